Background: an optimization exercise with open tools, aiming at small area, a short achievable clock period and few clock cycles. Do not read the settings as production practice. The RTL was checked by simulation tests, not by an equivalence proof against the original design. Order is by start time. A run may have started before the one above it ended, and the first run may already hold edits. Some runs may be left out. An edit can pass the tests and still lose a function that they never use.

File: design/flow/run.sh
#!/bin/bash
# synth_recipe.tcl (not shown) runs the flow's synth.tcl, then flattens the netlist and writes it again
# the make line also repeats each setting of config.mk as NAME=value (left out here)
make -C /OpenROAD-flow-scripts/flow DESIGN_CONFIG=/design/flow/config.mk WORK_HOME=/design/flow/orfs CLKGATE_MAP_FILE= SYNTH_SCRIPT=/design/flow/synth_recipe.tcl finish
File: design/flow/config.mk
export PLATFORM = sky130hd
export DESIGN_NAME = RISC_V_Processor
export DESIGN_NICKNAME = RISC_V_Processor
export VERILOG_FILES = /design/flow/design.v
export SDC_FILE = /design/flow/constraint.sdc
export NUM_CORES = 8
export LEC_CHECK = 0
export CAP_MARGIN = 20
export CORE_MARGIN = 2
export CORE_UTILIZATION = 40
export SETUP_SLACK_MARGIN = 0.4
export SLEW_MARGIN = 20
File: design/flow/constraint.sdc
create_clock -name core_clock -period 12.5 [get_ports {clk}]
set_input_delay 2.5000 -clock core_clock [delete_from_list [all_inputs] [get_ports {clk}]]
set_output_delay 2.5000 -clock core_clock [all_outputs]
set_load 0.01 [all_outputs]
File: design/flow/design.v
module Program_Counter(
    input  clk, reset, 
    input  [63:0] PC_In,
    output reg [63:0] PC_Out
);
    always @(posedge clk or posedge reset)
        if (reset == 1'b1)
            PC_Out <= 64'b0;
        else
            PC_Out <= PC_In;
endmodule
module Adder(
    input  [63:0] a,
    input  [63:0] b,
    output [63:0] c
);
    assign c = a + b;
endmodule
module MUX(
    input [63:0] A,
    input [63:0] B,
    output [63:0] O,
    input S
);
assign O = (S==1'b1) ? A: B;
endmodule
module MUX_3_1(
    input [63:0] A,
    input [63:0] B,
    input [63:0] C,
    output [63:0] O,
    input [1:0] S
);
assign O = (S==2'b00) ? A: (S==2'b01) ? B: C;
endmodule
module immediate_generator(
    input [31:0] instruction,
    output wire [63:0] immed_value
);
MUX_3_1 m1(
        .A({{52{instruction[31]}},instruction[31:20]}),
        .B({{52{instruction[31]}},instruction[31:25], instruction[11:7]}),
        .C({{52{instruction[31]}},instruction[31], instruction[7], instruction[30:25], instruction[11:8]}),
        .O(immed_value), .S(instruction[6:5])
    );
endmodule
module instruction_parser (
    input [31: 0] instruction,
    output [ 6: 0] opcode,
    output [11: 7] rd,
    output [14:12] funct3,
    output [19:15] rs1,
    output [24:20] rs2,
    output [31:25] funct7
);
    assign opcode = instruction [ 6: 0];
    assign rd     = instruction [11: 7];
    assign funct3 = instruction [14:12];
    assign rs1    = instruction [19:15];
    assign rs2    = instruction [24:20];
    assign funct7 = instruction [31:25];
endmodule
module registerFile (
    input  [63:0] WriteData,
    input  [4:0]  rs1,
    input  [4:0]  rs2,
    input  [4:0]  rd,
    input  RegWrite,
    input  clk,
    input  reset,
    output reg [63:0] ReadData1,
    output reg [63:0] ReadData2
);
    wire [63:0] registers [31:0];
    assign registers[0] = 64'd0;
    always @(*) begin
        ReadData1 = (reset == 1'b1) ? 64'd0 : registers[rs1];
        ReadData2 = (reset == 1'b1) ? 64'd0 : registers[rs2];
    end
    genvar i;
    generate
        for (i = 1; i < 32; i = i + 1) begin : gen_reg
            reg [63:0] r;
            always @(posedge clk or posedge reset) begin
                if (reset == 1'b1)
                    r <= i;
                else if (RegWrite == 1'b1 && rd == i)
                    r <= WriteData;
            end
            assign registers[i] = r;
        end
    endgenerate
endmodule
module Control_Unit(
    input  [6:0] Opcode,
    output reg Branch, MemRead, MemtoReg, MemWrite, ALUSrc, RegWrite,
    output reg [1:0] ALUOp
);
    always@(*) begin    
      case(Opcode)
        7'b0110011:
        begin                        
          ALUSrc   = 1'b0 ; 
          MemtoReg = 1'b0 ; 
          RegWrite = 1'b1 ; 
          MemRead  = 1'b0 ; 
          MemWrite = 1'b0 ; 
          Branch   = 1'b0 ; 
          ALUOp    = 2'b10;
        end
        7'b0000011:
        begin                        
          ALUSrc   = 1'b1 ; 
          MemtoReg = 1'b1 ; 
          RegWrite = 1'b1 ; 
          MemRead  = 1'b1 ; 
          MemWrite = 1'b0 ; 
          Branch   = 1'b0 ; 
          ALUOp    = 2'b00;
        end
        7'b0100011:
        begin                         
          ALUSrc   = 1'b1 ; 
          MemtoReg = 1'b0 ; 
          RegWrite = 1'b0 ; 
          MemRead  = 1'b0 ; 
          MemWrite = 1'b1 ; 
          Branch   = 1'b0 ; 
          ALUOp    = 2'b00;
        end
        7'b1100011:
        begin                         
          ALUSrc   = 1'b0 ; 
          MemtoReg = 1'b0 ; 
          RegWrite = 1'b0 ; 
          MemRead  = 1'b0 ; 
          MemWrite = 1'b0 ; 
          Branch   = 1'b1 ; 
          ALUOp    = 2'b01;
        end
        7'b0010011: begin          
          ALUSrc = 1'b1; 
          MemtoReg = 1'b0; 
          RegWrite = 1'b1; 
          MemRead = 1'b0; 
          MemWrite = 1'b0; 
          Branch = 1'b0; 
          ALUOp = 2'b00;
        end
        default: begin            
          ALUSrc = 1'b0; 
          MemtoReg = 1'b0; 
          RegWrite = 1'b0; 
          MemRead = 1'b0; 
          MemWrite = 1'b0; 
          Branch = 1'b0; 
          ALUOp = 2'b00;
        end
      endcase
    end
endmodule
module ALU_Control(
    input  [1:0] ALUOp,
    input  [3:0] Funct,
    output reg [3:0] Operation
);
    always @(ALUOp, Funct) begin
        Operation = 4'b0010;
        if(ALUOp == 2'b00)
          Operation = 4'b0010;
        else if(ALUOp == 2'b01)
          Operation = 4'b0110;
        else if(ALUOp == 2'b10) begin
          if      (Funct == 4'b0000)
              Operation = 4'b0010;
          else if (Funct == 4'b1000)
              Operation = 4'b0110;
          else if (Funct == 4'b0111)
              Operation = 4'b0000;
          else if (Funct == 4'b0110)
              Operation = 4'b0001;
        end
    end
endmodule
module ALU_64_bit(
    input  [63:0] A,
    input  [63:0] B,
    input  [ 3:0] Operation, 
    output reg [63:0] O, 
    output reg Zero
);
    always@(*)
        begin
            case (Operation)
                4'd0:     O = A & B; 
                4'd1:     O = A | B; 
                4'd2:     O = A + B; 
                4'd6:     O = A - B; 
                default:  O =~(A|B);
            endcase
            Zero = (O == 64'b0) ? 1'b1 : 1'b0;
        end
endmodule
module RISC_V_Processor(
    input clk, reset,
    output [63:0] Inst_address,
    input  [31:0] Inst_data,
    output [63:0] Mem_Addr,
    output [63:0] Mem_WriteData,
    output        Mem_Write,
    output        Mem_Read,
    input  [63:0] Mem_ReadData
);
    wire [63: 0] PC_Out, ReadData1, ReadData2, WriteData, ALUresult, imm_data, ReadDataMem;
    wire [63: 0] Adder1Out, Adder2Out, MuxBranchOut, MuxALUOut, MuxMemOut;
    wire [31: 0] instruction;
    wire [ 6: 0] Opcode, funct7;
    wire [ 4: 0] rs1, rs2, rd;
    wire [ 3: 0] Funct, Operation;
    wire [ 2: 0] funct3;
    wire [ 1: 0] ALUOp;
    wire Branch, MemRead, MemtoReg, MemWrite, ALUSrc, RegWrite, Zero;
    Program_Counter PC(
            .clk(clk),
            .reset(reset),
            .PC_In(MuxBranchOut),
            .PC_Out(PC_Out)
        );
    immediate_generator Igen(
            .instruction(instruction),
            .immed_value(imm_data)
        );
    Adder add1(
            .a(64'd4),
            .b(PC_Out),
            .c(Adder1Out)
        );
    Adder add2(
            .a(PC_Out),
            .b(imm_data << 1),
            .c(Adder2Out)
        );
    MUX muxBranch(
            .A(Adder2Out),
            .B(Adder1Out),
            .O(MuxBranchOut),
            .S(Branch&Zero)
        );
    assign Inst_address = PC_Out;
    assign instruction  = Inst_data;
    Control_Unit c1(
            .Opcode(Opcode),
            .Branch(Branch), 
            .MemRead(MemRead), 
            .MemtoReg(MemtoReg), 
            .MemWrite(MemWrite), 
            .ALUSrc(ALUSrc), 
            .RegWrite(RegWrite), 
            .ALUOp(ALUOp)
        );
    instruction_parser iParser(
            .instruction(instruction),
            .opcode(Opcode),
            .rd(rd),
            .rs1(rs1),
            .rs2(rs2),
            .funct3(funct3),
            .funct7(funct7)
        );
    registerFile rFile(
            .WriteData(MuxMemOut), 
            .rs1(rs1), 
            .rs2(rs2), 
            .rd(rd), 
            .clk(clk), 
            .reset(reset), 
            .RegWrite(RegWrite), 
            .ReadData1(ReadData1), .ReadData2(ReadData2)
        );
    ALU_Control ac1(
            .ALUOp(ALUOp),
            .Funct({instruction[30], funct3}),
            .Operation(Operation)
        );
    MUX muxALUSrc(
            .B(ReadData2),
            .A(imm_data),
            .O(MuxALUOut),
            .S(ALUSrc)
        );
    ALU_64_bit ALU64(
            .A(ReadData1),
            .B(MuxALUOut), 
            .O(ALUresult), 
            .Zero(Zero), 
            .Operation(Operation)
        );
    assign Mem_Addr      = ALUresult;
    assign Mem_WriteData = ReadData2;
    assign Mem_Write     = MemWrite;
    assign Mem_Read      = MemRead;
    assign ReadDataMem   = Mem_ReadData;
    MUX muxMemory(
            .A(ReadDataMem),
            .B(ALUresult),
            .O(MuxMemOut),
            .S(MemtoReg)
        );
endmodule
==> out/results.tsv, run 1 <==
stage	metric	value	unit
floorplan	Core Footprint	0.2712	mm^2
logic_synthesis	synthesized flop and latch total	2047	
logic_synthesis	Post-synth ARST share	1.000	
timing	RSZ-0062 raised after global routing	true	
critical_path	maximum fanout along the worst path	5	
timing	setup ws final	332.5	ps
critical_path	CP top delay family	simple AND/OR/NAND/NOR gates	
logic_synthesis	syn_area_per_cell	8.693	um^2
cells_and_area	layout cells sized above 1	0.1725	
cells_and_area	post-layout util	0.4983	
floorplan	row count	191	
critical_path	WS Path Type	primary input to output port	
cts	clock transition at the registers of the reported paths	60	ps
detailed_routing	Starting DRT DRC Count	23040	
logic_synthesis	Synth Warn #	5	
global_routing	initial antenna violation count	60	
detailed_routing	TritonRoute pass-1 iters	13	
critical_path	Crit. End Element	output port	
placed_design	input/output buffers	290	
cts	Sink Count	2047	
placed_design	Placed Instances	16630	
detailed_routing	Post-route DRC	0	
logic_synthesis	Post-synth EDFFs	0	
placed_design	detailed placer's ending HPWL	460600	um
timing	minimum clock period	12170	ps
timing	skew final	107.9	ps
logic_synthesis	post-synth top area share	0.4501	
logic_synthesis	biggest area consumer among synthesized cells	dfrtp_1	
logic_synthesis	Unique masters post-synth	87	
timing	Max Slew Vio Count	0	
critical_path	required time worst endpoint	10000	ps
critical_path	Arrival @ worst endpoint	9670	ps
run_status	outcome	no timing/DRC/antenna violations	
critical_path	worst path buffer plus inverter count	7	
timing	post-route clock period utilization	0.9734	
critical_path	CP max stage cell	or4_4	
run	max_cap viols	0	
cts	Clock Root Buffer	clkbuf_16	
timing	Final setup viols	0	
timing	worst hold margin	501.7	ps
detailed_routing	DR WL/cell	40.74	um
placed_design	RePlAce Congestion	1.062	
global_routing	Tot GR Track Use	0.4881	
critical_path	CP most frequent cell	buf_6	
floorplan	die footprint	0.2776	mm^2
placed_design	pre-CTS setup slack	-1007	ps
global_routing	grt ovf	0	
cells_and_area	final non-filler cell total	17150	
cts	TritonCTS clock tree	yes	
cells_and_area	fin nets	13590	
logic_synthesis	commonest register cell after synthesis	dfrtp_1	
timing	Hold Fails Final Rpt	0	
cells_and_area	Area Growth Syn to Fin	23.59	%
floorplan	Starting Density	0.4031	
hold_path	Min-Delay Path Class	register to register	
cts	htree depth	4	
floorplan	io pins	292	
logic_synthesis	Synth Net Count	12820	
logic_synthesis	synthesized instance count	12580	
timing	Slew HR	0.1442	
cts	CTS buffer count	229	
timing	Max Fclk	82.19	MHz
global_routing	vias in the first global route	111400	
detailed_routing	Total Routed Length	698900	um
cts	Skew-Pair Late Insertion Delay	1000	ps
detailed_routing	via count	119900	
critical_path	Crit path largest cell delay	530	ps
cts	maximum buffer depth of the clock tree	4	
logic_synthesis	Area contributors post-synth	dfrtp_1 (45%), o21ai_0 (9.6%), a22oi_1 (9.1%), nand2_1 (8.8%), clkbuf_1 (3.6%)	
logic_synthesis	area of the mapped netlist	0.1093	mm^2
timing	worst-margin pin slew	1284	ps
cts	cts hold-fix bufs	0	
critical_path	crit start category	primary input	
global_routing	largest net degree at the start of global routing	167	
global_routing	first-pass GRT wire length	945300	um
detailed_routing	post-route ant nets	0	
detailed_routing	DR vias/cell	6.989	
floorplan	Die Y	526.9	um
logic_synthesis	sequential share of the synthesized area	0.4694	
floorplan	die width	526.9	um
==> tightest hold or removal path, stage by stage, from the launching register on <==
cell	delay (ps)
dfstp_2	380
nand2_1	50
o21ai_0	70
==> cells in the mapped netlist (all sizes together) (20+ instances only) <==
cell,instances
and3,522
inv,78
buf,119
maj3,44
a221oi,101
nand2b,38
nor4,71
dfstp,80
a21oi,256
and4,26
a2111oi,148
nand3,301
nor3,121
xor2,109
clkbuf,1063
nor2,247
o31ai,21
mux2i,129
o21ai,2099
a22o,96
a222oi,40
nand2,2555
or2,20
o21a,21
a21o,82
xnor2,114
nand3b,20
nand4,204
a22oi,1329
dfrtp,1967
ha,137
and2,70
or4,40
nor2b,29
mux2,47
a31oi,44
==> logic make-up (layout without fill, tap and decap cells) <==
| kind of cell | after synthesis | count (layout) | synth area share |
|---|---|---|---|
| AO/OA/AOI/OAI | 4359 | 4359 | 0.2507 |
| XOR/XNOR | 224 | 224 | 0.01814 |
| adder cells (fa/ha/maj) | 183 | 183 | 0.02007 |
| buffers and inverters | 1261 | 2225 | 0.04378 |
| flip-flops | 2047 | 2047 | 0.4694 |
| multiplexers | 176 | 176 | 0.01675 |
| other | 1 | 41 | 0.00003429 |
| AND/OR/NAND/NOR | 4328 | 4329 | 0.1812 |
==> cells in the final DEF, fill, tap and decap left out, types with 136 or more instances in the layout <==
cell type | synthesis | layout
nand4_1 | 204 | 204
buf_12 | 0 | 136
a22oi_1 | 1329 | 1325
a21oi_1 | 256 | 226
nand2_1 | 2555 | 2518
dfrtp_1 | 1967 | 1967
o21ai_0 | 2093 | 2061
and3_1 | 522 | 515
buf_4 | 8 | 1247
clkbuf_16 | 0 | 232
nand3_1 | 300 | 297
nor2_1 | 247 | 198
clkdlybuf4s50_1 | 0 | 268
==> per-stage QoR <==
stage          cell area (um^2)  setup TNS (ps)
2_1_floorplan            109500               -
3_3_place_gp             125400          -17730
3_5_place_dp             125400          -15200
4_1_cts                  134200               0
5_1_grt                  135100               0
6_report                 135100               0
==> timing repair <==
action,4_1_cts,5_1_grt
buffers inserted,37,17
cloned,5,0
resized for setup,194,163
pin swaps,61,60
setup endpoints to repair,37,32
==> layout make-up <==
| cell class | instances | area [um^2] |
|---|---|---|
| flip-flops and latches | 2047 | 51320 |
| fillers | 25660 | 136100 |
| well taps | 3570 | 4467 |
| repair buffers | 1720 | 15590 |
| clock inverters | 102 | 1062 |
| diodes | 40 | 100.1 |
| multi-input cells | 9272 | 55570 |
| clock buffers | 324 | 6731 |
| inverters | 79 | 301.5 |
==> metal layers <==
| metal | vias up | GRT usage | part of all wire |
|---|---|---|---|
| met1 | 58380 | 0.6280 | 0.37 |
| met2 | 11050 | 0.6648 | 0.39 |
| met3 | 3116 | 0.2118 | 0.16 |
| met4 | 22 | 0.3091 | 0.081 |
| li1 | 47320 | - | - |
| met5 | - | 0 | 0.00021 |
==> worst paths after layout <==
kind,cells past startpoint,startpoint,slack (ps),endpoint
worst max-delay path,34,Inst_data[22],330,Mem_Addr[63]
worst min-delay path,2,rFile.gen_reg[12].r[3],500,rFile.gen_reg[12].r[3]
worst max register to register,39,rFile.gen_reg[4].r[19],3570,PC.PC_Out[21]
worst min register to register,2,rFile.gen_reg[12].r[3],500,rFile.gen_reg[12].r[3]
max in group asynchronous,8,reset,5750,rFile.gen_reg[24].r[29]
min in group asynchronous,3,reset,2440,rFile.gen_reg[29].r[7]
==> state kept, by name (all words and copies together), names as in the netlist <==
register and flops:
PC.PC_Out 63, rFile.gen.r 1984
Testbench counts, summed over its fixed seeds: cycles 63,650.
Power of run 1 is not shown: the default activity estimate is doubtful for this run.
==> run 2, diff against run 1 <==
==> design/flow/design.v (replaced) <==
module registerFile (
    input  [63:0] WriteData,
    input  [4:0]  rs1,
    input  [4:0]  rs2,
    input  [4:0]  rd,
    input  RegWrite,
    input  clk,
    input  reset,
    output [63:0] ReadData1,
    output [63:0] ReadData2
);
    wire [63:0] registers [31:0];
    assign registers[0] = 64'd0;
    assign ReadData1 = registers[rs1];
    assign ReadData2 = registers[rs2];
    genvar i;
    generate
        for (i = 1; i < 32; i = i + 1) begin : gen_reg
            reg [63:0] r;
            always @(posedge clk or posedge reset) begin
                if (reset == 1'b1)
                    r <= i;
                else if (RegWrite == 1'b1 && rd == i)
                    r <= WriteData;
            end
            assign registers[i] = r;
        end
    endgenerate
endmodule
module RISC_V_Processor(
    input clk, reset,
    output [63:0] Inst_address,
    input  [31:0] Inst_data,
    output [63:0] Mem_Addr,
    output [63:0] Mem_WriteData,
    output        Mem_Write,
    output        Mem_Read,
    input  [63:0] Mem_ReadData
);
    localparam OP_ADD = 2'd0, OP_SUB = 2'd1, OP_AND = 2'd2, OP_OR = 2'd3;
    reg [63:0] pc;
    reg        id_valid;
    reg [31:0] id_ir;
    reg [63:0] id_pc;
    reg        ex_regwrite, ex_memread, ex_memwrite, ex_branch;
    reg [1:0]  ex_op;
    reg [4:0]  ex_rd;
    reg [63:0] ex_a, ex_b, ex_s, ex_target;
    reg        ex_fwda, ex_fwdb, ex_fwds;
    reg        mem_regwrite, mem_memread, mem_memwrite;
    reg [4:0]  mem_rd;
    reg [63:0] mem_alu, mem_sd;
    reg        wb_regwrite;
    reg [4:0]  wb_rd;
    reg [63:0] wb_data;
    wire [6:0] opc = id_ir[6:0];
    wire [4:0] rs1 = id_ir[19:15];
    wire [4:0] rs2 = id_ir[24:20];
    wire [4:0] rd  = id_ir[11:7];
    wire is_r    = (opc == 7'b0110011);
    wire is_ld   = (opc == 7'b0000011);
    wire is_sd   = (opc == 7'b0100011);
    wire is_br   = (opc == 7'b1100011);
    wire is_addi = (opc == 7'b0010011);
    wire br_same = (rs1 == rs2);
    wire uses1   = is_r | is_ld | is_sd | is_addi | (is_br & ~br_same);
    wire uses2   = is_r | is_sd | (is_br & ~br_same);
    wire b_reg   = is_r | is_br;
    wire d_regwrite = (is_r | is_ld | is_addi) & (rd != 5'd0);
    wire [3:0] fn = {id_ir[30], id_ir[14:12]};
    wire [1:0] d_op = ~is_r            ? OP_ADD :
                      (fn == 4'b1000)  ? OP_SUB :
                      (fn == 4'b0111)  ? OP_AND :
                      (fn == 4'b0110)  ? OP_OR  : OP_ADD;
    wire [63:0] imm_i = {{52{id_ir[31]}}, id_ir[31:20]};
    wire [63:0] imm_s = {{52{id_ir[31]}}, id_ir[31:25], id_ir[11:7]};
    wire [63:0] imm_b = {{51{id_ir[31]}}, id_ir[31], id_ir[7], id_ir[30:25], id_ir[11:8], 1'b0};
    wire [63:0] id_target = id_pc + imm_b;
    wire stall     = id_valid & ex_memread &
                     ((uses1 & (ex_rd == rs1)) | (uses2 & (ex_rd == rs2)));
    wire id_uncond = id_valid & is_br & br_same;
    wire [63:0] rf1, rf2;
    registerFile rFile(
            .WriteData(wb_data),
            .rs1(rs1),
            .rs2(rs2),
            .rd(wb_rd),
            .clk(clk),
            .reset(reset),
            .RegWrite(wb_regwrite),
            .ReadData1(rf1), .ReadData2(rf2)
        );
    wire mem_hit1 = mem_regwrite & (mem_rd == rs1);
    wire mem_hit2 = mem_regwrite & (mem_rd == rs2);
    wire wb_hit1  = wb_regwrite & (wb_rd == rs1);
    wire wb_hit2  = wb_regwrite & (wb_rd == rs2);
    wire [63:0] rv1_nl = mem_hit1 ? mem_alu : wb_hit1 ? wb_data : rf1;
    wire [63:0] rv2_nl = mem_hit2 ? mem_alu : wb_hit2 ? wb_data : rf2;
    wire ld1 = mem_hit1 & mem_memread;
    wire ld2 = mem_hit2 & mem_memread;
    wire [63:0] rv1   = ld1 ? Mem_ReadData : rv1_nl;
    wire [63:0] rv2   = ld2 ? Mem_ReadData : rv2_nl;
    wire [63:0] b_nl  = b_reg ? rv2_nl : (is_sd ? imm_s : imm_i);
    wire [63:0] b_val = (b_reg & ld2) ? Mem_ReadData : b_nl;
    wire fwd1 = ex_regwrite & ~ex_memread & (ex_rd == rs1);
    wire fwd2 = ex_regwrite & ~ex_memread & (ex_rd == rs2);
    wire [63:0] A = ex_fwda ? mem_alu : ex_a;
    wire [63:0] B = ex_fwdb ? mem_alu : ex_b;
    wire [63:0] S = ex_fwds ? mem_alu : ex_s;
    wire        sub  = (ex_op == OP_SUB);
    wire [63:0] sum  = A + (B ^ {64{sub}}) + {63'd0, sub};
    wire [63:0] result = (ex_op == OP_AND) ? (A & B) :
                         (ex_op == OP_OR)  ? (A | B) : sum;
    wire taken = ex_branch & (A == B);
    assign Inst_address  = pc;
    assign Mem_Addr      = mem_alu;
    assign Mem_WriteData = mem_sd;
    assign Mem_Write     = mem_memwrite;
    assign Mem_Read      = mem_memread;
    always @(posedge clk or posedge reset) begin
        if (reset == 1'b1) begin
            pc           <= 64'd0;
            id_valid     <= 1'b0;
            ex_regwrite  <= 1'b0;
            ex_memread   <= 1'b0;
            ex_memwrite  <= 1'b0;
            ex_branch    <= 1'b0;
            mem_regwrite <= 1'b0;
            mem_memread  <= 1'b0;
            mem_memwrite <= 1'b0;
            wb_regwrite  <= 1'b0;
        end else begin
            if (taken)
                pc <= ex_target;
            else if (!stall)
                pc <= id_uncond ? id_target : pc + 64'd4;
            if (taken | id_uncond)
                id_valid <= 1'b0;
            else if (!stall)
                id_valid <= 1'b1;
            if (taken | stall | ~id_valid) begin
                ex_regwrite <= 1'b0;
                ex_memread  <= 1'b0;
                ex_memwrite <= 1'b0;
                ex_branch   <= 1'b0;
            end else begin
                ex_regwrite <= d_regwrite;
                ex_memread  <= is_ld;
                ex_memwrite <= is_sd;
                ex_branch   <= is_br & ~br_same;
            end
            mem_regwrite <= ex_regwrite;
            mem_memread  <= ex_memread;
            mem_memwrite <= ex_memwrite;
            wb_regwrite  <= mem_regwrite;
        end
    end
    always @(posedge clk) begin
        if (!stall) begin
            id_ir <= Inst_data;
            id_pc <= pc;
        end
        ex_op     <= d_op;
        ex_rd     <= rd;
        ex_a      <= rv1;
        ex_b      <= b_val;
        ex_s      <= rv2;
        ex_target <= id_target;
        ex_fwda   <= fwd1;
        ex_fwdb   <= fwd2 & b_reg;
        ex_fwds   <= fwd2;
        mem_rd    <= ex_rd;
        mem_alu   <= result;
        mem_sd    <= S;
        wb_rd     <= mem_rd;
        wb_data   <= mem_memread ? Mem_ReadData : mem_alu;
    end
endmodule
==> run 2 against run 1 <==
Effect of this change: first-iteration DRC count grew 2.5%; routed wire length fell by 8.0%; final area increased by 10%; critical path depth is 22 lower; largest cell class is now sequential cells; highest routed layer unchanged.
==> out/results.tsv, run 2 <==
stage	metric	value	unit
logic_synthesis	Synth Net Count	11650	
detailed_routing	Post-route DRC	0	
run_status	outcome	no timing/DRC/antenna violations	
critical_path	Crit. End Element	register	
global_routing	first-pass GRT wire length	880600	um
floorplan	Starting Density	0.4008	
timing	Post-Route Setup TNS	0	ps
critical_path	Crit path largest cell delay	880	ps
timing	Slew HR	0.1234	
cells_and_area	Fillers	29660	
cells_and_area	commonest non-fill, non-tap cell in the layout	mux2_2	
critical_path	Critical Path Stages	12	
detailed_routing	post-route ant nets	0	
critical_path	worst path buffer plus inverter count	2	
logic_synthesis	sequential share of the synthesized area	0.4875	
floorplan	Core Footprint	0.3266	mm^2
logic_synthesis	Area contributors post-synth	dfrtp_1 (38%), mux2_2 (19%), dfxtp_1 (7.2%), a22oi_1 (3.9%), a221oi_1 (3.9%)	
critical_path	WS Path Type	register to register	
logic_synthesis	post-synthesis simple-gate area fraction	0.05823	
logic_synthesis	Post-synth EDFFs	96	
floorplan	die footprint	0.3319	mm^2
global_routing	vias in the first global route	110300	
logic_synthesis	syn_area_per_cell	11.59	um^2
timing	Final setup viols	0	
timing	skew final	73.57	ps
cts	CTS buffer count	287	
hold_path	Min-Delay Path Class	register to register	
logic_synthesis	synthesized instance count	11300	
cts	Sink Count	2621	
logic_synthesis	Post-Synth Adder-Cell Area	0.02458	
global_routing	largest net degree at the start of global routing	183	
floorplan	Die Y	576.1	um
detailed_routing	DR vias/cell	7.303	
critical_path	CP top delay family	simple AND/OR/NAND/NOR gates	
logic_synthesis	most frequent cell after synthesis	mux2_2	
timing	Max Fclk	166.1	MHz
detailed_routing	Total Routed Length	643000	um
placed_design	Cell Area, Placed	0.1390	mm^2
timing	minimum clock period	6021	ps
logic_synthesis	Unique masters post-synth	98	
floorplan	row count	210	
cells_and_area	fin nets	11520	
detailed_routing	TritonRoute pass-1 iters	14	
cts	maximum buffer depth of the clock tree	4	
timing	post-route clock period utilization	0.4817	
cells_and_area	commonest non-fill, non-tap cells in the layout	mux2_2 (2168), dfrtp_1 (1976), a22oi_1 (680)	
cells_and_area	Top reg by flops	rFile.gen.r	
critical_path	required time worst endpoint	13280	ps
cts	htree depth	5	
detailed_routing	Starting DRT DRC Count	23620	
logic_synthesis	top cells by count, synth	mux2_2 (2168), dfrtp_1 (1977), clkbuf_1 (879), a22oi_1 (680), a221oi_1 (576)	
logic_synthesis	mux cell area share after synthesis	0.2020	
logic_synthesis	synthesized flop and latch total	2621	
critical_path	Arrival @ worst endpoint	6800	ps
hold_path	Hold Path Cell Cnt	0	
placed_design	input/output buffers	291	
logic_synthesis	area of the mapped netlist	0.1309	mm^2
cells_and_area	max reg flops	1984	
placed_design	detailed placer's ending HPWL	361400	um
logic_synthesis	Post-Synth XOR/XNOR Area	0.01728	
critical_path	CP max stage cell	dfxtp_4	
logic_synthesis	Post-synth ARST share	0.7848	
logic_synthesis	commonest register cell after synthesis	dfrtp_1	
cells_and_area	Area Growth Syn to Fin	13.69	%
cts	Clock Root Buffer	clkbuf_16	
cts	# resized after CTS	0	
cells_and_area	layout cells sized above 1	0.2775	
logic_synthesis	biggest area consumer among synthesized cells	dfrtp_1	
run	max_cap viols	0	
global_routing	Tot GR Track Use	0.3733	
logic_synthesis	compound-cell area share of the yosys netlist	0.1747	
critical_path	maximum fanout along the worst path	36	
global_routing	met1 GRT Util	0.4705	
cts	setup bufs post-CTS	0	
critical_path	sequence of cells on the critical path	buf_4, mux2i_1, ha_1, nor2_1, nand4_1, nor4_2, buf_4, and4_1, nor2_1, a21o_1, a221o_1, a21o_1	
timing	Hold Fails Final Rpt	0	
global_routing	met3 usage	0.1570	
cells_and_area	footprint of the multi-input gates	0.06328	mm^2
critical_path	crit start category	register	
detailed_routing	DR WL/cell	40.74	um
timing	RSZ-0062 raised after global routing	false	
placed_design	RePlAce Congestion	0.9583	
cells_and_area	register area	0.06387	mm^2
logic_synthesis	post-synth top area share	0.3779	
critical_path	worst r2r path cells	12	
cts	clock transition at the registers of the reported paths	60	ps
global_routing	met2 global-route usage	0.5081	
floorplan	die width	576.1	um
timing	Max Slew Vio Count	0	
logic_synthesis	Synth Warn #	2	
floorplan	io pins	292	
cts	cts hold-fix bufs	0	
cells_and_area	design area	0.1488	mm^2
timing	worst-margin pin slew	1305	ps
global_routing	initial antenna violation count	49	
cts	TritonCTS clock tree	yes	
global_routing	grt ovf	0	
global_routing	layer with the highest usage	met2	
cts	Skew-Pair Late Insertion Delay	940	ps
detailed_routing	via count	115300	
logic_synthesis	largest family of logic cells by synthesized area	multiplexers	
## run 2: final cells by class
type	instances	area share
clock buffers	436	0.05779
flip-flops and latches	2621	0.4291
clock inverters	72	0.006507
repair buffers	587	0.03818
well taps	4346	0.03653
diodes	46	0.0007734
inverters	232	0.005910
multi-input cells	7445	0.4252
## run 2: cells by family after synthesis
kind of cell,after synthesis
compound gates,3019
xor+xnor,241
fa+ha+maj,257
buf+inv,1230
flops,2621
mux,2359
simple gates,1569
## run 2: worst register-to-register path: cells and delay by family (launching register included)
family | cells | cell delay, ps
and+or+nand+nor | 5 | 2500
buffers and inverters | 2 | 1050
DFF | 1 | 880
AOI/OAI and AO/OA | 3 | 670
muxes | 1 | 500
adders and majority gates | 1 | 300
## run 2: through the flow
step	utilization	hold slack, ps	worst slack, ps	cells
3_3_place_gp	0.4254	345.7	5606	15220
5_1_grt	0.4554	379.6	6467	15740
3_5_place_dp	0.4257	345.1	6766	15230
2_1_floorplan	-	331.2	-18500	11300
4_1_cts	0.4550	367.5	6750	15730
6_report	0.4557	362.6	6479	15790
## run 2: path summary, 6_finish.rpt
path | end | start | slack [ps]
setup / recovery | pc[58] | ex_fwdb | 6480
hold / removal | mem_memwrite | ex_memwrite | 360
setup reg to reg | pc[58] | ex_fwdb | 6480
hold reg to reg | mem_memwrite | ex_memwrite | 360
max in group asynchronous | rFile.gen_reg[30].r[61] | reset | 7620
min in group asynchronous | rFile.gen_reg[28].r[9] | reset | 2040
## run 2: per-layer routing
layer | up-vias | share of wire
li1 | 43070 | -
met1 | 57660 | 0.36
met2 | 10950 | 0.39
met3 | 3569 | 0.15
met4 | 32 | 0.093
met5 | - | 0.00043
Testbench counts for the RTL of run 2, summed over its fixed seeds: cycles 71,611.
Power of run 2 is not shown: the default activity estimate is doubtful for this run.
==> run 3, diff against run 2 <==
--- a/design/flow/design.v
+++ b/design/flow/design.v
@@ -1 +1,33 @@
+module Adder #(parameter W = 64) (
+    input  [W-1:0] a,
+    input  [W-1:0] b,
+    input          ci,
+    output [W-1:0] c,
+    output         co
+);
+    localparam L = (W <= 2) ? 1 : (W <= 4) ? 2 : (W <= 8) ? 3 : (W <= 16) ? 4 :
+                   (W <= 32) ? 5 : (W <= 64) ? 6 : 7;
+    wire [W-1:0] p0 = a ^ b;
+    wire [W-1:0] g0 = a & b;
+    wire [W-1:0] g [0:L];
+    wire [W-1:0] p [0:L];
+    assign g[0] = {g0[W-1:1], g0[0] | (p0[0] & ci)};
+    assign p[0] = p0;
+    genvar k, i;
+    generate
+        for (k = 0; k < L; k = k + 1) begin : lvl
+            for (i = 0; i < W; i = i + 1) begin : col
+                if (i >= (1 << k)) begin : merge
+                    assign g[k+1][i] = g[k][i] | (p[k][i] & g[k][i - (1 << k)]);
+                    assign p[k+1][i] = p[k][i] & p[k][i - (1 << k)];
+                end else begin : pass
+                    assign g[k+1][i] = g[k][i];
+                    assign p[k+1][i] = p[k][i];
+                end
+            end
+        end
+    endgenerate
+    assign c  = p0 ^ {g[L][W-2:0], ci};
+    assign co = g[L][W-1];
+endmodule
 module registerFile (
@@ -11,6 +43,22 @@
 );
-    wire [63:0] registers [31:0];
-    assign registers[0] = 64'd0;
-    assign ReadData1 = registers[rs1];
-    assign ReadData2 = registers[rs2];
+    wire [63:0] regs [1:31];
+    wire [31:1] w;
+    wire [31:0] dec1 = 32'd1 << rs1;
+    wire [31:0] dec2 = 32'd1 << rs2;
+    wire [31:1] sel1 = dec1[31:1] & w;
+    wire [31:1] sel2 = dec2[31:1] & w;
+    wire        dflt1 = ~|sel1;
+    wire        dflt2 = ~|sel2;
+    reg  [63:0] rd1, rd2;
+    integer k;
+    always @(*) begin
+        rd1 = {59'd0, rs1 & {5{dflt1}}};
+        rd2 = {59'd0, rs2 & {5{dflt2}}};
+        for (k = 1; k < 32; k = k + 1) begin
+            rd1 = rd1 | (regs[k] & {64{sel1[k]}});
+            rd2 = rd2 | (regs[k] & {64{sel2[k]}});
+        end
+    end
+    assign ReadData1 = rd1;
+    assign ReadData2 = rd2;
     genvar i;
@@ -19,9 +67,15 @@
             reg [63:0] r;
+            reg        wr;
             always @(posedge clk or posedge reset) begin
                 if (reset == 1'b1)
-                    r <= i;
+                    wr <= 1'b0;
                 else if (RegWrite == 1'b1 && rd == i)
+                    wr <= 1'b1;
+            end
+            always @(posedge clk) begin
+                if (RegWrite == 1'b1 && rd == i)
                     r <= WriteData;
             end
-            assign registers[i] = r;
+            assign regs[i] = r;
+            assign w[i]    = wr;
         end
@@ -42,9 +96,11 @@
     reg        id_valid;
+    reg        id_jumped;        
     reg [31:0] id_ir;
-    reg [63:0] id_pc;
+    reg [13:0] id_tlo;           
+    reg [50:0] id_pchi;          
     reg        ex_regwrite, ex_memread, ex_memwrite, ex_branch;
-    reg [1:0]  ex_op;
+    reg        ex_sub, ex_and, ex_or;
     reg [4:0]  ex_rd;
     reg [63:0] ex_a, ex_b, ex_s, ex_target;
-    reg        ex_fwda, ex_fwdb, ex_fwds;
+    reg        ex_fwds_ld;
     reg        mem_regwrite, mem_memread, mem_memwrite;
@@ -52,5 +108,7 @@
     reg [63:0] mem_alu, mem_sd;
-    reg        wb_regwrite;
-    reg [4:0]  wb_rd;
-    reg [63:0] wb_data;
+    wire [31:0] fi     = Inst_data;
+    wire        f_unc  = (fi[6:0] == 7'b1100011) & (fi[19:15] == fi[24:20]);
+    wire [12:0] f_imm  = {fi[31], fi[7], fi[30:25], fi[11:8], 1'b0};
+    wire [13:0] f_lo   = {1'b0, pc[12:0]} + {1'b0, f_imm};
+    wire [63:0] pc4    = pc + 64'd4;
     wire [6:0] opc = id_ir[6:0];
@@ -66,3 +124,3 @@
     wire uses1   = is_r | is_ld | is_sd | is_addi | (is_br & ~br_same);
-    wire uses2   = is_r | is_sd | (is_br & ~br_same);
+    wire uses2   = is_r | (is_br & ~br_same);
     wire b_reg   = is_r | is_br;
@@ -76,16 +134,19 @@
     wire [63:0] imm_s = {{52{id_ir[31]}}, id_ir[31:25], id_ir[11:7]};
-    wire [63:0] imm_b = {{51{id_ir[31]}}, id_ir[31], id_ir[7], id_ir[30:25], id_ir[11:8], 1'b0};
-    wire [63:0] id_target = id_pc + imm_b;
+    wire        t_carry = id_tlo[13];
+    wire        t_sign  = id_ir[31];
+    wire [50:0] t_hi    = id_pchi + {{50{t_sign & ~t_carry}}, t_sign ^ t_carry};
+    wire [63:0] id_target = {t_hi, id_tlo[12:0]};
+    wire        id_fix  = id_valid & id_jumped & (t_sign ^ t_carry);
     wire stall     = id_valid & ex_memread &
                      ((uses1 & (ex_rd == rs1)) | (uses2 & (ex_rd == rs2)));
-    wire id_uncond = id_valid & is_br & br_same;
     wire [63:0] rf1, rf2;
+    wire [63:0] mem_wd = mem_memread ? Mem_ReadData : mem_alu;
     registerFile rFile(
-            .WriteData(wb_data),
+            .WriteData(mem_wd),
             .rs1(rs1),
             .rs2(rs2),
-            .rd(wb_rd),
+            .rd(mem_rd),
             .clk(clk),
             .reset(reset),
-            .RegWrite(wb_regwrite),
+            .RegWrite(mem_regwrite),
             .ReadData1(rf1), .ReadData2(rf2)
@@ -94,6 +155,4 @@
     wire mem_hit2 = mem_regwrite & (mem_rd == rs2);
-    wire wb_hit1  = wb_regwrite & (wb_rd == rs1);
-    wire wb_hit2  = wb_regwrite & (wb_rd == rs2);
-    wire [63:0] rv1_nl = mem_hit1 ? mem_alu : wb_hit1 ? wb_data : rf1;
-    wire [63:0] rv2_nl = mem_hit2 ? mem_alu : wb_hit2 ? wb_data : rf2;
+    wire [63:0] rv1_nl = mem_hit1 ? mem_alu : rf1;
+    wire [63:0] rv2_nl = mem_hit2 ? mem_alu : rf2;
     wire ld1 = mem_hit1 & mem_memread;
@@ -106,9 +165,11 @@
     wire fwd2 = ex_regwrite & ~ex_memread & (ex_rd == rs2);
-    wire [63:0] A = ex_fwda ? mem_alu : ex_a;
-    wire [63:0] B = ex_fwdb ? mem_alu : ex_b;
-    wire [63:0] S = ex_fwds ? mem_alu : ex_s;
-    wire        sub  = (ex_op == OP_SUB);
-    wire [63:0] sum  = A + (B ^ {64{sub}}) + {63'd0, sub};
-    wire [63:0] result = (ex_op == OP_AND) ? (A & B) :
-                         (ex_op == OP_OR)  ? (A | B) : sum;
+    wire [63:0] A = ex_a;
+    wire [63:0] B = ex_b;
+    wire [63:0] S = ex_fwds_ld ? Mem_ReadData : ex_s;
+    wire [63:0] sum;
+    wire        sum_co;
+    Adder #(.W(64)) add_alu(.a(A), .b(B ^ {64{ex_sub}}), .ci(ex_sub),
+                            .c(sum), .co(sum_co));
+    wire [63:0] result = ex_and ? (A & B) :
+                         ex_or  ? (A | B) : sum;
     wire taken = ex_branch & (A == B);
@@ -119,2 +180,3 @@
     assign Mem_Read      = mem_memread;
+    wire jump = ~taken & ~id_fix & ~stall & f_unc;
     always @(posedge clk or posedge reset) begin
@@ -130,9 +192,8 @@
             mem_memwrite <= 1'b0;
-            wb_regwrite  <= 1'b0;
         end else begin
-            if (taken)
-                pc <= ex_target;
-            else if (!stall)
-                pc <= id_uncond ? id_target : pc + 64'd4;
-            if (taken | id_uncond)
+            if (jump)
+                pc <= {pc[63:13], f_lo[12:0]};
+            else
+                pc <= taken ? ex_target : id_fix ? id_target : stall ? pc : pc4;
+            if (taken | id_fix)
                 id_valid <= 1'b0;
@@ -154,3 +215,2 @@
             mem_memwrite <= ex_memwrite;
-            wb_regwrite  <= mem_regwrite;
         end
@@ -159,14 +219,16 @@
         if (!stall) begin
-            id_ir <= Inst_data;
-            id_pc <= pc;
-        end
-        ex_op     <= d_op;
+            id_ir     <= Inst_data;
+            id_tlo    <= f_lo;
+            id_pchi   <= pc[63:13];
+            id_jumped <= f_unc;
+        end
+        ex_sub    <= (d_op == OP_SUB);
+        ex_and    <= (d_op == OP_AND);
+        ex_or     <= (d_op == OP_OR);
         ex_rd     <= rd;
-        ex_a      <= rv1;
-        ex_b      <= b_val;
-        ex_s      <= rv2;
+        ex_a      <= fwd1 ? result : rv1;
+        ex_b      <= (fwd2 & b_reg) ? result : b_val;
+        ex_s      <= fwd2 ? result : rv2;
         ex_target <= id_target;
-        ex_fwda   <= fwd1;
-        ex_fwdb   <= fwd2 & b_reg;
-        ex_fwds   <= fwd2;
+        ex_fwds_ld <= ex_regwrite & ex_memread & (ex_rd == rs2);
         mem_rd    <= ex_rd;
@@ -174,4 +236,2 @@
         mem_sd    <= S;
-        wb_rd     <= mem_rd;
-        wb_data   <= mem_memread ? Mem_ReadData : mem_alu;
     end
==> design/flow/flow/run.sh (new file) <==
#!/bin/bash
# The standard ORFS flow, unchanged, asked to repair setup timing
# toward a tighter target than the constraint (a larger setup margin).
set -o pipefail
bash standard.sh SETUP_SLACK_MARGIN=8.6 finish > standard.log 2>&1
==> design/flow/standard.sh (new file) <==
#!/bin/bash
# synth_recipe.tcl (not shown) runs the flow's synth.tcl, then flattens the netlist and writes it again
# the make line also repeats each setting of config.mk as NAME=value (left out here)
make -C /OpenROAD-flow-scripts/flow DESIGN_CONFIG=/design/flow/config.mk WORK_HOME=/design/flow/orfs CLKGATE_MAP_FILE= SYNTH_SCRIPT=/design/flow/synth_recipe.tcl "${@:-finish}"
removed: design/flow/run.sh
==> run 3 against run 2 <==
Effect of this change: the layout now fails its checks (antenna violations); core utilization rose by 2.9 points; register-to-register slack improved by 1400 ps; critical path depth shrank 8.
==> out/results.tsv, run 3 <==
stage	metric	value	unit
run_status	outcome	failed layout checks	
run_status	violated checks	antenna violations	
timing	Max Slew Vio Count	0	
timing	Max Fclk	216.4	MHz
logic_synthesis	Area contributors post-synth	edfxtp_1 (54%), dfxtp_1 (6.9%), a22oi_1 (5.9%), a221oi_1 (3.5%), a22o_1 (3.4%)	
hold_path	Worst Hold Path EP	ex_target[12]	
hold_path	Hold Path Cell Cnt	0	
logic_synthesis	synthesized flop and latch total	2583	
detailed_routing	Starting DRT DRC Count	26220	
timing	worst-margin pin slew	1328	ps
global_routing	vias in the first global route	96110	
detailed_routing	post-route ant nets	1	
cts	Clock Root Buffer	clkbuf_16	
logic_synthesis	Synth Warn #	3	
floorplan	die width	540.6	um
critical_path	Worst R2R Start	mem_regwrite	
cts	Skew-Pair Late Insertion Delay	940	ps
cts	CTS buffer count	277	
cells_and_area	final non-filler cell total	13510	
floorplan	Starting Density	0.4011	
logic_synthesis	commonest register cell after synthesis	edfxtp_1	
cells_and_area	post-layout util	0.4847	
cts	maximum buffer depth of the clock tree	4	
critical_path	WS Path Type	register to register	
logic_synthesis	Unique masters post-synth	95	
logic_synthesis	Post-synth ARST share	0.03988	
logic_synthesis	post-synthesis simple-gate area fraction	0.07433	
placed_design	Placed Instances	12520	
cells_and_area	Area Growth Syn to Fin	20.85	%
detailed_routing	met3 routed WL	120100	um
logic_synthesis	mux cell area share after synthesis	0.01361	
critical_path	maximum fanout along the worst path	30	
timing	minimum clock period	4622	ps
cts	htree depth	5	
detailed_routing	Post-route DRC	0	
logic_synthesis	most frequent cell after synthesis	edfxtp_1	
timing	RSZ-0062 raised after global routing	true	
critical_path	Crit. End Element	register	
cells_and_area	layout cells sized above 1	0.2127	
logic_synthesis	Post-Synth XOR/XNOR Area	0.01916	
floorplan	Die Y	540.6	um
timing	Post-Route Setup TNS	0	ps
critical_path	Worst R2R End	rFile.gen_reg[17].r[46]	
timing	skew final	52.20	ps
global_routing	Tot GR Track Use	0.4164	
floorplan	io pins	292	
detailed_routing	TritonRoute pass-1 iters	15	
detailed_routing	met1 wire length	210200	um
timing	Hold Fails Final Rpt	0	
logic_synthesis	compound-cell area share of the yosys netlist	0.2000	
floorplan	row count	197	
timing	Final setup viols	0	
cells_and_area	commonest non-fill, non-tap cells in the layout	edfxtp_1 (2082), a22oi_1 (901), buf_4 (459)	
floorplan	die footprint	0.2922	mm^2
cells_and_area	commonest non-fill, non-tap cell in the layout	edfxtp_1	
cts	cts hold-fix bufs	0	
logic_synthesis	sequential share of the synthesized area	0.6344	
logic_synthesis	post-synth top area share	0.5428	
logic_synthesis	Post-synth EDFFs	2082	
logic_synthesis	syn_area_per_cell	13.00	um^2
logic_synthesis	Synth Net Count	9212	
detailed_routing	DR vias/cell	7.851	
timing	Slew HR	0.1145	
timing	setup ws final	7878	ps
cells_and_area	max reg flops	1984	
cells_and_area	fin nets	9772	
critical_path	required time worst endpoint	13030	ps
placed_design	input/output buffers	291	
global_routing	initial antenna violation count	60	
cts	clock transition at the registers of the reported paths	70	ps
detailed_routing	via count	106000	
timing	post-route clock period utilization	0.3697	
critical_path	Arrival @ worst endpoint	5150	ps
logic_synthesis	biggest area consumer among synthesized cells	edfxtp_1	
placed_design	RePlAce Congestion	1.024	
placed_design	detailed placer's ending HPWL	351100	um
detailed_routing	Total Routed Length	639300	um
critical_path	R2R setup slack	7880	ps
logic_synthesis	area of the mapped netlist	0.1152	mm^2
hold_path	Min-Delay Path Class	register to register	
cells_and_area	Top reg by flops	rFile.gen.r	
global_routing	first-pass GRT wire length	835700	um
global_routing	largest net degree at the start of global routing	90	
logic_synthesis	largest family of logic cells by synthesized area	compound AO/OA/AOI/OAI gates	
hold_path	worst hold start	id_tlo[12]	
detailed_routing	top sig layer	met5	
detailed_routing	DR WL/cell	47.33	um
floorplan	Core Footprint	0.2872	mm^2
cts	Sink Count	2583	
logic_synthesis	Post-Synth Adder-Cell Area	0.02811	
global_routing	grt ovf	0	
cts	TritonCTS clock tree	yes	
logic_synthesis	top cells by count, synth	edfxtp_1 (2082), a22oi_1 (902), clkbuf_1 (468), a221oi_1 (458), a22o_1 (452)	
placed_design	pre-CTS setup slack	7067	ps
run	max_cap viols	0	
critical_path	worst r2r path cells	4	
logic_synthesis	synthesized instance count	8857	
critical_path	crit start category	register	
detailed_routing	met2 wire len	240400	um
-- run 3: worst max-delay path, stage by stage (launching register included) --
cell     delay, ps
dfrtp_1       1020
nand3_1        590
nor2_4         670
buf_4         1000
buf_4          860
-- run 3: cell type report --
cell class                 count  area, um^2
inverter                     234       893.4
clock buffer                 354        7657
sequential                  2583       73400
multi-input combinational   5415       42250
clock inverter               136        1408
antenna                       97       242.7
timing repair buffer         906        8612
fill                       24710      148000
tap                         3781        4731
-- run 3: worst max path at each step --
stage	cells past startpoint	end	slack (ps)	from
2_1_floorplan	14	id_tlo[11]	8100	Inst_data[8]
3_3_place_gp	9	pc[58]	7130	Inst_data[17]
3_5_place_dp	14	ex_b[58]	7070	ex_sub
4_1_cts	3	Mem_Read	8160	mem_memread
5_1_grt	3	Mem_Read	8160	mem_memread
6_report	4	rFile.gen_reg[17].r[46]	7880	mem_regwrite
-- run 3: cells by family after synthesis --
group           Yosys count
flops                  2583
mux                     142
buf+inv                 889
simple gates           1678
xor+xnor                252
compound gates         3056
fa+ha+maj               257
-- run 3: per-stage QoR --
stage	hold WS, ps	instance area (um^2)
detailed placement	342.7	123000
finish	345.8	139200
CTS	352.7	136100
floorplan	331.2	115500
global placement	343.6	123000
global route	359.1	139000
-- run 3: what timing repair did --
action                                   CTS  global route
setup buffers                            243           113
pin swaps                                106           133
endpoints found under the setup margin   757           535
gates resized for setup                 1467           365
cloned                                    32             6
-- run 3: layer usage --
| metal | GRT usage | vias up |
|---|---|---|
| met5 | 0.02630 | - |
| met4 | 0.3067 | 56 |
| met3 | 0.2113 | 4030 |
| met2 | 0.5505 | 13270 |
| met1 | 0.5127 | 51270 |
| li1 | - | 37410 |
Testbench counts for the RTL of run 3, summed over its fixed seeds: cycles 66,592.
Power of run 3 is not shown: the default activity estimate is doubtful for this run.
==> run 4, diff against run 3 <==
--- a/design/flow/design.v
+++ b/design/flow/design.v
@@ -36,4 +36,5 @@
     input  [4:0]  rs2,
-    input  [4:0]  rd,
-    input  RegWrite,
+    input  [31:0] dec1,        
+    input  [31:0] dec2,
+    input  [31:1] we,          
     input  clk,
@@ -45,4 +46,2 @@
     wire [31:1] w;
-    wire [31:0] dec1 = 32'd1 << rs1;
-    wire [31:0] dec2 = 32'd1 << rs2;
     wire [31:1] sel1 = dec1[31:1] & w;
@@ -71,3 +70,3 @@
                     wr <= 1'b0;
-                else if (RegWrite == 1'b1 && rd == i)
+                else if (we[i] == 1'b1)
                     wr <= 1'b1;
@@ -75,3 +74,3 @@
             always @(posedge clk) begin
-                if (RegWrite == 1'b1 && rd == i)
+                if (we[i] == 1'b1)
                     r <= WriteData;
@@ -98,5 +97,7 @@
     reg [31:0] id_ir;
+    reg [31:0] id_dec1, id_dec2;  
+    reg        id_mhit1, id_mhit2;  
     reg [13:0] id_tlo;           
     reg [50:0] id_pchi;          
-    reg        ex_regwrite, ex_memread, ex_memwrite, ex_branch;
+    reg        ex_regwrite, ex_memread, ex_memwrite, ex_branch, ex_uncond;
     reg        ex_sub, ex_and, ex_or;
@@ -106,2 +107,4 @@
     reg        mem_regwrite, mem_memread, mem_memwrite;
+    reg        mem_ldwb;         
+    reg [31:1] mem_we;           
     reg [4:0]  mem_rd;
@@ -138,3 +141,3 @@
     wire [63:0] id_target = {t_hi, id_tlo[12:0]};
-    wire        id_fix  = id_valid & id_jumped & (t_sign ^ t_carry);
+    wire        id_cross = id_jumped & (t_sign ^ t_carry);
     wire stall     = id_valid & ex_memread &
@@ -142,3 +145,3 @@
     wire [63:0] rf1, rf2;
-    wire [63:0] mem_wd = mem_memread ? Mem_ReadData : mem_alu;
+    wire [63:0] mem_wd = mem_ldwb ? Mem_ReadData : mem_alu;
     registerFile rFile(
@@ -147,14 +150,15 @@
             .rs2(rs2),
-            .rd(mem_rd),
+            .dec1(id_dec1),
+            .dec2(id_dec2),
+            .we(mem_we),
             .clk(clk),
             .reset(reset),
-            .RegWrite(mem_regwrite),
             .ReadData1(rf1), .ReadData2(rf2)
         );
-    wire mem_hit1 = mem_regwrite & (mem_rd == rs1);
-    wire mem_hit2 = mem_regwrite & (mem_rd == rs2);
+    wire mem_hit1 = id_mhit1;
+    wire mem_hit2 = id_mhit2;
     wire [63:0] rv1_nl = mem_hit1 ? mem_alu : rf1;
     wire [63:0] rv2_nl = mem_hit2 ? mem_alu : rf2;
-    wire ld1 = mem_hit1 & mem_memread;
-    wire ld2 = mem_hit2 & mem_memread;
+    wire ld1 = mem_hit1 & mem_ldwb;
+    wire ld2 = mem_hit2 & mem_ldwb;
     wire [63:0] rv1   = ld1 ? Mem_ReadData : rv1_nl;
@@ -174,3 +178,4 @@
                          ex_or  ? (A | B) : sum;
-    wire taken = ex_branch & (A == B);
+    wire taken = ex_branch & (ex_uncond | (A == B));
+    wire [31:0] ex_wdec = 32'd1 << ex_rd;
     assign Inst_address  = pc;
@@ -180,3 +185,3 @@
     assign Mem_Read      = mem_memread;
-    wire jump = ~taken & ~id_fix & ~stall & f_unc;
+    wire jump = ~taken & ~stall & f_unc;
     always @(posedge clk or posedge reset) begin
@@ -192,2 +197,4 @@
             mem_memwrite <= 1'b0;
+            mem_ldwb     <= 1'b0;
+            mem_we       <= 31'd0;
         end else begin
@@ -196,4 +203,4 @@
             else
-                pc <= taken ? ex_target : id_fix ? id_target : stall ? pc : pc4;
-            if (taken | id_fix)
+                pc <= taken ? ex_target : stall ? pc : pc4;
+            if (taken)
                 id_valid <= 1'b0;
@@ -210,3 +217,3 @@
                 ex_memwrite <= is_sd;
-                ex_branch   <= is_br & ~br_same;
+                ex_branch   <= is_br & (~br_same | id_cross);
             end
@@ -215,2 +222,4 @@
             mem_memwrite <= ex_memwrite;
+            mem_ldwb     <= ex_memread & ex_regwrite;
+            mem_we       <= ex_regwrite ? ex_wdec[31:1] : 31'd0;
         end
@@ -220,2 +229,4 @@
             id_ir     <= Inst_data;
+            id_dec1   <= 32'd1 << Inst_data[19:15];
+            id_dec2   <= 32'd1 << Inst_data[24:20];
             id_tlo    <= f_lo;
@@ -224,2 +235,4 @@
         end
+        id_mhit1  <= ex_regwrite & (ex_rd == (stall ? rs1 : Inst_data[19:15]));
+        id_mhit2  <= ex_regwrite & (ex_rd == (stall ? rs2 : Inst_data[24:20]));
         ex_sub    <= (d_op == OP_SUB);
@@ -232,2 +245,3 @@
         ex_target <= id_target;
+        ex_uncond <= br_same;
         ex_fwds_ld <= ex_regwrite & ex_memread & (ex_rd == rs2);
==> design/flow/flow/run.sh (replaced) <==
#!/bin/bash
# The standard ORFS flow (standard.sh), unchanged, with these settings:
#  - setup repair aims for a larger slack than the constraint needs
#    (SETUP_SLACK_MARGIN), so the achieved clock period is shorter;
#  - buf_2 as the port buffer cell;
#  - a denser core (CORE_UTILIZATION 60), for shorter wires;
#  - larger clock-tree sink clusters (fewer clock buffers);
#  - more antenna repair rounds after detailed routing, if needed.
# ORFS writes each step's full log under orfs/logs; make's output goes to
# standard.log here.
set -o pipefail
bash standard.sh SETUP_SLACK_MARGIN=8.6 CORE_UTILIZATION=60 \
  BUFFER_PORTS_ARGS="-buffer_cell sky130_fd_sc_hd__buf_2" \
  CTS_CLUSTER_SIZE=25 CTS_CLUSTER_DIAMETER=80 \
  MAX_REPAIR_ANTENNAS_ITER_DRT=8 \
  finish > standard.log 2>&1
==> run 4 against run 3 <==
Effect of this change: the run now finishes clean; synthesized area up 2.1%; non-clock buffer count fell by 197; final area down 6.1%; routed wire length is 12% lower; critical path type unchanged; highest routed layer unchanged.
==> out/results.tsv, run 4 <==
stage	metric	value	unit
cts	TritonCTS clock tree	yes	
timing	post-route clock period utilization	0.3312	
logic_synthesis	biggest area consumer among synthesized cells	edfxtp_1	
timing	Post-Route Setup TNS	0	ps
timing	RSZ-0062 raised after global routing	true	
logic_synthesis	Post-synth EDFFs	2144	
cells_and_area	max reg flops	1984	
logic_synthesis	most frequent cell after synthesis	edfxtp_1	
detailed_routing	DR vias/cell	8.417	
timing	Slew HR	0.04865	
detailed_routing	Post-route DRC	0	
cts	clock transition at the registers of the reported paths	100	ps
timing	Max Fclk	241.6	MHz
cells_and_area	Area Growth Syn to Fin	11.15	%
global_routing	initial antenna violation count	60	
critical_path	Crit path largest cell delay	840	ps
logic_synthesis	area of the mapped netlist	0.1176	mm^2
global_routing	largest net degree at the start of global routing	90	
placed_design	input/output buffers	291	
critical_path	CP max stage cell	nor4_2	
hold_path	Hold Path Cell Cnt	0	
critical_path	maximum fanout along the worst path	29	
cts	CTS buffer count	139	
cts	Skew-Pair Late Insertion Delay	880	ps
critical_path	CP top delay family	simple AND/OR/NAND/NOR gates	
logic_synthesis	top cells by count, synth	edfxtp_1 (2144), a22oi_1 (751), a221oi_1 (595), a22o_1 (586), a21oi_1 (525)	
critical_path	sequence of cells on the critical path	and2_4, buf_4, buf_4, a22o_1, a221oi_1, nand3_1, nor4_2, a21oi_1, a21oi_1, o21ai_0	
cts	Sink Count	2674	
detailed_routing	post-route ant nets	0	
hold_path	Worst Hold Path EP	ex_target[0]	
hold_path	worst hold start	id_tlo[0]	
detailed_routing	Starting DRT DRC Count	24330	
logic_synthesis	Area contributors post-synth	edfxtp_1 (55%), dfxtp_1 (6.7%), a22oi_1 (4.8%), a221oi_1 (4.4%), a22o_1 (4.4%)	
run_status	outcome	no timing/DRC/antenna violations	
cells_and_area	Top reg by flops	rFile.gen.r	
timing	minimum clock period	4140	ps
cts	htree depth	4	
logic_synthesis	Unique masters post-synth	100	
detailed_routing	TritonRoute pass-1 iters	13	
timing	skew final	54.60	ps
critical_path	Worst R2R Start	rFile.gen_reg[27].wr	
timing	Hold Fails Final Rpt	0	
logic_synthesis	sequential share of the synthesized area	0.6433	
floorplan	io pins	292	
logic_synthesis	Synth Net Count	9349	
logic_synthesis	commonest register cell after synthesis	edfxtp_1	
cells_and_area	commonest non-fill, non-tap cell in the layout	edfxtp_1	
timing	worst-margin pin slew	1419	ps
detailed_routing	DR WL/cell	47.06	um
logic_synthesis	Post-synth ARST share	0.05011	
logic_synthesis	synthesized instance count	8994	
critical_path	Worst R2R End	ex_a[42]	
floorplan	die width	446.7	um
cts	Clock Root Buffer	clkbuf_16	
cells_and_area	fin nets	9559	
critical_path	Arrival @ worst endpoint	4850	ps
placed_design	RePlAce Congestion	1.005	
cells_and_area	commonest non-fill, non-tap cells in the layout	edfxtp_1 (2144), a22oi_1 (751), a221oi_1 (592)	
logic_synthesis	synthesized flop and latch total	2674	
global_routing	vias in the first global route	92610	
global_routing	grt ovf	0	
critical_path	required time worst endpoint	13210	ps
detailed_routing	via count	100500	
global_routing	Tot GR Track Use	0.5488	
critical_path	WS Path Type	register to register	
logic_synthesis	syn_area_per_cell	13.08	um^2
cts	maximum buffer depth of the clock tree	3	
floorplan	Starting Density	0.6038	
critical_path	Crit. End Element	register	
critical_path	crit start category	register	
critical_path	R2R setup slack	8360	ps
timing	Final setup viols	0	
detailed_routing	Total Routed Length	562100	um
logic_synthesis	Synth Warn #	3	
critical_path	worst path buffer plus inverter count	2	
placed_design	detailed placer's ending HPWL	322500	um
floorplan	row count	162	
cells_and_area	layout cells sized above 1	0.1623	
floorplan	Die Y	446.7	um
logic_synthesis	post-synth top area share	0.5474	
hold_path	Min-Delay Path Class	register to register	
global_routing	first-pass GRT wire length	748600	um
floorplan	die footprint	0.1996	mm^2
timing	Max Slew Vio Count	0	
floorplan	Core Footprint	0.1948	mm^2
run	max_cap viols	0	
critical_path	worst r2r path cells	10	
==> run 4: changes by cell type in the layout (fill, tap and decap cells not counted), moves of 63 or more <==
cell	delta
buf_6	-129
a222oi_1	-128
a221oi_1	+139
nand2b_1	+78
and3_4	-65
a22oi_1	-150
buf_2	+159
buf_4	-90
a22o_1	+134
a21oi_1	+157
nand2_1	+126
and2_4	+63
clkdlybuf4s50_1	-86
clkbuf_16	-142
==> run 4: worst max path at each step <==
stage	from	endpoint	cells past startpoint
4_1_cts	pc[40]	Inst_address[40]	1
2_1_floorplan	Inst_data[8]	pc[11]	13
3_3_place_gp	Inst_data[20]	pc[62]	9
3_5_place_dp	Inst_data[20]	pc[62]	9
6_report	rFile.gen_reg[27].wr	ex_a[42]	10
5_1_grt	ex_sub	ex_b[47]	15
==> run 4: logic make-up after synthesis <==
group | after synthesis | synth area share
AO/OA/AOI/OAI | 3109 | 0.1987
flip-flops | 2674 | 0.6433
AND/OR/NAND/NOR | 1752 | 0.07655
multiplexers | 94 | 0.008734
XOR/XNOR | 227 | 0.01690
buffers and inverters | 881 | 0.02823
adder cells (fa/ha/maj) | 257 | 0.02753
==> run 4: routing by layer <==
metal / track usage / routed length [um]
met4: 0.4601 / 64810
met2: 0.7395 / 218500
met5: 0.008547 / 798
met3: 0.2516 / 105600
met1: 0.6670 / 172400
==> run 4: timing repair <==
action	in CTS	in global routing
pin swaps	30	48
setup endpoints to repair	481	238
setup buffers	101	35
resized for setup	295	156
hold buffers	0	0
cloned	5	2
==> run 4: layout make-up <==
type                            instances  area (um^2)
Antenna cell                           41        102.6
Multi-Input combinational cell       5442        40510
Sequential cell                      2674        75980
Inverter                              237        923.4
Clock inverter                         52        650.6
Tap cell                             2624         3283
Clock buffer                          165         3789
Timing Repair Buffer                  709         5478
Timing Repair inverter                  1        8.758
Fill cell                           13970        64060
==> run 4: metrics by stage <==
stage                     instances  setup WS (ps)  instance area (um^2)  hold slack (ps)    util
after floorplan                8994           8120                118000            323.3       -
after global placement        11530           6970                122900            324.3  0.6310
after detailed placement      11540           6887                123000            326.9  0.6315
after CTS                     11860           8514                129400            339.9  0.6642
after global routing          11910           8401                130600            354.0  0.6707
final                         11950           8360                130700            339.7  0.6711
Testbench counts for the RTL of run 4, summed over its fixed seeds: cycles 66,592.
Power of run 4 is not shown: the default activity estimate is doubtful for this run.
==> run 5, diff against run 4 <==
--- a/design/flow/design.v
+++ b/design/flow/design.v
@@ -36,4 +36,6 @@
     input  [4:0]  rs2,
-    input  [31:0] dec1,        
-    input  [31:0] dec2,
+    input  [31:1] sel1,        
+    input  [31:1] sel2,
+    input         dflt1,       
+    input         dflt2,
     input  [31:1] we,          
@@ -42,3 +44,4 @@
     output [63:0] ReadData1,
-    output [63:0] ReadData2
+    output [63:0] ReadData2,
+    output [31:1] written
 );
@@ -46,6 +49,3 @@
     wire [31:1] w;
-    wire [31:1] sel1 = dec1[31:1] & w;
-    wire [31:1] sel2 = dec2[31:1] & w;
-    wire        dflt1 = ~|sel1;
-    wire        dflt2 = ~|sel2;
+    assign written = w;
     reg  [63:0] rd1, rd2;
@@ -97,3 +97,4 @@
     reg [31:0] id_ir;
-    reg [31:0] id_dec1, id_dec2;  
+    reg [31:1] id_sel1, id_sel2;  
+    reg        id_dflt1, id_dflt2;  
     reg        id_mhit1, id_mhit2;  
@@ -145,2 +146,9 @@
     wire [63:0] rf1, rf2;
+    wire [31:1] rf_written;
+    wire [4:0]  n_rs1  = stall ? rs1 : Inst_data[19:15];
+    wire [4:0]  n_rs2  = stall ? rs2 : Inst_data[24:20];
+    wire [31:0] n_dec1 = 32'd1 << n_rs1;
+    wire [31:0] n_dec2 = 32'd1 << n_rs2;
+    wire [31:1] n_sel1 = n_dec1[31:1] & (rf_written | mem_we);
+    wire [31:1] n_sel2 = n_dec2[31:1] & (rf_written | mem_we);
     wire [63:0] mem_wd = mem_ldwb ? Mem_ReadData : mem_alu;
@@ -150,4 +158,7 @@
             .rs2(rs2),
-            .dec1(id_dec1),
-            .dec2(id_dec2),
+            .sel1(id_sel1),
+            .sel2(id_sel2),
+            .dflt1(id_dflt1),
+            .dflt2(id_dflt2),
+            .written(rf_written),
             .we(mem_we),
@@ -229,4 +240,2 @@
             id_ir     <= Inst_data;
-            id_dec1   <= 32'd1 << Inst_data[19:15];
-            id_dec2   <= 32'd1 << Inst_data[24:20];
             id_tlo    <= f_lo;
@@ -235,2 +244,6 @@
         end
+        id_sel1   <= n_sel1;
+        id_sel2   <= n_sel2;
+        id_dflt1  <= ~|n_sel1;
+        id_dflt2  <= ~|n_sel2;
         id_mhit1  <= ex_regwrite & (ex_rd == (stall ? rs1 : Inst_data[19:15]));
==> run 5 against run 4 <==
Effect of this change: non-clock buffer count down 22; core utilization down 0.41 points; critical path type unchanged; flip-flop and latch count up 2; still clean on timing, DRC and antenna; via count up 1.6%; sequential share of layout area about the same; critical path depth down 1; worst setup slack worse by 56 ps; first-iteration DRC count up 5.9%; cell count up 1.4%; synthesized cell count up 2.3%.
==> out/results.tsv, run 5 <==
stage	metric	value	unit
cts	Clock Root Buffer	clkbuf_16	
run_status	outcome	no timing/DRC/antenna violations	
run	max_cap viols	0	
detailed_routing	Starting DRT DRC Count	25760	
cells_and_area	Area Growth Syn to Fin	10.54	%
timing	Hold Fails Final Rpt	0	
cells_and_area	commonest non-fill, non-tap cell in the layout	edfxtp_1	
cts	maximum buffer depth of the clock tree	3	
floorplan	die width	446.8	um
cells_and_area	fin nets	9717	
floorplan	io pins	292	
detailed_routing	via count	102100	
logic_synthesis	post-synth top area share	0.5313	
timing	skew final	46.61	ps
critical_path	crit start category	register	
placed_design	detailed placer's ending HPWL	323200	um
logic_synthesis	commonest register cell after synthesis	edfxtp_1	
timing	RSZ-0062 raised after global routing	true	
timing	worst-margin pin slew	1385	ps
critical_path	WS Path Type	register to register	
critical_path	sequence of cells on the critical path	buf_4, buf_4, a22o_1, a221oi_1, nand4_1, nor3_2, a21oi_1, a2111oi_0, a211oi_1	
logic_synthesis	Post-synth ARST share	0.05007	
floorplan	die footprint	0.1997	mm^2
placed_design	Cell Area, Placed	0.1229	mm^2
cts	TritonCTS clock tree	yes	
logic_synthesis	syn_area_per_cell	12.78	um^2
floorplan	Die Y	446.8	um
critical_path	CP most frequent cell	buf_4	
cells_and_area	layout cells sized above 1	0.1476	
logic_synthesis	synthesized instance count	9205	
timing	Max Fclk	238.3	MHz
logic_synthesis	Synth Warn #	3	
cts	Sink Count	2676	
cells_and_area	footprint of the multi-input gates	0.04026	mm^2
logic_synthesis	sequential share of the synthesized area	0.6381	
cells_and_area	Top reg by flops	rFile.gen.r	
detailed_routing	TritonRoute pass-1 iters	13	
global_routing	Tot GR Track Use	0.5502	
timing	Slew HR	0.06869	
detailed_routing	Post-route DRC	0	
timing	Max Slew Vio Count	0	
global_routing	largest net degree at the start of global routing	83	
logic_synthesis	Unique masters post-synth	103	
floorplan	Starting Density	0.6034	
cts	Skew-Pair Late Insertion Delay	880	ps
cells_and_area	max reg flops	1984	
logic_synthesis	most frequent cell after synthesis	edfxtp_1	
detailed_routing	DR vias/cell	8.427	
placed_design	RePlAce Congestion	1.039	
timing	post-route clock period utilization	0.3357	
critical_path	CP top delay family	compound AO/OA/AOI/OAI gates	
hold_path	Min-Delay Path Class	register to register	
global_routing	first-pass GRT wire length	751700	um
cells_and_area	post-layout util	0.6671	
logic_synthesis	biggest area consumer among synthesized cells	edfxtp_1	
critical_path	required time worst endpoint	13210	ps
critical_path	Arrival @ worst endpoint	4900	ps
critical_path	CP max stage cell	nor3_2	
cells_and_area	Fillers	14350	
logic_synthesis	area of the mapped netlist	0.1177	mm^2
logic_synthesis	top cells by count, synth	edfxtp_1 (2082), a22oi_1 (1073), a21oi_1 (594), dfxtp_1 (460), clkbuf_1 (450)	
detailed_routing	post-route ant nets	0	
logic_synthesis	Area contributors post-synth	edfxtp_1 (53%), dfxtp_1 (7.8%), a22oi_1 (6.8%), a221oi_1 (3.2%), a22o_1 (3.1%)	
logic_synthesis	Post-synth EDFFs	2082	
critical_path	maximum fanout along the worst path	34	
cells_and_area	commonest non-fill, non-tap cells in the layout	edfxtp_1 (2082), a22oi_1 (1073), a21oi_1 (580)	
timing	Post-Route Setup TNS	0	ps
logic_synthesis	synthesized flop and latch total	2676	
floorplan	row count	162	
detailed_routing	DR WL/cell	46.56	um
critical_path	Crit. End Element	register	
cts	htree depth	4	
critical_path	worst path buffer plus inverter count	2	
global_routing	vias in the first global route	93030	
critical_path	Crit path largest cell delay	1030	ps
global_routing	grt ovf	0	
cells_and_area	register area	0.07565	mm^2
timing	Final setup viols	0	
cts	clock transition at the registers of the reported paths	100	ps
cts	CTS buffer count	143	
cells_and_area	design area	0.1301	mm^2
detailed_routing	Total Routed Length	564100	um
logic_synthesis	Synth Net Count	9560	
global_routing	initial antenna violation count	41	
floorplan	Core Footprint	0.1950	mm^2
timing	minimum clock period	4196	ps
placed_design	input/output buffers	291	
cts	cts hold-fix bufs	0	
[run 5: worst paths after layout]
kind / slack (ps) / endpoint / start / cells past startpoint
setup / recovery: 8300 / ex_b[54] / id_sel2[31] / 9
hold / removal: 350 / ex_target[1] / id_tlo[1] / 0
setup reg to reg: 8300 / ex_b[54] / id_sel2[31] / 9
hold reg to reg: 350 / ex_target[1] / id_tlo[1] / 0
max in group asynchronous: 9010 / mem_we[28] / reset / 4
min in group asynchronous: 1750 / mem_memread / reset / 2
[run 5: cells by family (layout without fill, tap and decap cells)]
group | after synthesis | count (layout) | synth area share
AOI/OAI and AO/OA | 3247 | 3248 | 0.2011
DFF | 2676 | 2676 | 0.6381
and+or+nand+nor | 1786 | 1786 | 0.07780
buffers and inverters | 923 | 1172 | 0.03015
adders and majority gates | 257 | 257 | 0.02752
xor gates and xnor gates | 214 | 214 | 0.01593
muxes | 102 | 102 | 0.009421
other | 0 | 38 | 0
[run 5: routing by layer]
layer	wire length [um]	GRT usage	vias up	share of wire
li1	-	-	37210	-
met1	176700	0.6880	48830	0.31
met2	217400	0.7257	12530	0.39
met3	108000	0.2537	3498	0.19
met4	61600	0.4469	40	0.11
met5	373	0.006593	-	0.00066
[run 5: layout make-up]
class / instances / share of cell area
multi-input combinational: 5607 / 0.3095
clock buffer: 182 / 0.03087
antenna: 38 / 0.0007311
clock inverter: 56 / 0.004713
inverter: 247 / 0.007224
tap: 2624 / 0.02524
sequential: 2676 / 0.5816
timing repair buffer: 687 / 0.04008
[run 5: per-stage QoR]
step	setup slack [ps]	cells	hold WS [ps]
2_1_floorplan	8043	9205	323.3
3_3_place_gp	7531	11720	324.6
3_5_place_dp	7545	11720	326.9
4_1_cts	8471	12050	342.1
5_1_grt	8471	12080	347.7
6_report	8304	12120	345.7
[run 5: worst register-to-register path, cell delays in order, from the launching register on]
cell and delay [ps]:
dfxtp_4 460, buf_4 380, buf_4 550, a22o_1 390
a221oi_1 240, nand4_1 210, nor3_2 1030, a21oi_1 160
a2111oi_0 520, a211oi_1 90
[run 5: what timing repair did]
| item | 4_1_cts | 5_1_grt |
|---|---|---|
| gates resized for setup | 261 | 96 |
| pin swaps | 6 | 25 |
| setup endpoints to repair | 366 | 306 |
| buffers inserted | 94 | 24 |
| gates cloned | 0 | 3 |
| endpoints found under the hold margin | 0 | 0 |
Testbench counts for the RTL of run 5, summed over its fixed seeds: cycles 66,592.
Power of run 5 is not shown: the default activity estimate is doubtful for this run.
==> run 6, diff against run 5 <==
--- a/design/flow/flow/run.sh
+++ b/design/flow/flow/run.sh
@@ -11,3 +11,3 @@
 set -o pipefail
-bash standard.sh SETUP_SLACK_MARGIN=8.6 CORE_UTILIZATION=60 \
+bash standard.sh SETUP_SLACK_MARGIN=8.8 CORE_UTILIZATION=60 \
   BUFFER_PORTS_ARGS="-buffer_cell sky130_fd_sc_hd__buf_2" \
==> run 6 against run 5 <==
Effect of this change: still clean; final area increased by 2.2%; fmax is 4.3% higher; register-to-register slack improved by 170 ps; via count grew 1.3%; hold slack improved by 1.5 ps; core utilization rose by 1.4 points; synthesized area unchanged; cell count up 1.1%; routed wire length increased by 0.96%; sequential share of layout area fell by 1.2 points; clock skew is 10 ps higher; first-iteration DRC count is 0.47% lower; largest cell class unchanged.
==> out/results.tsv, run 6 <==
stage	metric	value	unit
cts	cts hold-fix bufs	0	
detailed_routing	Starting DRT DRC Count	25640	
cells_and_area	layout cells sized above 1	0.1838	
timing	post-route clock period utilization	0.3218	
logic_synthesis	Area contributors post-synth	edfxtp_1 (53%), dfxtp_1 (7.8%), a22oi_1 (6.8%), a221oi_1 (3.2%), a22o_1 (3.1%)	
cts	Sink Count	2676	
timing	Final setup viols	0	
detailed_routing	Post-route DRC	0	
cts	clock transition at the registers of the reported paths	100	ps
critical_path	Worst R2R End	ex_a[49]	
timing	Post-Route Setup TNS	0	ps
floorplan	io pins	292	
detailed_routing	via count	103500	
timing	setup ws final	8477	ps
cts	TritonCTS clock tree	yes	
critical_path	crit start category	register	
logic_synthesis	synthesized flop and latch total	2676	
logic_synthesis	biggest area consumer among synthesized cells	edfxtp_1	
global_routing	Tot GR Track Use	0.5519	
placed_design	pre-CTS setup slack	6906	ps
detailed_routing	DR vias/cell	8.447	
global_routing	met3 usage	0.2638	
placed_design	input/output buffers	291	
critical_path	Arrival @ worst endpoint	4740	ps
logic_synthesis	Post-synth EDFFs	2082	
logic_synthesis	synthesized instance count	9205	
floorplan	die footprint	0.1997	mm^2
logic_synthesis	Post-synth ARST share	0.05007	
timing	Max Slew Vio Count	0	
critical_path	worst r2r path cells	8	
global_routing	layer with the highest usage	met2	
cts	CTS buffer count	139	
global_routing	largest net degree at the start of global routing	128	
cells_and_area	footprint of the multi-input gates	0.04159	mm^2
critical_path	WS Path Type	register to register	
global_routing	grt ovf	0	
hold_path	Worst Hold Path EP	ex_target[1]	
logic_synthesis	area of the mapped netlist	0.1177	mm^2
floorplan	Die Y	446.8	um
cts	htree depth	4	
critical_path	Crit. End Element	register	
hold_path	worst hold start	id_tlo[1]	
critical_path	Worst R2R Start	id_sel1[18]	
timing	Max Fclk	248.6	MHz
global_routing	first-pass GRT wire length	755100	um
cells_and_area	register area	0.07571	mm^2
critical_path	R2R setup slack	8480	ps
hold_path	Min-Delay Path Class	register to register	
placed_design	Placed Instances	11720	
cells_and_area	Fillers	13930	
detailed_routing	post-route ant nets	0	
global_routing	met2 global-route usage	0.7324	
detailed_routing	DR WL/cell	46.50	um
critical_path	required time worst endpoint	13210	ps
timing	worst hold margin	347.2	ps
logic_synthesis	most frequent cell after synthesis	edfxtp_1	
cts	Skew-Pair Late Insertion Delay	890	ps
global_routing	vias in the first global route	94060	
timing	RSZ-0062 raised after global routing	true	
cells_and_area	Area Growth Syn to Fin	12.92	%
placed_design	detailed placer's ending HPWL	322600	um
logic_synthesis	syn_area_per_cell	12.78	um^2
floorplan	Starting Density	0.6034	
cells_and_area	max reg flops	1984	
cells_and_area	commonest non-fill, non-tap cells in the layout	edfxtp_1 (2082), a22oi_1 (1071), a21oi_1 (530)	
timing	worst-margin pin slew	1399	ps
floorplan	Core Footprint	0.1950	mm^2
detailed_routing	Total Routed Length	569500	um
cells_and_area	Top reg by flops	rFile.gen.r	
logic_synthesis	post-synth top area share	0.5313	
timing	skew final	56.70	ps
timing	minimum clock period	4023	ps
logic_synthesis	Unique masters post-synth	103	
logic_synthesis	Synth Net Count	9560	
global_routing	met1 GRT Util	0.6836	
run_status	outcome	no timing/DRC/antenna violations	
cells_and_area	final non-filler cell total	12250	
cts	maximum buffer depth of the clock tree	3	
hold_path	Hold Path Cell Cnt	0	
global_routing	initial antenna violation count	45	
logic_synthesis	commonest register cell after synthesis	edfxtp_1	
cts	Clock Root Buffer	clkbuf_16	
cells_and_area	commonest non-fill, non-tap cell in the layout	edfxtp_1	
floorplan	row count	162	
logic_synthesis	Synth Warn #	3	
timing	Slew HR	0.05844	
critical_path	maximum fanout along the worst path	25	
placed_design	RePlAce Congestion	1.036	
logic_synthesis	sequential share of the synthesized area	0.6381	
logic_synthesis	top cells by count, synth	edfxtp_1 (2082), a22oi_1 (1073), a21oi_1 (594), dfxtp_1 (460), clkbuf_1 (450)	
timing	Hold Fails Final Rpt	0	
floorplan	die width	446.8	um
run	max_cap viols	0	
cells_and_area	fin nets	9850	
detailed_routing	TritonRoute pass-1 iters	14	
-- run 6: cell counts after synthesis --
No cell type changed its count.
-- run 6: worst max-delay path, stage by stage, from the launching register on --
cell and delay, ps:
dfxtp_4 580, buf_4 470, buf_4 510, a22oi_1 380
nand4_1 180, nor4_2 1080, a21oi_1 120, a211oi_1 400
a21oi_2 60
-- run 6: per-layer routing --
| layer | wire length [um] | vias up |
|---|---|---|
| li1 | - | 37510 |
| met1 | 177700 | 49330 |
| met2 | 220200 | 12890 |
| met3 | 108900 | 3686 |
| met4 | 62270 | 37 |
| met5 | 440 | - |
-- run 6: layout make-up --
cell class                 instances  share of cell area
antenna                           46           0.0008663
clock buffer                     172             0.02902
clock inverter                    51            0.004143
inverter                         247            0.007100
multi-input combinational       5608              0.3130
sequential                      2676              0.5698
tap                             2624             0.02471
timing repair buffer             821             0.05123
timing repair inverter             2          0.00009416
-- run 6: what timing repair did --
| action | in CTS | in global routing |
|---|---|---|
| resized for setup | 489 | 287 |
| pin swaps | 70 | 152 |
| gates cloned | 6 | 1 |
| buffers inserted | 163 | 78 |
| setup endpoints to repair | 599 | 483 |
-- run 6: cells by family (layout without fill, tap and decap cells) --
family | after synthesis | count (layout) | share of synthesized area
other cells | 0 | 46 | 0
buf+inv | 923 | 1293 | 0.03015
xor+xnor | 214 | 214 | 0.01593
simple gates | 1786 | 1786 | 0.07780
flops | 2676 | 2676 | 0.6381
mux | 102 | 102 | 0.009421
compound gates | 3247 | 3249 | 0.2011
fa+ha+maj | 257 | 257 | 0.02752
-- run 6: stage by stage --
step | area [um^2] | util
floorplan | 118200 | -
global placement | 123000 | 0.6307
detailed placement | 123100 | 0.6311
CTS | 130800 | 0.6709
global route | 132800 | 0.6809
finish | 132900 | 0.6814
-- run 6: how the worst max path moves through the flow --
| stage | from | endpoint | slack [ps] |
|---|---|---|---|
| 2_1_floorplan | Inst_data[8] | pc[11] | 8040 |
| 3_3_place_gp | ex_b[31] | pc[52] | 6700 |
| 3_5_place_dp | ex_a[45] | pc[45] | 6910 |
| 4_1_cts | pc[9] | Inst_address[9] | 8480 |
| 5_1_grt | Inst_data[8] | pc[11] | 8460 |
| 6_report | id_sel1[18] | ex_a[49] | 8480 |
Power of run 6 is not shown: the default activity estimate is doubtful for this run.
==> run 7, diff against run 6 <==
--- a/design/flow/design.v
+++ b/design/flow/design.v
@@ -105,3 +105,5 @@
     reg [4:0]  ex_rd;
-    reg [63:0] ex_a, ex_b, ex_s, ex_target;
+    reg [63:0] ex_a, ex_b, ex_target;    
+    reg [11:0] ex_imm;                     
+    reg        ex_useimm;                  
     reg        ex_fwds_ld;
@@ -136,4 +138,3 @@
                       (fn == 4'b0110)  ? OP_OR  : OP_ADD;
-    wire [63:0] imm_i = {{52{id_ir[31]}}, id_ir[31:20]};
-    wire [63:0] imm_s = {{52{id_ir[31]}}, id_ir[31:25], id_ir[11:7]};
+    wire [11:0] imm12 = is_sd ? {id_ir[31:25], id_ir[11:7]} : id_ir[31:20];
     wire        t_carry = id_tlo[13];
@@ -176,4 +177,2 @@
     wire [63:0] rv2   = ld2 ? Mem_ReadData : rv2_nl;
-    wire [63:0] b_nl  = b_reg ? rv2_nl : (is_sd ? imm_s : imm_i);
-    wire [63:0] b_val = (b_reg & ld2) ? Mem_ReadData : b_nl;
     wire fwd1 = ex_regwrite & ~ex_memread & (ex_rd == rs1);
@@ -181,4 +180,4 @@
     wire [63:0] A = ex_a;
-    wire [63:0] B = ex_b;
-    wire [63:0] S = ex_fwds_ld ? Mem_ReadData : ex_s;
+    wire [63:0] B = ex_useimm ? {{52{ex_imm[11]}}, ex_imm} : ex_b;
+    wire [63:0] S = ex_fwds_ld ? Mem_ReadData : ex_b;
     wire [63:0] sum;
@@ -255,4 +254,5 @@
         ex_a      <= fwd1 ? result : rv1;
-        ex_b      <= (fwd2 & b_reg) ? result : b_val;
-        ex_s      <= fwd2 ? result : rv2;
+        ex_b      <= fwd2 ? result : rv2;
+        ex_imm    <= imm12;
+        ex_useimm <= ~b_reg;
         ex_target <= id_target;
==> run 7 against run 6 <==
Effect of this change: global-route usage up 0.62 points; sequential share of layout area shrank 1.2 points; routed wire length decreased by 0.30%; first-iteration DRC count fell by 4.1%; synthesized area shrank 1.4%; clock skew fell by 2.1 ps; largest cell class unchanged; highest routed layer unchanged; register-to-register slack worse by 97 ps; fmax fell by 2.4%.
==> out/results.tsv, run 7 <==
stage	metric	value	unit
floorplan	die footprint	0.1968	mm^2
cts	clock transition at the registers of the reported paths	100	ps
global_routing	grt ovf	0	
floorplan	Core Footprint	0.1924	mm^2
cells_and_area	design area	0.1339	mm^2
critical_path	crit start category	register	
cells_and_area	fin nets	9795	
run_status	outcome	no timing/DRC/antenna violations	
cells_and_area	register area	0.07473	mm^2
timing	RSZ-0062 raised after global routing	true	
critical_path	worst r2r path cells	8	
cts	TritonCTS clock tree	yes	
floorplan	Starting Density	0.6028	
hold_path	Min-Delay Path Class	register to register	
cells_and_area	Top reg by flops	rFile.gen.r	
timing	worst hold margin	340.0	ps
detailed_routing	top sig layer	met5	
critical_path	Worst R2R End	ex_b[47]	
timing	worst-margin pin slew	1356	ps
detailed_routing	post-route ant nets	0	
logic_synthesis	Synth Warn #	3	
critical_path	Arrival @ worst endpoint	4820	ps
cts	Clock Root Buffer	clkbuf_16	
logic_synthesis	Post-synth EDFFs	2082	
logic_synthesis	synthesized flop and latch total	2625	
detailed_routing	DR WL/cell	46.93	um
detailed_routing	Post-route DRC	0	
hold_path	Worst Hold Path EP	ex_target[8]	
detailed_routing	met1 wire length	172700	um
timing	post-route clock period utilization	0.3296	
placed_design	RePlAce Congestion	1.013	
detailed_routing	DR vias/cell	8.475	
timing	Max Slew Vio Count	0	
global_routing	first-pass GRT wire length	756200	um
timing	Final setup viols	0	
placed_design	Cell Area, Placed	0.1214	mm^2
cts	htree depth	4	
cts	Sink Count	2625	
hold_path	Hold Path Cell Cnt	0	
placed_design	detailed placer's ending HPWL	317900	um
cts	maximum buffer depth of the clock tree	3	
global_routing	initial antenna violation count	54	
logic_synthesis	top cells by count, synth	edfxtp_1 (2082), a22oi_1 (1233), a21oi_1 (652), clkbuf_1 (469), dfxtp_1 (409)	
detailed_routing	TritonRoute pass-1 iters	14	
critical_path	Worst R2R Start	id_sel2[21]	
critical_path	R2R setup slack	8380	ps
global_routing	Tot GR Track Use	0.5582	
cells_and_area	layout cells sized above 1	0.2127	
logic_synthesis	Unique masters post-synth	96	
global_routing	vias in the first global route	93950	
logic_synthesis	commonest register cell after synthesis	edfxtp_1	
critical_path	Crit. End Element	register	
cells_and_area	Area Growth Syn to Fin	15.46	%
floorplan	Die Y	443.6	um
floorplan	row count	161	
global_routing	largest net degree at the start of global routing	90	
timing	Slew HR	0.09604	
floorplan	io pins	292	
detailed_routing	met2 wire len	220900	um
logic_synthesis	post-synth top area share	0.5391	
logic_synthesis	syn_area_per_cell	12.80	um^2
timing	Hold Fails Final Rpt	0	
logic_synthesis	most frequent cell after synthesis	edfxtp_1	
logic_synthesis	biggest area consumer among synthesized cells	edfxtp_1	
cts	CTS buffer count	136	
logic_synthesis	synthesized instance count	9062	
logic_synthesis	Area contributors post-synth	edfxtp_1 (54%), a22oi_1 (8.0%), dfxtp_1 (7.1%), dfrtp_1 (2.9%), a21oi_1 (2.8%)	
detailed_routing	Starting DRT DRC Count	24580	
detailed_routing	Total Routed Length	567800	um
cts	Skew-Pair Late Insertion Delay	890	ps
placed_design	input/output buffers	291	
logic_synthesis	area of the mapped netlist	0.1160	mm^2
run	max_cap viols	0	
logic_synthesis	Post-synth ARST share	0.05105	
floorplan	die width	443.6	um
cells_and_area	commonest non-fill, non-tap cell in the layout	edfxtp_1	
detailed_routing	via count	102500	
hold_path	worst hold start	id_tlo[8]	
timing	Post-Route Setup TNS	0	ps
cells_and_area	footprint of the multi-input gates	0.04248	mm^2
cells_and_area	commonest non-fill, non-tap cells in the layout	edfxtp_1 (2082), a22oi_1 (1233), a21oi_1 (531)	
cells_and_area	Fillers	13190	
critical_path	maximum fanout along the worst path	24	
critical_path	WS Path Type	register to register	
timing	skew final	54.65	ps
timing	minimum clock period	4120	ps
logic_synthesis	sequential share of the synthesized area	0.6387	
cells_and_area	max reg flops	1984	
detailed_routing	met3 routed WL	106900	um
critical_path	required time worst endpoint	13200	ps
timing	Max Fclk	242.7	MHz
logic_synthesis	Synth Net Count	9417	
[run 7: cell count changes after synthesis, sizes merged, moves of 63 or more]
cell,change
xnor2,+70
a22oi,+159
nand2,-83
a22o,-83
o21ai,-63
a221oi,-74
[run 7: worst max-delay path by stage]
stage / start / end / slack [ps]
2_1_floorplan: Inst_data[8] / pc[11] / 8080
6_report: id_sel2[21] / ex_b[47] / 8380
3_5_place_dp: ex_useimm / pc[8] / 6980
5_1_grt: ex_useimm / ex_a[63] / 8350
4_1_cts: pc[12] / Inst_address[12] / 8500
3_3_place_gp: ex_useimm / pc[3] / 6620
[run 7: metal layers]
metal,GRT usage,vias to the layer above
li1,-,37110
met1,0.6720,48760
met2,0.7473,12630
met3,0.2624,3978
met4,0.4850,56
met5,0.006349,-
[run 7: worst max-delay path, stage by stage (launching register included)]
cell and delay, ps:
dfxtp_4 620, buf_4 510, a22o_1 330, a221oi_1 270, nand4_1 190, nor3_2 880
a21oi_1 160, a211oi_1 930, a221oi_2 30
[run 7: repair_timing]
action / in CTS / in global routing
hold buffers: 0 / 0
gates resized for setup: 736 / 329
hold endpoints to repair: 0 / 0
setup buffers: 201 / 112
endpoints found under the setup margin: 501 / 415
cloned: 19 / 8
pin swaps: 102 / 170
[run 7: cell families (layout without fill, tap and decap cells)]
family,count (synthesis),in the layout,synth area share
xor+xnor,234,234,0.01767
buf+inv,947,1406,0.03089
compound gates,3164,3167,0.1967
mux,133,133,0.01241
fa+ha+maj,257,257,0.02792
flops,2625,2625,0.6387
simple gates,1702,1705,0.07572
other cells,0,46,0
[run 7: layout make-up]
type,instances,share of cell area
Tap cell,2526,0.02361
Clock inverter,50,0.004102
Inverter,279,0.007943
Sequential cell,2625,0.5581
Timing Repair Buffer,902,0.05976
Antenna cell,46,0.0008597
Multi-Input combinational cell,5496,0.3173
Clock buffer,175,0.02833
[run 7: metrics by stage]
step                        util  cells  setup WS [ps]
after floorplan                -   9062           8080
after global placement    0.6305  11480           6616
after detailed placement  0.6309  11480           6978
after CTS                 0.6807  11930           8501
after global routing      0.6955  12060           8347
final                     0.6960  12100           8380
Testbench counts for the RTL of run 7, summed over its fixed seeds: cycles 66,592.
Power of run 7 is not shown: the default activity estimate is doubtful for this run.
==> run 8, diff against run 7 <==
--- a/design/flow/design.v
+++ b/design/flow/design.v
@@ -105,5 +105,3 @@
     reg [4:0]  ex_rd;
-    reg [63:0] ex_a, ex_b, ex_target;    
-    reg [11:0] ex_imm;                     
-    reg        ex_useimm;                  
+    reg [63:0] ex_a, ex_b, ex_s, ex_target;
     reg        ex_fwds_ld;
@@ -138,3 +136,4 @@
                       (fn == 4'b0110)  ? OP_OR  : OP_ADD;
-    wire [11:0] imm12 = is_sd ? {id_ir[31:25], id_ir[11:7]} : id_ir[31:20];
+    wire [63:0] imm_i = {{52{id_ir[31]}}, id_ir[31:20]};
+    wire [63:0] imm_s = {{52{id_ir[31]}}, id_ir[31:25], id_ir[11:7]};
     wire        t_carry = id_tlo[13];
@@ -177,2 +176,4 @@
     wire [63:0] rv2   = ld2 ? Mem_ReadData : rv2_nl;
+    wire [63:0] b_nl  = b_reg ? rv2_nl : (is_sd ? imm_s : imm_i);
+    wire [63:0] b_val = (b_reg & ld2) ? Mem_ReadData : b_nl;
     wire fwd1 = ex_regwrite & ~ex_memread & (ex_rd == rs1);
@@ -180,4 +181,4 @@
     wire [63:0] A = ex_a;
-    wire [63:0] B = ex_useimm ? {{52{ex_imm[11]}}, ex_imm} : ex_b;
-    wire [63:0] S = ex_fwds_ld ? Mem_ReadData : ex_b;
+    wire [63:0] B = ex_b;
+    wire [63:0] S = ex_fwds_ld ? Mem_ReadData : ex_s;
     wire [63:0] sum;
@@ -254,5 +255,4 @@
         ex_a      <= fwd1 ? result : rv1;
-        ex_b      <= fwd2 ? result : rv2;
-        ex_imm    <= imm12;
-        ex_useimm <= ~b_reg;
+        ex_b      <= (fwd2 & b_reg) ? result : b_val;
+        ex_s      <= fwd2 ? result : rv2;
         ex_target <= id_target;
--- a/design/flow/flow/run.sh
+++ b/design/flow/flow/run.sh
@@ -4,4 +4,4 @@
 #    (SETUP_SLACK_MARGIN), so the achieved clock period is shorter;
-#  - buf_2 as the port buffer cell;
-#  - a denser core (CORE_UTILIZATION 60), for shorter wires;
+#  - buf_1 as the port buffer cell;
+#  - a denser core (CORE_UTILIZATION 65), for shorter wires;
 #  - larger clock-tree sink clusters (fewer clock buffers);
@@ -11,4 +11,4 @@
 set -o pipefail
-bash standard.sh SETUP_SLACK_MARGIN=8.8 CORE_UTILIZATION=60 \
-  BUFFER_PORTS_ARGS="-buffer_cell sky130_fd_sc_hd__buf_2" \
+bash standard.sh SETUP_SLACK_MARGIN=8.8 CORE_UTILIZATION=65 \
+  BUFFER_PORTS_ARGS="-buffer_cell sky130_fd_sc_hd__buf_1" \
   CTS_CLUSTER_SIZE=25 CTS_CLUSTER_DIAMETER=80 \
==> run 8 against run 7 <==
Effect of this change: routed wire length is 1.3% lower; critical path type unchanged; critical path depth is 1 higher; sequential share of layout area is 1.3 points higher; fmax is 2.3% higher; final area is 0.99% lower; flip-flop and latch count is 51 higher; non-clock buffer count is 113 lower; global-route usage is 2.8 points higher; still clean; highest routed layer unchanged; clock skew is 18 ps lower; synthesized area is 1.5% higher; die area is 6.3% lower; critical endpoint is now ex_a[34]; first-iteration DRC count is 13% higher.
==> out/results.tsv, run 8 <==
stage	metric	value	unit
placed_design	Cell Area, Placed	0.1223	mm^2
cts	TritonCTS clock tree	yes	
logic_synthesis	most frequent cell after synthesis	edfxtp_1	
detailed_routing	DR vias/cell	8.729	
cts	CTS buffer count	140	
logic_synthesis	sequential share of the synthesized area	0.6381	
logic_synthesis	Post-synth ARST share	0.05007	
floorplan	Core Footprint	0.1804	mm^2
placed_design	pre-CTS setup slack	7224	ps
global_routing	vias in the first global route	94950	
cells_and_area	Fillers	11770	
floorplan	row count	156	
detailed_routing	Total Routed Length	560500	um
logic_synthesis	synthesized instance count	9205	
global_routing	first-pass GRT wire length	746500	um
logic_synthesis	synthesized flop and latch total	2676	
critical_path	Crit. End Element	register	
placed_design	input/output buffers	291	
timing	Final setup viols	0	
critical_path	crit start category	register	
critical_path	maximum fanout along the worst path	30	
placed_design	detailed placer's ending HPWL	313600	um
logic_synthesis	biggest area consumer among synthesized cells	edfxtp_1	
critical_path	WS Path Type	register to register	
logic_synthesis	top cells by count, synth	edfxtp_1 (2082), a22oi_1 (1073), a21oi_1 (594), dfxtp_1 (460), clkbuf_1 (450)	
timing	Slew HR	0.09970	
floorplan	io pins	292	
logic_synthesis	Synth Net Count	9560	
cells_and_area	register area	0.07574	mm^2
cts	cts hold-fix bufs	0	
timing	post-route clock period utilization	0.3221	
timing	setup ws final	8474	ps
floorplan	Starting Density	0.6524	
cells_and_area	Top reg by flops	rFile.gen.r	
detailed_routing	Post-route DRC	0	
logic_synthesis	syn_area_per_cell	12.78	um^2
critical_path	required time worst endpoint	13230	ps
cells_and_area	Area Growth Syn to Fin	12.66	%
cts	maximum buffer depth of the clock tree	3	
cts	Sink Count	2676	
timing	Max Slew Vio Count	0	
detailed_routing	post-route ant nets	0	
cells_and_area	design area	0.1326	mm^2
detailed_routing	Starting DRT DRC Count	27700	
detailed_routing	DR WL/cell	46.71	um
logic_synthesis	Post-synth EDFFs	2082	
timing	Post-Route Setup TNS	0	ps
logic_synthesis	commonest register cell after synthesis	edfxtp_1	
run_status	outcome	no timing/DRC/antenna violations	
timing	minimum clock period	4026	ps
critical_path	CP top delay family	compound AO/OA/AOI/OAI gates	
critical_path	CP max stage cell	nor4_1	
detailed_routing	TritonRoute pass-1 iters	13	
hold_path	Min-Delay Path Class	register to register	
critical_path	worst path buffer plus inverter count	2	
timing	RSZ-0062 raised after global routing	true	
timing	skew final	36.68	ps
global_routing	Tot GR Track Use	0.5866	
cells_and_area	footprint of the multi-input gates	0.04169	mm^2
placed_design	RePlAce Congestion	1.042	
cts	Clock Root Buffer	clkbuf_16	
cells_and_area	commonest non-fill, non-tap cell in the layout	edfxtp_1	
cells_and_area	layout cells sized above 1	0.1710	
global_routing	initial antenna violation count	53	
critical_path	Arrival @ worst endpoint	4750	ps
detailed_routing	via count	104700	
timing	worst-margin pin slew	1338	ps
logic_synthesis	Unique masters post-synth	103	
cells_and_area	max reg flops	1984	
cts	Skew-Pair Late Insertion Delay	880	ps
logic_synthesis	Synth Warn #	3	
timing	Max Fclk	248.4	MHz
cells_and_area	commonest non-fill, non-tap cells in the layout	edfxtp_1 (2082), a22oi_1 (1073), a21oi_1 (550)	
critical_path	sequence of cells on the critical path	buf_4, buf_4, a22o_1, a221oi_1, nand3_1, nor4_1, a21oi_1, a21oi_1, o21ai_0	
critical_path	Crit path largest cell delay	970	ps
cts	clock transition at the registers of the reported paths	100	ps
cells_and_area	fin nets	9819	
floorplan	Die Y	429.5	um
logic_synthesis	Area contributors post-synth	edfxtp_1 (53%), dfxtp_1 (7.8%), a22oi_1 (6.8%), a221oi_1 (3.2%), a22o_1 (3.1%)	
floorplan	die footprint	0.1844	mm^2
global_routing	largest net degree at the start of global routing	128	
run	max_cap viols	0	
logic_synthesis	area of the mapped netlist	0.1177	mm^2
timing	Hold Fails Final Rpt	0	
global_routing	grt ovf	0	
floorplan	die width	429.5	um
cts	htree depth	4	
logic_synthesis	post-synth top area share	0.5313	
## run 8: cell types whose count changed after synthesis, moves of 47 or more
cell      previous run  this run
a21o_1              59       115
a22oi_1           1233      1073
nand2_1            315       400
xor2_1              78       128
o21ai_0            142       189
a22o_1             341       423
dfxtp_1            409       460
a21oi_1            652       594
a221oi_1           351       426
xnor2_1            156        86
## run 8: area by class of cell
class / count / share of cell area
sequential: 2676 / 0.5714
multi-input combinational: 5610 / 0.3145
timing repair buffer: 789 / 0.04944
clock buffer: 182 / 0.02939
tap: 2370 / 0.02237
inverter: 247 / 0.007117
clock inverter: 55 / 0.004502
antenna: 70 / 0.001321
## run 8: worst paths after layout
check	end	slack [ps]	start	cells past startpoint
max	ex_a[34]	8470	id_sel1[8]	9
min	ex_target[11]	350	id_tlo[11]	0
max reg2reg	ex_a[34]	8470	id_sel1[8]	9
min reg2reg	ex_target[11]	350	id_tlo[11]	0
max in group asynchronous	mem_we[28]	9480	reset	4
min in group asynchronous	id_valid	1700	reset	2
## run 8: cell families (layout without fill, tap and decap cells)
family / after synthesis / after routing / share of synthesized area
fa+ha+maj: 257 / 257 / 0.02752
buf+inv: 923 / 1273 / 0.03015
mux: 102 / 102 / 0.009421
simple gates: 1786 / 1786 / 0.07780
other cells: 0 / 70 / 0
flops: 2676 / 2676 / 0.6381
xor+xnor: 214 / 214 / 0.01593
compound gates: 3247 / 3251 / 0.2011
## run 8: stage by stage
stage,util,hold slack [ps],cells
3_5_place_dp,0.6782,330.6,11450
6_report,0.7350,346.0,12000
3_3_place_gp,0.6775,324.0,11450
4_1_cts,0.7202,348.0,11830
2_1_floorplan,-,323.3,9205
5_1_grt,0.7341,356.6,11940
## run 8: repair_timing
action / CTS / global route
pin swaps: 46 / 90
setup buffers: 133 / 91
resized for setup: 647 / 303
setup endpoints to repair: 512 / 349
cloned: 5 / 3
## run 8: layer usage
metal | GRT usage | wire (um)
met4 | 0.5198 | 70460
met2 | 0.7706 | 213700
met1 | 0.6883 | 163700
met5 | 0.02056 | 772
met3 | 0.3149 | 111800
Testbench counts for the RTL of run 8, summed over its fixed seeds: cycles 66,592.
Power of run 8 is not shown: the default activity estimate is doubtful for this run.

[re-timing with driven ports]
Ports are ideal in the flow. The routed layouts listed here were re-timed in OpenROAD. Step 1 sets driving cells, clkbuf_16 on the clock port and buf_2 on the other inputs (assumed; they add their load-dependent delay and slew). Step 2 also shifts input and output timing later by t, the mid clock arrival at the registers, as if the neighbouring blocks saw the same clock. a / b / c = ideal ports / drivers / drivers and shift; a / b = the first two.
run | t, ns | slack for setup (ns) | latest minus earliest clock arrival (ns) | slew at the worst register clock pin (ns)
run 1 | 1.044 | 0.333 / 0.276 / 0.276 | 0.108 / 0.108 | 0.07 / 0.07
run 2 | 0.997 | 6.479 / 6.479 / 6.479 | 0.102 / 0.102 | 0.07 / 0.07
run 3 | 1.018 | 7.878 / 7.878 / 7.526 | 0.053 / 0.053 | 0.07 / 0.07
run 4 | 0.958 | 8.360 / 8.360 / 7.767 | 0.058 / 0.059 | 0.11 / 0.11
run 5 | 0.964 | 8.304 / 8.304 / 7.651 | 0.053 / 0.053 | 0.11 / 0.11
run 6 | 0.968 | 8.477 / 8.418 / 7.691 | 0.061 / 0.061 | 0.11 / 0.11
run 7 | 0.959 | 8.380 / 8.380 / 7.846 | 0.056 / 0.055 | 0.11 / 0.11
run 8 | 0.962 | 8.474 / 8.423 / 7.629 | 0.041 / 0.041 | 0.11 / 0.11
The setup slack of run 8, which loses most, moves by -0.051 ns with the drivers and by -0.845 ns with both steps.
